What follows belongs to an exercise in optimizing a design on an open flow for small area; a production flow would make more cautious choices. RTL that was checked went through simulation tests only; none was proved equivalent to the original. The runs stand in the order in which they began. Some may have run side by side, so a run need not build on the results above it, and the first need not be the original design. Not every run is shown, and edits may drop behaviour that the tests do not exercise. The RTL of runs 1 and 2 was laid out without a check of its function. No run shown here takes its clock network from TritonCTS; it comes from the design's own scripts or RTL. The clock input has no modelled driver; a real chip could not lean on it and would need a root buffer or a full tree. Power and IR drop assume default switching activity.

==> design.v <==
`timescale 1ns/1ps
module mtm_Alu (
    input  wire clk,    
    input  wire rst_n,  
    input  wire sin,    
    output wire sout    
);
localparam [1:0] RX = 2'd0, CP = 2'd1, TX = 2'd2, TE = 2'd3;
reg  [1:0]  ph;
reg  [3:0]  bc;
reg  [3:0]  fc;
reg  [64:0] q;       
reg         p;       
reg         ls, rs;  
reg         sd;      
reg         dly;     
reg         t;       
reg  [3:0]  crc;     
reg         op2, op0;
reg         cf;      
wire rx = (ph == RX);
wire cp = (ph == CP);
wire tx = (ph == TX);
wire te = (ph == TE);
wire pay   = !bc[3];                 
wire b7    = (bc == 4'd7);
wire b8    = (bc == 4'd8);
wire full  = !fc[3] && fc[2] && fc[1];  
wire tend  = tx && b8 && fc[2] && fc[0];
wire eend  = te && b7;
wire a   = q[0] ^ p;
wire b   = q[32] ^ p;
wire c   = op2 ? (a ^ b ^ cf) : (op0 ? (a | b) : (a & b));
wire cfn = op2 & (((a ^ op0) & b) | (((a ^ op0) | b) & cf));
wire step = cp && rs && !dly;    
reg  tbit;
always @* begin
    if (te)
        case ({t && full, dly})
            2'b11:   tbit = 8'b11001001 >> bc[2:0];    
            2'b10:   tbit = 8'b10100101 >> bc[2:0];    
            default: tbit = 8'b10010011 >> bc[2:0];    
        endcase
    else if (fc[2])
        tbit = (bc[2:0] == 3'd0) ? 1'b0 : (bc[2:0] == 3'd4) ? (q[63] ^ p) :
               bc[2] ? crc[2] : cf;    
    else
        tbit = q[31] ^ p;
end
wire cd  = tx ? tbit : (sin | (t && bc == 4'd0));
wire cfb = cd ^ (tx ? crc[2] : crc[3]);
wire crc_ok = (crc[2:0] == 3'd0) && !cfb;
wire push = rx && !t && (pay || (b8 && dly));
wire txsh = tx && pay && !fc[2];
wire up_n = ls && !push && !txsh;
reg  [1:0] ph_n;
reg  [3:0] bc_n, fc_n;
always @* begin
    ph_n = ph;
    fc_n = fc;
    if (rx && b8)
        bc_n = sin ? bc : 4'd15;
    else if (tend || (cp && !step))
        bc_n = bc;
    else
        bc_n = bc + 4'd1;
    if ((b7 && (tx || step || (rx && !t))) || tend)    
        fc_n = fc + 4'd1;
    if (rx && b7 && (t || full)) begin
        if (t && full && !dly && crc_ok) begin
            ph_n = CP;
        end else begin
            ph_n = TE;
        end
    end
    if (step && b7 && fc[0])
        ph_n = TX;
    if (tend)
        ph_n = RX;
    if (eend) begin
        ph_n = RX;
        fc_n = 4'd14;
    end
    if (!rst_n) begin
        ph_n = RX;
        bc_n = 4'd8;
        fc_n = 4'd14;
    end
end
wire cp_n   = cp && !(step && b7 && fc[0]);
wire push_n = rx && !t && ((!bc[3] && !b7) || (b7 && dly));
wire txsh_n = tx && !fc[2] && ((!bc[3] && !b7) || (bc == 4'd15));
wire ls_n   = push_n || txsh_n || (!cp_n && !up_n);
wire lo  = (dly ? sd : sin) ^ p;
wire hi  = 1'b0;
wire mid = step ? (c ^ p) : q[32];
integer i;
always @(posedge clk) begin
    p   <= !p;
    ls  <= ls_n;
    rs  <= !ls_n;
    ph  <= ph_n;
    bc  <= bc_n;
    fc  <= fc_n;
    q[0]  <= !((lo | rs) & (q[1] | ls));
    for (i = 1; i < 64; i = i + 1)
        if (i != 31) q[i] <= !((q[i-1] | rs) & (q[i+1] | ls));
    q[31] <= !((q[30] | rs) & (mid | ls));
    q[64] <= !((q[63] | rs) & (hi | ls));
    if (!cp && pay) crc <= {crc[2:0], 1'b0} ^ {2'b00, cfb, cfb};
    if (tend || eend) crc <= 4'd0;
    if (rx) sd <= sin;
    if (rx) begin
        if (bc == 4'd15) t <= sin;
        if (b8) dly <= 1'b0;
        if (!t && bc == 4'd0) dly <= rs;    
        if (t && bc == 4'd2) dly <= sin;
        if (t && bc == 4'd1) op2 <= sin;
        if (t && bc == 4'd3) op0 <= sin;
        cf <= 1'b0;
    end
    if (ph_n == CP) dly <= up_n;
    if (ph[1] && fc[2] && pay && bc[2:0] != 3'd0) begin    
        cf <= sd;
        sd <= t;
    end
    if (step) begin
        cf <= cfn;
        sd <= cf ^ cfn;
        t  <= t & !c;
    end
    if (!rst_n) begin
        p   <= 1'b0;
        ls  <= 1'b1;
        rs  <= 1'b0;
        crc <= 4'd0;
    end
end
assign sout = (rx || cp) || !((bc == 4'd14) || ((bc == 4'd15) && tx && !fc[2]) || (pay && !tbit));
endmodule
==> flow/run.sh <==
#!/bin/bash
# The standard layout (standard.sh, standard synthesis unchanged), with these changes:
#  - the port buffers are buf_1 cells;
#  - after clock tree synthesis, flow/clocktree.tcl replaces its tree by three clkbuf_16
#    buffers fed by the clock port, each driving the clock pins of a third of the
#    flip-flops (cut by position), and sets combinational gates to their smallest drive
#    (repair_design then fixes any slew or capacitance limit); the rest of the flow
#    (routing, finish) is standard.
# Logs: standard_cts.log and standard.log (make's output), clocktree.log (OpenROAD's),
# and each ORFS step's full log under orfs/logs.
set -euo pipefail
export CTS_ARGS="-sink_clustering_enable -repair_clock_nets -dont_use_dummy_load"
export BUFFER_PORTS_ARGS="-buffer_cell sky130_fd_sc_hd__buf_1"
bash standard.sh cts > standard_cts.log 2>&1
R=orfs/results/${FLOW_PLATFORM}/mtm_Alu/base
LIB=$(ls ${FLOW_HOME}/platforms/${FLOW_PLATFORM}/lib/sky130_fd_sc_hd__tt_025C_1v80.lib) \
PLATFORM_DIR=${FLOW_HOME}/platforms/${FLOW_PLATFORM} \
IN_ODB=$R/4_cts.odb IN_SDC=$R/4_cts.sdc OUT_ODB=$R/4_cts_new.odb \
NBUF=3 BUFCELL=sky130_fd_sc_hd__clkbuf_16 \
  openroad -no_init -exit flow/clocktree.tcl > clocktree.log 2>&1
cp $R/4_cts_new.odb $R/4_1_cts.odb
sleep 1
cp $R/4_cts_new.odb $R/4_cts.odb
rm -f $R/4_cts_new.odb
bash standard.sh > standard.log 2>&1
==> flow/clocktree.tcl <==
# Rebuild the clock tree that CTS made: drive the flip-flop clock pins from NBUF buffers of
# type BUFCELL, all fed by the clock port's net; then size gates down (below).
# Reads and writes the odb given in env vars.
set lib $::env(LIB)
read_db $::env(IN_ODB)
read_liberty $lib
read_sdc $::env(IN_SDC)
source $::env(PLATFORM_DIR)/setRC.tcl
set block [ord::get_db_block]
set nbuf $::env(NBUF)
set bufcell $::env(BUFCELL)
set db [ord::get_db]
set master [$db findMaster $bufcell]
# the clock port's net
set clkbterm [$block findBTerm clk]
set rootnet [$clkbterm getNet]
# collect sinks: flip-flop clock pins reached through the CTS buffers
set sinks {}
set todo [list $rootnet]
set cts_bufs {}
set cts_nets {}
while {[llength $todo] > 0} {
  set net [lindex $todo 0]
  set todo [lrange $todo 1 end]
  foreach it [$net getITerms] {
    if {[$it isOutputSignal]} { continue }
    set inst [$it getInst]
    set mname [[$inst getMaster] getName]
    if {[string match "*clkbuf*" $mname] || [string match "*clkinv*" $mname]} {
      lappend cts_bufs $inst
      foreach o [$inst getITerms] {
        if {[$o isOutputSignal] && [$o getNet] ne "NULL"} {
          lappend todo [$o getNet]
          lappend cts_nets [$o getNet]
        }
      }
    } else {
      lappend sinks $it
    }
  }
}
puts "sinks [llength $sinks], old clock buffers [llength $cts_bufs]"
foreach it $sinks { $it disconnect }
foreach inst $cts_bufs { odb::dbInst_destroy $inst }
foreach net $cts_nets { odb::dbNet_destroy $net }
# order the sinks by position and cut them into nbuf groups
set pts {}
foreach it $sinks {
  set inst [$it getInst]
  set loc [$inst getLocation]
  lappend pts [list [lindex $loc 0] [lindex $loc 1] $it]
}
set n [llength $pts]
if {$nbuf == 2} {
  set pts [lsort -integer -index 0 $pts]
  set groups [list [lrange $pts 0 [expr {$n/2-1}]] [lrange $pts [expr {$n/2}] end]]
} elseif {$nbuf == 4} {
  set pts [lsort -integer -index 0 $pts]
  set h [expr {$n/2}]
  set groups {}
  foreach half [list [lrange $pts 0 [expr {$h-1}]] [lrange $pts $h end]] {
    set half [lsort -integer -index 1 $half]
    set m [llength $half]
    lappend groups [lrange $half 0 [expr {$m/2-1}]] [lrange $half [expr {$m/2}] end]
  }
} else {
  set pts [lsort -integer -index 0 $pts]
  set groups {}
  for {set g 0} {$g < $nbuf} {incr g} {
    lappend groups [lrange $pts [expr {$g*$n/$nbuf}] [expr {($g+1)*$n/$nbuf-1}]]
  }
}
set g 0
foreach grp $groups {
  set sx 0; set sy 0
  foreach p $grp { incr sx [lindex $p 0]; incr sy [lindex $p 1] }
  set cx [expr {$sx / [llength $grp]}]
  set cy [expr {$sy / [llength $grp]}]
  set inst [odb::dbInst_create $block $master "clkbuf_leaf_$g"]
  $inst setLocation $cx $cy
  $inst setPlacementStatus PLACED
  set net [odb::dbNet_create $block "clknet_leaf_$g"]
  $net setSigType CLOCK
  foreach it [$inst getITerms] {
    set mt [[$it getMTerm] getName]
    if {$mt eq "A"} { $it connect $rootnet }
    if {$mt eq "X"} { $it connect $net }
  }
  foreach p $grp { [lindex $p 2] connect $net }
  puts "leaf $g: [llength $grp] sinks at $cx $cy"
  incr g
}
# Synthesis (ABC) leaves some gates of a low fanout at drive 2 or 4; put every
# combinational gate at its smallest drive, then let repair_design fix any slew or
# capacitance limit that this breaks. Flip-flops, buffers and clock cells stay as they are.
set ndown 0
foreach inst [$block getInsts] {
  set mname [[$inst getMaster] getName]
  if {![regexp {^(sky130_fd_sc_hd__[a-z0-9]+)_([0-9]+)$} $mname -> base drive]} { continue }
  if {$drive <= 1} { continue }
  if {[regexp {__(df|edf|sdf|clk|buf|tap|fill|decap|conb|dly)} $mname]} { continue }
  set small ""
  foreach d {0 1} {
    if {$small eq "" && [$db findMaster ${base}_$d] ne "NULL"} { set small ${base}_$d }
  }
  if {$small eq ""} { continue }
  puts "downsize [$inst getName] $mname -> $small"
  replace_cell [$inst getName] $small
  incr ndown
}
puts "downsized $ndown gates"
estimate_parasitics -placement
repair_design
detailed_placement
check_placement -verbose
estimate_parasitics -placement
report_clock_skew
set worst 0
foreach pin [all_registers -clock_pins -edge_triggered] {
  foreach edge {rise fall} {
    foreach a {min max} {
      set s [expr {[sta::time_ui_sta [get_property $pin slew_${a}_$edge]] * 1e12}]
      if {$s > $worst} { set worst $s }
    }
  }
}
puts "worst flip-flop clock pin slew (placement estimate): $worst ps"
report_check_types -max_slew -max_capacitance
write_db $::env(OUT_ODB)
==> standard.sh <==
#!/bin/bash
# synth_recipe.tcl (not shown) runs the flow's synth.tcl, then flattens the netlist and writes it again
# the make line also repeats each setting of config.mk as NAME=value (left out here)
make -C /OpenROAD-flow-scripts/flow DESIGN_CONFIG=/design/flow/config.mk WORK_HOME=/design/flow/orfs CLKGATE_MAP_FILE= SYNTH_SCRIPT=/design/flow/synth_recipe.tcl "${@:-finish}"
==> config.mk <==
export PLATFORM = sky130hd
export DESIGN_NAME = mtm_Alu
export DESIGN_NICKNAME = mtm_Alu
export VERILOG_FILES = /design/flow/design.v
export SDC_FILE = /design/flow/constraint.sdc
export NUM_CORES = 4
export LEC_CHECK = 0
export ABC_AREA = 1
export CAP_MARGIN = 20
export CORE_MARGIN = 2
export CORE_UTILIZATION = 40
export SLEW_MARGIN = 20
==> constraint.sdc <==
create_clock -name core_clock -period 8.0 [get_ports {clk}]
set_input_delay 1.6000 -clock core_clock [delete_from_list [all_inputs] [get_ports {clk}]]
set_output_delay 1.6000 -clock core_clock [all_outputs]
set_load 0.01 [all_outputs]
==> flow_summary.html, run 1 <==
<table>
<tr><th>Metric</th><th>Value</th></tr>
<tr><th colspan="2">STA</th></tr>
<tr><td>Post-Route Setup TNS</td><td>0 ns</td></tr>
<tr><td>Hold Slack</td><td>0.409 ns</td></tr>
<tr><td>Final hold viol count</td><td>0</td></tr>
<tr><td>Final Slew Violations</td><td>0</td></tr>
<tr><td>Clock tree skew after final layout</td><td>0.00615 ns</td></tr>
<tr><td>Share of the clock period used by the worst path after layout</td><td>45.1%</td></tr>
<tr><td>Final setup viols</td><td>0</td></tr>
<tr><td>Headroom to the max-slew limit</td><td>38.6%</td></tr>
<tr><td>Transition time at the pin with the least slew margin</td><td>0.915 ns</td></tr>
<tr><td>Post-layout min period</td><td>3.60 ns</td></tr>
<tr><td>Unrepaired setup endpoints after global routing</td><td>false</td></tr>
<tr><td>Max frequency</td><td>0.277 GHz</td></tr>
<tr><th colspan="2">Floorplanning</th></tr>
<tr><td>Vertical extent of the die</td><td>95.8 um</td></tr>
<tr><td>Full die area</td><td>0.00917 mm2</td></tr>
<tr><td>Starting Density</td><td>41.2%</td></tr>
<tr><td>Placeable core region</td><td>0.00818 mm2</td></tr>
<tr><td>Die width</td><td>95.8 um</td></tr>
<tr><td>Placement Rows</td><td>33</td></tr>
<tr><td># IOs</td><td>4</td></tr>
<tr><th colspan="2">Synthesis</th></tr>
<tr><td>Synth area leaders</td><td>sky130_fd_sc_hd__dfxtp_1, sky130_fd_sc_hd__o22ai_1, sky130_fd_sc_hd__edfxtp_1</td></tr>
<tr><td>Gate Count Post-Synth</td><td>373</td></tr>
<tr><td>Synth Area in XOR/XNOR</td><td>1.56%</td></tr>
<tr><td>Adder-cell share of the synthesized area</td><td>2.60%</td></tr>
<tr><td>Post-synthesis instance area</td><td>0.00337 mm2</td></tr>
<tr><td>Mean instance size in the synthesized netlist</td><td>9.03 um2</td></tr>
<tr><td>Number of warnings issued by yosys</td><td>1</td></tr>
<tr><td>Library cell with the largest summed area after synthesis</td><td>sky130_fd_sc_hd__dfxtp_1</td></tr>
<tr><td>Synth unique cells</td><td>36</td></tr>
<tr><td>Simple-gate share of the synthesized area</td><td>15.6%</td></tr>
<tr><td>Synthesized Nets</td><td>383</td></tr>
<tr><td>Synth Area in Compound Gates</td><td>20.5%</td></tr>
<tr><td>Post-synthesis register bit count</td><td>88</td></tr>
<tr><td>Sequential-to-total area share from yosys stat</td><td>54.1%</td></tr>
<tr><td>Proportion of synthesized area in mux cells</td><td>0%</td></tr>
<tr><td>Share of the synthesized area in the top cell type</td><td>48.7%</td></tr>
<tr><td>Combinational family with the most area after synthesis</td><td>compound AO/OA/AOI/OAI gates</td></tr>
<tr><th colspan="2">Setup path</th></tr>
<tr><td>Largest delay share family, worst path</td><td>simple AND/OR/NAND/NOR gates</td></tr>
<tr><td>Cell repeated most along the worst path</td><td>sky130_fd_sc_hd__nand2_1</td></tr>
<tr><td>Largest driver fanout on the critical path</td><td>7</td></tr>
<tr><td>Worst setup startpoint</td><td>fc[2]</td></tr>
<tr><td>Critical-path cell with the highest stage delay</td><td>sky130_fd_sc_hd__dfxtp_1</td></tr>
<tr><td>Setup slack of the worst register-to-register path</td><td>5.36 ns</td></tr>
<tr><td>Worst Path Buf+Inv</td><td>2</td></tr>
<tr><td>Startpoint-to-endpoint class of the critical path</td><td>reg2out</td></tr>
<tr><td>Reg2reg end</td><td>bc[2]</td></tr>
<tr><td>Required time at the worst-slack endpoint</td><td>6.40 ns</td></tr>
<tr><td>Cell Chain, Critical Path</td><td>nand2_1, nor2_1, nand2_1, nor2_1, nor2_1, inv_1, a21oi_1, o21ai_0, nand3_1, nand2_1, o21ai_1, nand2_1, buf_1</td></tr>
<tr><td>Data arrival, critical path</td><td>2.00 ns</td></tr>
<tr><td>Kind of start point of the critical path</td><td>flip-flop</td></tr>
<tr><td>Launch point of the worst reg-to-reg path</td><td>rs</td></tr>
<tr><td>Worst reg2reg path depth</td><td>7</td></tr>
<tr><td>Capturing element type of the critical path</td><td>output port</td></tr>
<tr><td>Critical path's largest stage delay</td><td>0.49 ns</td></tr>
<tr><th colspan="2">Layout</th></tr>
<tr><td>Share of cells above drive strength 1</td><td>1.38%</td></tr>
<tr><td>Antenna diode instance count</td><td>0</td></tr>
<tr><td>Post-layout util</td><td>42.1%</td></tr>
<tr><td>Final design area excluding fillers</td><td>0.00344 mm2</td></tr>
<tr><td>Number of inserted filler cells in the final layout</td><td>834</td></tr>
<tr><td>Relative area change from synthesis to final layout</td><td>2.19%</td></tr>
<tr><td>Count of nets after finishing</td><td>375</td></tr>
<tr><th colspan="2">Clock tree</th></tr>
<tr><td>Number of buffers inserted for hold repair after clock tree synthesis</td><td>0</td></tr>
<tr><td>Total setup buffers inserted after CTS</td><td>0</td></tr>
<tr><td>Total of cells resized after clock tree synthesis</td><td>0</td></tr>
<tr><td>Clock network latency to the later pin of the worst-skew pair</td><td>0.16 ns</td></tr>
<tr><td>Total number of clock tree sinks</td><td>88</td></tr>
<tr><td>Clk slew on worst S/H paths</td><td>0.10 ns</td></tr>
<tr><th colspan="2">Detailed routing</th></tr>
<tr><td>Vias after detailed routing</td><td>2497</td></tr>
<tr><td>DRC violation count after routing</td><td>0</td></tr>
<tr><td>Initial detailed-routing violation count</td><td>140</td></tr>
<tr><td>First-pass iteration count of the detailed router</td><td>4</td></tr>
<tr><td>Via density per instance</td><td>5.34</td></tr>
<tr><td>Residual antenna-violating net count after detailed routing</td><td>0</td></tr>
<tr><td>Wirelength, routed</td><td>6.38 mm</td></tr>
<tr><td>Routed length per placed instance</td><td>13.6 um</td></tr>
<tr><th colspan="2">Hold path</th></tr>
<tr><td>End point of the most critical hold path</td><td>q[63]</td></tr>
<tr><td>Min-Delay Path Depth</td><td>1</td></tr>
<tr><td>Type of the tightest min-delay check</td><td>reg2reg</td></tr>
<tr><td>HP Start</td><td>q[64]</td></tr>
<tr><th colspan="2">Global routing</th></tr>
<tr><td>Antenna violations before repair</td><td>0</td></tr>
<tr><td>Pin count of the biggest net entering global routing</td><td>67</td></tr>
<tr><td>Overall routing resource usage</td><td>14.7%</td></tr>
<tr><td>Number of global-route vias before repair</td><td>2309</td></tr>
<tr><td>Global-route wire length before repair</td><td>10.9 mm</td></tr>
<tr><td>Final global-route overflow total</td><td>0</td></tr>
<tr><th colspan="2">Power</th></tr>
<tr><td>Share of power burned in the clock network</td><td>13.8%</td></tr>
<tr><td>Combinational share of power</td><td>22.3%</td></tr>
<tr><td>Sw Share</td><td>31.8%</td></tr>
<tr><td>Fraction of power consumed by sequential logic</td><td>63.9%</td></tr>
<tr><td>PnR Total Power</td><td>1.24 mW</td></tr>
<tr><td>Leakage power</td><td>1.34 nW</td></tr>
<tr><td>Internal Pwr Total</td><td>847 uW</td></tr>
<tr><td>PwrDens</td><td>361 mW/mm2</td></tr>
<tr><td>Power dissipated by switching net loads</td><td>395 uW</td></tr>
<tr><td>Worst voltage drop across the vdd grid</td><td>0.203 mV</td></tr>
<tr><th colspan="2">Placement</th></tr>
<tr><td>Global placement routability congestion</td><td>0.895</td></tr>
<tr><td>Port buffer count</td><td>3</td></tr>
<tr><td>Post-DP HPWL</td><td>4.42 mm</td></tr>
<tr><td>Area after detailed placement</td><td>0.00345 mm2</td></tr>
<tr><th colspan="2">Job</th></tr>
<tr><td>Max-cap violations</td><td>0</td></tr>
<tr><th colspan="2">Status</th></tr>
<tr><td>Result of the run</td><td>complete, no violations</td></tr>
</table>
[worst register-to-register path, stage by stage, from the launching register on]
cell and delay, ns:
sky130_fd_sc_hd__dfxtp_4 0.79, sky130_fd_sc_hd__inv_1 0.14, sky130_fd_sc_hd__nor3_1 0.77, sky130_fd_sc_hd__o211ai_1 0.30, sky130_fd_sc_hd__nand2_1 0.21, sky130_fd_sc_hd__nand2_1 0.08, sky130_fd_sc_hd__xor2_1 0.16, sky130_fd_sc_hd__a21oi_1 0.08
[power groups by stage]
stage | combinational [mW] | clock, mW | sequential, mW
after global routing | 0.317 | 0.194 | 0.821
after CTS | 0.288 | 0.238 | 0.795
final | 0.277 | 0.171 | 0.793
after floorplan | 0.278 | 0 | 0.727
after global placement | 0.279 | 0 | 0.801
after detailed placement | 0.286 | 0 | 0.804
[final cells by class]
cell class	count	area (um2)	area share, %
Buffer	3	75.1	2.18
Tap cell	105	131	3.82
Timing Repair Buffer	3	11.3	0.327
Inverter	33	124	3.60
Multi-Input combinational cell	236	1270	37.0
Sequential cell	88	1830	53.1
[worst max path at each step]
stage,end,depth (start not counted)
floorplan,sout,11
CTS,sout,13
finish,sout,13
global placement,sout,13
detailed placement,sout,13
global route,sout,13
[flip-flops by register name, summed over array words and instances (netlist names)]
name / count
bc: 4
cf: 1
crc: 4
dly: 1
fc: 4
ls: 1
op0: 1
op2: 1
p: 1
ph: 2
q: 65
rs: 1
sd: 1
t: 1
[synth_stat cells, drive strengths merged]
master,number
a21oi,17
a21o,1
xor2,4
edfxtp,6
ha,7
clkbuf,8
buf,8
o22ai,66
nor4,1
nand4,3
a31oi,2
o21ai,21
nor3,5
xnor2,2
nand3,19
nand3b,2
a22oi,1
dfxtp,82
nor2,25
inv,33
nand2,54
o211ai,4
o31ai,2
[metrics by stage]
step                      instances  setup slack (ns)
after floorplan                 373              5.06
final                           468              4.40
after global placement          465              4.76
after CTS                       474              4.32
after global routing            468              4.16
after detailed placement        465              4.72
[cell families after synthesis]
family,count (synthesis)
compound gates,114
xor+xnor,6
fa+ha+maj,7
buf+inv,49
flops,88
simple gates,109
[layout by cell type, fill, tap and decap left out]
cell type / n
sky130_fd_sc_hd__buf_1: 3
sky130_fd_sc_hd__nand3b_1: 2
sky130_fd_sc_hd__o31ai_1: 2
sky130_fd_sc_hd__clkbuf_16: 3
sky130_fd_sc_hd__nor3_1: 5
sky130_fd_sc_hd__nor4_1: 1
sky130_fd_sc_hd__dfxtp_1: 80
sky130_fd_sc_hd__nand2_1: 54
sky130_fd_sc_hd__a21o_1: 1
sky130_fd_sc_hd__o22ai_1: 66
sky130_fd_sc_hd__nor2_1: 25
sky130_fd_sc_hd__dfxtp_4: 2
sky130_fd_sc_hd__xor2_1: 4
sky130_fd_sc_hd__a21oi_1: 17
sky130_fd_sc_hd__inv_1: 33
sky130_fd_sc_hd__o211ai_1: 4
sky130_fd_sc_hd__edfxtp_1: 6
sky130_fd_sc_hd__a31oi_1: 2
sky130_fd_sc_hd__nand3_1: 19
sky130_fd_sc_hd__o21ai_0: 19
sky130_fd_sc_hd__o21ai_1: 2
sky130_fd_sc_hd__ha_1: 7
sky130_fd_sc_hd__xnor2_1: 2
sky130_fd_sc_hd__nand4_1: 3
sky130_fd_sc_hd__a22oi_1: 1
[layer usage]
layer / routed length, um / global-route usage, % / share of wire (%) / vias to the layer above
met3: 118 / 2.35 / 1.8 / 9
met5: 0 / 0 / 0 / -
met4: 87 / 3.69 / 1.4 / 0
met2: 2930 / 23.8 / 46 / 24
li1: - / - / - / 1305
met1: 3250 / 20.5 / 51 / 1159
==> run 2, diff against run 1 <==
--- a/flow/run.sh
+++ b/flow/run.sh
@@ -1,4 +1,4 @@
 #!/bin/bash
-# The standard layout (standard.sh, standard synthesis unchanged), with these changes:
+# The standard layout (standard.sh), with these changes:
 #  - the port buffers are buf_1 cells;
 #  - after clock tree synthesis, flow/clocktree.tcl replaces its tree by three clkbuf_16
@@ -10,4 +10,11 @@
 # and each ORFS step's full log under orfs/logs.
 set -euo pipefail
+# Synthesis: ORFS's, unchanged but for the ABC script that maps the combinational logic
+# (flow/abc_area.script: area-oriented mapping, no up-sizing). Flip-flops are mapped before
+# ABC runs, so the registers, their names and their cell types are the standard synthesis's.
+rm -rf scripts_abc
+cp -r "${FLOW_HOME}/scripts" scripts_abc
+cp flow/abc_area.script scripts_abc/abc_area.script
+export SCRIPTS_DIR="$PWD/scripts_abc"
 export CTS_ARGS="-sink_clustering_enable -repair_clock_nets -dont_use_dummy_load"
 export BUFFER_PORTS_ARGS="-buffer_cell sky130_fd_sc_hd__buf_1"
==> flow/abc_area.script (new file) <==
strash
&get -n
&st
&synch2
&dch
&nf -R 1000 -p -F 8 -A 8 -C 32
&put
topo
==> run 2 against run 1 <==
  * Fmax increased by 1.7%
  * Still clean
  * Clock power about the same
  * Final cell count decreased by 9.6%
  * First-iteration DRC count increased by 14%
  * Global-route usage decreased by 1.1 points
  * Critical path depth decreased by 5
  * Flip-flop and latch count unchanged
==> flow_summary.html, run 2 <==
<table>
<tr><th>Metric</th><th>Value</th></tr>
<tr><th colspan="2">Status</th></tr>
<tr><td>Result of the run</td><td>complete, no violations</td></tr>
<tr><th colspan="2">Synthesis</th></tr>
<tr><td>Post-synthesis register bit count</td><td>88</td></tr>
<tr><td>Gate Count Post-Synth</td><td>315</td></tr>
<tr><td>Post-synthesis instance area</td><td>0.00314 mm2</td></tr>
<tr><td>Library cell with the largest summed area after synthesis</td><td>sky130_fd_sc_hd__dfxtp_1</td></tr>
<tr><td>Mean instance size in the synthesized netlist</td><td>9.96 um2</td></tr>
<tr><td>Number of warnings issued by yosys</td><td>1</td></tr>
<tr><td>EDFF count, synth</td><td>6</td></tr>
<tr><td>Share of the synthesized area in the top cell type</td><td>52.3%</td></tr>
<tr><td>Synth Area in Compound Gates</td><td>23.2%</td></tr>
<tr><td>Synth unique cells</td><td>27</td></tr>
<tr><td>Primary flip-flop cell chosen by synthesis mapping</td><td>sky130_fd_sc_hd__dfxtp_1</td></tr>
<tr><td>Proportion of synthesized area in mux cells</td><td>0.957%</td></tr>
<tr><td>Synth area leaders</td><td>sky130_fd_sc_hd__dfxtp_1, sky130_fd_sc_hd__o22ai_1, sky130_fd_sc_hd__edfxtp_1</td></tr>
<tr><td>Most instantiated library cell after synthesis</td><td>sky130_fd_sc_hd__dfxtp_1</td></tr>
<tr><td>Combinational family with the most area after synthesis</td><td>compound AO/OA/AOI/OAI gates</td></tr>
<tr><td>Adder-cell share of the synthesized area</td><td>2.79%</td></tr>
<tr><td>Async set-reset flop share out of synthesis</td><td>0%</td></tr>
<tr><td>Synth Area in XOR/XNOR</td><td>3.63%</td></tr>
<tr><td>Simple-gate share of the synthesized area</td><td>10.2%</td></tr>
<tr><td>Sequential-to-total area share from yosys stat</td><td>58.1%</td></tr>
<tr><td>Post-synth top cells</td><td>sky130_fd_sc_hd__dfxtp_1, sky130_fd_sc_hd__o22ai_1, sky130_fd_sc_hd__nand2_1</td></tr>
<tr><td>Synthesized Nets</td><td>325</td></tr>
<tr><th colspan="2">Setup path</th></tr>
<tr><td>Required time at the worst-slack endpoint</td><td>6.40 ns</td></tr>
<tr><td>Critical-path cell with the highest stage delay</td><td>sky130_fd_sc_hd__dfxtp_1</td></tr>
<tr><td>Reg2reg end</td><td>bc[3]</td></tr>
<tr><td>Cell Chain, Critical Path</td><td>clkinv_1, ha_1, o21ai_0, a21oi_1, o22a_1, o22ai_1, o211ai_1, buf_1</td></tr>
<tr><td>Worst setup startpoint</td><td>bc[1]</td></tr>
<tr><td>WP depth</td><td>8</td></tr>
<tr><td>Largest delay share family, worst path</td><td>compound AO/OA/AOI/OAI gates</td></tr>
<tr><td>Setup slack of the worst register-to-register path</td><td>5.59 ns</td></tr>
<tr><td>Data arrival, critical path</td><td>1.94 ns</td></tr>
<tr><td>Worst Path Buf+Inv</td><td>2</td></tr>
<tr><td>Capturing element type of the critical path</td><td>output port</td></tr>
<tr><td>Largest driver fanout on the critical path</td><td>8</td></tr>
<tr><td>Startpoint-to-endpoint class of the critical path</td><td>reg2out</td></tr>
<tr><td>CP endpoint</td><td>sout</td></tr>
<tr><td>Worst reg2reg path depth</td><td>10</td></tr>
<tr><td>Kind of start point of the critical path</td><td>flip-flop</td></tr>
<tr><td>Critical path's largest stage delay</td><td>0.49 ns</td></tr>
<tr><td>Launch point of the worst reg-to-reg path</td><td>bc[1]</td></tr>
<tr><th colspan="2">STA</th></tr>
<tr><td>Unrepaired setup endpoints after global routing</td><td>false</td></tr>
<tr><td>Share of the clock period used by the worst path after layout</td><td>44.3%</td></tr>
<tr><td>Post-Route Setup TNS</td><td>0 ns</td></tr>
<tr><td>Final Slew Violations</td><td>0</td></tr>
<tr><td>Transition time at the pin with the least slew margin</td><td>0.637 ns</td></tr>
<tr><td>Headroom to the max-slew limit</td><td>57.5%</td></tr>
<tr><td>Final hold viol count</td><td>0</td></tr>
<tr><td>Final setup viols</td><td>0</td></tr>
<tr><td>Post-layout min period</td><td>3.54 ns</td></tr>
<tr><td>Clock tree skew after final layout</td><td>0.00600 ns</td></tr>
<tr><td>Max frequency</td><td>0.282 GHz</td></tr>
<tr><th colspan="2">Global routing</th></tr>
<tr><td>Number of global-route vias before repair</td><td>2103</td></tr>
<tr><td>Overall routing resource usage</td><td>13.6%</td></tr>
<tr><td>Global-route wire length before repair</td><td>9.74 mm</td></tr>
<tr><td>Pin count of the biggest net entering global routing</td><td>68</td></tr>
<tr><td>Antenna violations before repair</td><td>0</td></tr>
<tr><td>Final global-route overflow total</td><td>0</td></tr>
<tr><th colspan="2">Layout</th></tr>
<tr><td>Number of inserted filler cells in the final layout</td><td>751</td></tr>
<tr><td>Largest register by flop count</td><td>q</td></tr>
<tr><td>Count of nets after finishing</td><td>333</td></tr>
<tr><td>Most frequent standard cell in the layout excluding fill and tap cells</td><td>sky130_fd_sc_hd__dfxtp_1</td></tr>
<tr><td>Share of cells above drive strength 1</td><td>1.56%</td></tr>
<tr><td>Antenna diode instance count</td><td>0</td></tr>
<tr><td>Relative area change from synthesis to final layout</td><td>7.06%</td></tr>
<tr><td>Top library cells by usage in the layout, fill and taps aside</td><td>sky130_fd_sc_hd__dfxtp_1, sky130_fd_sc_hd__o22ai_1, sky130_fd_sc_hd__nand2_1, sky130_fd_sc_hd__o21ai_0, sky130_fd_sc_hd__nor2_1</td></tr>
<tr><td>Flip-flop count of the largest register, all copies and words added</td><td>65</td></tr>
<tr><td>Post-layout util</td><td>43.9%</td></tr>
<tr><th colspan="2">Power</th></tr>
<tr><td>Worst voltage drop across the vdd grid</td><td>0.135 mV</td></tr>
<tr><td>Leakage power</td><td>1.20 nW</td></tr>
<tr><td>PwrDens</td><td>364 mW/mm2</td></tr>
<tr><th colspan="2">Hold path</th></tr>
<tr><td>Type of the tightest min-delay check</td><td>reg2reg</td></tr>
<tr><td>HP Start</td><td>q[64]</td></tr>
<tr><th colspan="2">Floorplanning</th></tr>
<tr><td>Full die area</td><td>0.00857 mm2</td></tr>
<tr><td>Placeable core region</td><td>0.00765 mm2</td></tr>
<tr><td>Vertical extent of the die</td><td>92.6 um</td></tr>
<tr><td>Placement Rows</td><td>32</td></tr>
<tr><td>Starting Density</td><td>41.0%</td></tr>
<tr><td>Die width</td><td>92.6 um</td></tr>
<tr><td># IOs</td><td>4</td></tr>
<tr><th colspan="2">Detailed routing</th></tr>
<tr><td>Via density per instance</td><td>5.52</td></tr>
<tr><td>Routed length per placed instance</td><td>13.5 um</td></tr>
<tr><td>Residual antenna-violating net count after detailed routing</td><td>0</td></tr>
<tr><td>Vias after detailed routing</td><td>2334</td></tr>
<tr><td>Wirelength, routed</td><td>5.71 mm</td></tr>
<tr><td>First-pass iteration count of the detailed router</td><td>4</td></tr>
<tr><td>Initial detailed-routing violation count</td><td>160</td></tr>
<tr><td>DRC violation count after routing</td><td>0</td></tr>
<tr><th colspan="2">Placement</th></tr>
<tr><td>Port buffer count</td><td>3</td></tr>
<tr><td>Global placement routability congestion</td><td>0.820</td></tr>
<tr><td>Post-DP HPWL</td><td>3.76 mm</td></tr>
<tr><th colspan="2">Clock tree</th></tr>
<tr><td>Total of cells resized after clock tree synthesis</td><td>0</td></tr>
<tr><td>Clk slew on worst S/H paths</td><td>0.10 ns</td></tr>
<tr><td>Clock network latency to the later pin of the worst-skew pair</td><td>0.16 ns</td></tr>
<tr><td>Number of buffers inserted for hold repair after clock tree synthesis</td><td>0</td></tr>
<tr><td>Total setup buffers inserted after CTS</td><td>0</td></tr>
<tr><td>Total number of clock tree sinks</td><td>88</td></tr>
<tr><th colspan="2">Job</th></tr>
<tr><td>Max-cap violations</td><td>0</td></tr>
</table>
==> run 2: cell types whose count changed after synthesis, moves of 4 or more <==
cell,change
sky130_fd_sc_hd__inv_1,-31
sky130_fd_sc_hd__nand2_1,-15
sky130_fd_sc_hd__nand3_1,-15
sky130_fd_sc_hd__o21ai_0,+11
sky130_fd_sc_hd__clkinv_1,+10
sky130_fd_sc_hd__clkbuf_1,-8
sky130_fd_sc_hd__nand2_2,-8
sky130_fd_sc_hd__buf_1,-6
sky130_fd_sc_hd__and3_1,+5
sky130_fd_sc_hd__xnor2_1,+5
sky130_fd_sc_hd__nor2_2,-4
sky130_fd_sc_hd__nor3_1,+4
==> run 2: area by class of cell <==
class,count,area (um2),area share [%]
Inverter,10,37.5,1.12
Buffer,3,75.1,2.24
Multi-Input combinational cell,217,1280,38.0
Timing Repair Buffer,3,11.3,0.335
Sequential cell,88,1830,54.5
Tap cell,102,128,3.80
==> run 2: per-stage QoR <==
step / power (mW) / instances / instance area, um2 / setup WS (ns) / hold slack (ns)
floorplan: 0.975 / 315 / 3140 / 4.94 / 0.399
global placement: 1.05 / 420 / 3280 / 4.75 / 0.405
detailed placement: 1.06 / 420 / 3280 / 4.64 / 0.410
CTS: 1.29 / 429 / 3400 / 4.28 / 0.424
global route: 1.31 / 423 / 3360 / 4.28 / 0.456
finish: 1.22 / 423 / 3360 / 4.46 / 0.424
==> run 2: kinds of logic (layout without fill, tap and decap cells) <==
kind of cell,Yosys count,after routing
AO/OA/AOI/OAI,122,122
XOR/XNOR,13,13
adder cells (fa/ha/maj),7,7
buffers and inverters,10,16
flip-flops,88,88
multiplexers,3,3
AND/OR/NAND/NOR,72,72
==> run 2: worst min path at each step <==
stage | to | slack [ns] | cells after the start
finish | q[63] | 0.42 | 1
global route | q[63] | 0.46 | 1
CTS | q[63] | 0.42 | 1
detailed placement | q[63] | 0.41 | 1
global placement | q[63] | 0.41 | 1
floorplan | q[63] | 0.40 | 1
==> run 2: power breakdown <==
group	switching, mW	internal (mW)
combinational	0.113	0.139
clock	0.102	0.0694
sequential	0.162	0.637
==> run 2: routing by layer <==
| metal | vias to the layer above | wire length, um | track usage (%) | part of all wire, % |
|---|---|---|---|---|
| li1 | 1194 | - | - | - |
| met1 | 1104 | 2940 | 18.7 | 51 |
| met5 | - | 0 | 0 | 0 |
| met2 | 31 | 2560 | 21.9 | 45 |
| met3 | 5 | 152 | 2.85 | 2.7 |
| met4 | 0 | 59 | 3.11 | 1.0 |
==> run 2: worst reg2reg max path: cells and delay by family (launching register included) <==
kind,cells,cell delay [ns]
AO/OA/AOI/OAI,2,0.52
flip-flops,1,0.49
buffers and inverters,1,0.15
AND/OR/NAND/NOR,5,0.72
XOR/XNOR,1,0.15
adder cells (fa/ha/maj),1,0.28
==> run 3, diff against run 2 <==
--- a/design.v
+++ b/design.v
@@ -27,6 +27,5 @@
 wire b8    = (bc == 4'd8);
 wire full  = !fc[3] && fc[2] && fc[1];  
-wire tend  = tx && b8 && fc[2] && fc[0];
-wire eend  = te && b7;
+wire rend  = ph[1] && b7 && (ph[0] || fc[2]);    
 wire a   = q[0] ^ p;
 wire b   = q[32] ^ p;
@@ -48,6 +47,6 @@
         tbit = q[31] ^ p;
 end
-wire cd  = tx ? tbit : (sin | (t && bc == 4'd0));
-wire cfb = cd ^ (tx ? crc[2] : crc[3]);
+wire cd  = ph[1] ? tbit : (sin | (t && bc == 4'd0));    
+wire cfb = cd ^ (ph[1] ? crc[2] : crc[3]);
 wire crc_ok = (crc[2:0] == 3'd0) && !cfb;
 wire push = rx && !t && (pay || (b8 && dly));
@@ -61,9 +60,9 @@
     if (rx && b8)
         bc_n = sin ? bc : 4'd15;
-    else if (tend || (cp && !step))
+    else if (cp && !step)
         bc_n = bc;
     else
         bc_n = bc + 4'd1;
-    if ((b7 && (tx || step || (rx && !t))) || tend)    
+    if (b7 && (tx || step || (rx && !t)))    
         fc_n = fc + 4'd1;
     if (rx && b7 && (t || full)) begin
@@ -76,7 +75,5 @@
     if (step && b7 && fc[0])
         ph_n = TX;
-    if (tend)
-        ph_n = RX;
-    if (eend) begin
+    if (rend) begin
         ph_n = RX;
         fc_n = 4'd14;
@@ -109,5 +106,5 @@
     q[64] <= !((q[63] | rs) & (hi | ls));
     if (!cp && pay) crc <= {crc[2:0], 1'b0} ^ {2'b00, cfb, cfb};
-    if (tend || eend) crc <= 4'd0;
+    if (rend) crc <= 4'd0;
     if (rx) sd <= sin;
     if (rx) begin
@@ -116,6 +113,6 @@
         if (!t && bc == 4'd0) dly <= rs;    
         if (t && bc == 4'd2) dly <= sin;
-        if (t && bc == 4'd1) op2 <= sin;
-        if (t && bc == 4'd3) op0 <= sin;
+        if (bc == 4'd1) op2 <= sin;    
+        if (bc == 4'd3) op0 <= sin;
         cf <= 1'b0;
     end
--- a/flow/run.sh
+++ b/flow/run.sh
@@ -10,6 +10,6 @@
 # and each ORFS step's full log under orfs/logs.
 set -euo pipefail
-# Synthesis: ORFS's, unchanged but for the ABC script that maps the combinational logic
-# (flow/abc_area.script: area-oriented mapping, no up-sizing). Flip-flops are mapped before
+# Synthesis: ORFS's, unchanged but for the mapping of the combinational logic: the ABC
+# script (flow/abc_area.script: area-oriented mapping, no up-sizing), and no adder cells. Flip-flops are mapped before
 # ABC runs, so the registers, their names and their cell types are the standard synthesis's.
 rm -rf scripts_abc
@@ -17,4 +17,6 @@
 cp flow/abc_area.script scripts_abc/abc_area.script
 export SCRIPTS_DIR="$PWD/scripts_abc"
+# No adder extraction either: ABC maps the counters' increments with the rest.
+export ADDER_MAP_FILE=
 export CTS_ARGS="-sink_clustering_enable -repair_clock_nets -dont_use_dummy_load"
 export BUFFER_PORTS_ARGS="-buffer_cell sky130_fd_sc_hd__buf_1"
==> run 3 against run 2 <==
  * Setup slack better by 0.067 ns
  * First-iteration DRC count is 0.63% lower
  * Via count is 0.56% lower
  * Flip-flop and latch count stayed put
  * Sequential share of layout area is 0.95 points higher
  * Total power is 3.6% lower
  * Wire length is 0.49% lower
  * Critical endpoint unchanged
  * Worst hold slack worse by 0.00098 ns
  * Core utilization is 1.1 points higher
  * Largest cell class unchanged
==> flow_summary.html, run 3 <==
<table>
<tr><th>Metric</th><th>Value</th></tr>
<tr><th colspan="2">Synthesis</th></tr>
<tr><td>Synth unique cells</td><td>34</td></tr>
<tr><td>Library cell with the largest summed area after synthesis</td><td>sky130_fd_sc_hd__dfxtp_1</td></tr>
<tr><td>Synth area leaders</td><td>sky130_fd_sc_hd__dfxtp_1, sky130_fd_sc_hd__o22ai_1, sky130_fd_sc_hd__edfxtp_1</td></tr>
<tr><td>Mean instance size in the synthesized netlist</td><td>10.1 um2</td></tr>
<tr><td>Most instantiated library cell after synthesis</td><td>sky130_fd_sc_hd__dfxtp_1</td></tr>
<tr><td>EDFF count, synth</td><td>6</td></tr>
<tr><td>Sequential-to-total area share from yosys stat</td><td>59.2%</td></tr>
<tr><td>Number of warnings issued by yosys</td><td>1</td></tr>
<tr><td>Share of the synthesized area in the top cell type</td><td>53.4%</td></tr>
<tr><td>Post-synthesis register bit count</td><td>88</td></tr>
<tr><td>Async set-reset flop share out of synthesis</td><td>0%</td></tr>
<tr><td>Synthesized Nets</td><td>306</td></tr>
<tr><td>Primary flip-flop cell chosen by synthesis mapping</td><td>sky130_fd_sc_hd__dfxtp_1</td></tr>
<tr><td>Gate Count Post-Synth</td><td>303</td></tr>
<tr><td>Post-synth top cells</td><td>sky130_fd_sc_hd__dfxtp_1, sky130_fd_sc_hd__o22ai_1, sky130_fd_sc_hd__nand2_1</td></tr>
<tr><td>Post-synthesis instance area</td><td>0.00308 mm2</td></tr>
<tr><th colspan="2">Layout</th></tr>
<tr><td>Antenna diode instance count</td><td>0</td></tr>
<tr><td>Final design area excluding fillers</td><td>0.00330 mm2</td></tr>
<tr><td>Count of nets after finishing</td><td>315</td></tr>
<tr><td>Largest register by flop count</td><td>q</td></tr>
<tr><td>Flip-flop count of the largest register, all copies and words added</td><td>65</td></tr>
<tr><td>Area of the multi-input gates</td><td>0.00124 mm2</td></tr>
<tr><td>Relative area change from synthesis to final layout</td><td>7.32%</td></tr>
<tr><td>Post-layout util</td><td>45.0%</td></tr>
<tr><td>Top library cells by usage in the layout, fill and taps aside</td><td>sky130_fd_sc_hd__dfxtp_1, sky130_fd_sc_hd__o22ai_1, sky130_fd_sc_hd__nand2_1, sky130_fd_sc_hd__a21oi_1, sky130_fd_sc_hd__o21ai_0</td></tr>
<tr><td>Number of inserted filler cells in the final layout</td><td>700</td></tr>
<tr><td>Number of non-filler instances in the completed layout</td><td>409</td></tr>
<tr><td>Most frequent standard cell in the layout excluding fill and tap cells</td><td>sky130_fd_sc_hd__dfxtp_1</td></tr>
<tr><td>Share of cells above drive strength 1</td><td>1.94%</td></tr>
<tr><td>Sequential cell area</td><td>0.00183 mm2</td></tr>
<tr><th colspan="2">Setup path</th></tr>
<tr><td>Startpoint-to-endpoint class of the critical path</td><td>reg2out</td></tr>
<tr><td>Cell repeated most along the worst path</td><td>sky130_fd_sc_hd__a21oi_1</td></tr>
<tr><td>Data arrival, critical path</td><td>1.88 ns</td></tr>
<tr><td>Required time at the worst-slack endpoint</td><td>6.40 ns</td></tr>
<tr><td>Reg2reg end</td><td>dly</td></tr>
<tr><td>Cell Chain, Critical Path</td><td>o22ai_1, a21oi_1, a31oi_1, a21oi_1, o21ai_0, o211ai_1, buf_1</td></tr>
<tr><td>Capturing element type of the critical path</td><td>output port</td></tr>
<tr><td>Critical path's largest stage delay</td><td>0.63 ns</td></tr>
<tr><td>Critical-path cell with the highest stage delay</td><td>sky130_fd_sc_hd__dfxtp_1</td></tr>
<tr><td>Largest driver fanout on the critical path</td><td>15</td></tr>
<tr><td>Worst reg2reg path depth</td><td>7</td></tr>
<tr><td>Kind of start point of the critical path</td><td>flip-flop</td></tr>
<tr><td>Launch point of the worst reg-to-reg path</td><td>ph[0]</td></tr>
<tr><td>Setup slack of the worst register-to-register path</td><td>5.24 ns</td></tr>
<tr><th colspan="2">Placement</th></tr>
<tr><td>Cell count after placement</td><td>406</td></tr>
<tr><td>Post-DP HPWL</td><td>3.76 mm</td></tr>
<tr><td>Area after detailed placement</td><td>0.00322 mm2</td></tr>
<tr><td>Worst slack at placement</td><td>4.75 ns</td></tr>
<tr><td>Global placement routability congestion</td><td>0.806</td></tr>
<tr><td>Port buffer count</td><td>3</td></tr>
<tr><th colspan="2">Floorplanning</th></tr>
<tr><td>Full die area</td><td>0.00841 mm2</td></tr>
<tr><td>Vertical extent of the die</td><td>91.7 um</td></tr>
<tr><td># IOs</td><td>4</td></tr>
<tr><td>Placeable core region</td><td>0.00733 mm2</td></tr>
<tr><td>Placement Rows</td><td>31</td></tr>
<tr><td>Die width</td><td>91.7 um</td></tr>
<tr><td>Starting Density</td><td>42.0%</td></tr>
<tr><th colspan="2">Clock tree</th></tr>
<tr><td>Total setup buffers inserted after CTS</td><td>0</td></tr>
<tr><td>Number of buffers inserted for hold repair after clock tree synthesis</td><td>0</td></tr>
<tr><td>Total of cells resized after clock tree synthesis</td><td>0</td></tr>
<tr><td>Clk slew on worst S/H paths</td><td>0.10 ns</td></tr>
<tr><td>Clock network latency to the later pin of the worst-skew pair</td><td>0.17 ns</td></tr>
<tr><td>Total number of clock tree sinks</td><td>88</td></tr>
<tr><th colspan="2">STA</th></tr>
<tr><td>Final Slew Violations</td><td>0</td></tr>
<tr><td>Clock tree skew after final layout</td><td>0.00576 ns</td></tr>
<tr><td>Post-Route Setup TNS</td><td>0 ns</td></tr>
<tr><td>Hold Slack</td><td>0.423 ns</td></tr>
<tr><td>Headroom to the max-slew limit</td><td>51.6%</td></tr>
<tr><td>Post-layout min period</td><td>3.48 ns</td></tr>
<tr><td>Final setup viols</td><td>0</td></tr>
<tr><td>Final hold viol count</td><td>0</td></tr>
<tr><td>Transition time at the pin with the least slew margin</td><td>0.723 ns</td></tr>
<tr><td>Minimum setup slack in the final design</td><td>4.52 ns</td></tr>
<tr><td>Unrepaired setup endpoints after global routing</td><td>false</td></tr>
<tr><td>Share of the clock period used by the worst path after layout</td><td>43.4%</td></tr>
<tr><td>Max frequency</td><td>0.288 GHz</td></tr>
<tr><th colspan="2">Global routing</th></tr>
<tr><td>Number of global-route vias before repair</td><td>2133</td></tr>
<tr><td>Pin count of the biggest net entering global routing</td><td>68</td></tr>
<tr><td>Final global-route overflow total</td><td>0</td></tr>
<tr><td>Global-route wire length before repair</td><td>9.92 mm</td></tr>
<tr><td>Overall routing resource usage</td><td>14.0%</td></tr>
<tr><td>Antenna violations before repair</td><td>0</td></tr>
<tr><th colspan="2">Hold path</th></tr>
<tr><td>HP Start</td><td>q[64]</td></tr>
<tr><td>Min-Delay Path Depth</td><td>1</td></tr>
<tr><td>Type of the tightest min-delay check</td><td>reg2reg</td></tr>
<tr><td>End point of the most critical hold path</td><td>q[63]</td></tr>
<tr><th colspan="2">Detailed routing</th></tr>
<tr><td>Residual antenna-violating net count after detailed routing</td><td>0</td></tr>
<tr><td>First-pass iteration count of the detailed router</td><td>4</td></tr>
<tr><td>Routed length per placed instance</td><td>13.9 um</td></tr>
<tr><td>Met2 routed wirelength</td><td>2.61 mm</td></tr>
<tr><td>Top Metal Used</td><td>met4</td></tr>
<tr><td>Initial detailed-routing violation count</td><td>159</td></tr>
<tr><td>Wirelength, routed</td><td>5.69 mm</td></tr>
<tr><td>Routed length on met3</td><td>156 um</td></tr>
<tr><td>Via density per instance</td><td>5.67</td></tr>
<tr><td>DRC violation count after routing</td><td>0</td></tr>
<tr><td>Routed metal-1 wire length</td><td>2.88 mm</td></tr>
<tr><td>Vias after detailed routing</td><td>2321</td></tr>
<tr><th colspan="2">Power</th></tr>
<tr><td>PwrDens</td><td>357 mW/mm2</td></tr>
<tr><td>Worst voltage drop across the vdd grid</td><td>0.146 mV</td></tr>
<tr><td>PnR Total Power</td><td>1.18 mW</td></tr>
<tr><td>Leakage power</td><td>1.19 nW</td></tr>
<tr><th colspan="2">Job</th></tr>
<tr><td>Max-cap violations</td><td>0</td></tr>
<tr><th colspan="2">Status</th></tr>
<tr><td>Result of the run</td><td>complete, no violations</td></tr>
</table>
run 3: cell count changes in the layout (fill, tap and decap cells not counted), moves of 3 or more:
cell | before | now
sky130_fd_sc_hd__a21oi_1 | 14 | 19
sky130_fd_sc_hd__ha_1 | 7 | 0
sky130_fd_sc_hd__and3_1 | 5 | 2
sky130_fd_sc_hd__nor3_1 | 7 | 4
sky130_fd_sc_hd__o22ai_1 | 64 | 68
sky130_fd_sc_hd__nor4_1 | 0 | 3
sky130_fd_sc_hd__nand2_1 | 30 | 26
sky130_fd_sc_hd__clkinv_1 | 10 | 4
sky130_fd_sc_hd__o21ai_0 | 29 | 18
run 3: logic make-up (layout without fill, tap and decap cells):
group | Yosys count | in the layout | synth area share, %
AO/OA/AOI/OAI | 121 | 121 | 24.1
flip-flops | 88 | 88 | 59.2
AND/OR/NAND/NOR | 73 | 73 | 11.2
XOR/XNOR | 15 | 15 | 4.27
buffers and inverters | 4 | 11 | 0.488
multiplexers | 2 | 2 | 0.651
run 3: how the worst max path moves through the flow:
| stage | from | depth (start not counted) | slack, ns | to |
|---|---|---|---|---|
| floorplan | fc[2] | 8 | 5.06 | sout |
| global placement | sin | 8 | 4.78 | dly |
| detailed placement | bc[2] | 5 | 4.75 | sout |
| CTS | bc[0] | 5 | 4.39 | sout |
| global route | bc[0] | 5 | 4.32 | sout |
| finish | bc[2] | 7 | 4.52 | sout |
run 3: per-layer routing:
layer,track usage [%],up-vias
li1,-,1176
met1,19.5,1108
met2,23.2,34
met3,1.97,3
met4,2.78,0
met5,0,-
run 3: cell type report:
class	count	area share [%]
buffer	3	2.27
inverter	4	0.455
multi-input combinational	211	37.5
sequential	88	55.4
tap	99	3.75
timing repair buffer	4	0.569
run 3: power by group:
group	internal (mW)	switching, mW
clock network	0.0694	0.103
registers	0.631	0.160
logic	0.128	0.0875
run 3: critical path: cells and delay by family (launching register included):
family	cells	cell delay (ns)
AOI/OAI and AO/OA	6	0.90
buffers and inverters	1	0.17
DFF	1	0.63
==> run 4, diff against run 3 <==
--- a/design.v
+++ b/design.v
@@ -41,9 +41,8 @@
             default: tbit = 8'b10010011 >> bc[2:0];    
         endcase
-    else if (fc[2])
-        tbit = (bc[2:0] == 3'd0) ? 1'b0 : (bc[2:0] == 3'd4) ? (q[63] ^ p) :
-               bc[2] ? crc[2] : cf;    
+    else if (fc[2] && bc[2] && bc[1:0] != 2'd0)
+        tbit = crc[2];
     else
-        tbit = q[31] ^ p;
+        tbit = q[31] ^ p;    
 end
 wire cd  = ph[1] ? tbit : (sin | (t && bc == 4'd0));    
@@ -51,5 +50,5 @@
 wire crc_ok = (crc[2:0] == 3'd0) && !cfb;
 wire push = rx && !t && (pay || (b8 && dly));
-wire txsh = tx && pay && !fc[2];
+wire txsh = tx && pay;
 wire up_n = ls && !push && !txsh;
 reg  [1:0] ph_n;
@@ -87,7 +86,16 @@
 wire cp_n   = cp && !(step && b7 && fc[0]);
 wire push_n = rx && !t && ((!bc[3] && !b7) || (b7 && dly));
-wire txsh_n = tx && !fc[2] && ((!bc[3] && !b7) || (bc == 4'd15));
+wire txsh_n = tx && ((!bc[3] && !b7) || (bc == 4'd15));
 wire ls_n   = push_n || txsh_n || (!cp_n && !up_n);
-wire lo  = (dly ? sd : sin) ^ p;
+reg  flagv;
+always @*
+    case (bc[2:0])
+        3'd1:    flagv = cf;
+        3'd2:    flagv = sd;
+        3'd3:    flagv = t;
+        3'd4:    flagv = q[35] ^ p;
+        default: flagv = 1'b0;
+    endcase
+wire lo  = (tx ? flagv : dly ? sd : sin) ^ p;
 wire hi  = 1'b0;
 wire mid = step ? (c ^ p) : q[32];
@@ -118,8 +126,4 @@
     end
     if (ph_n == CP) dly <= up_n;
-    if (ph[1] && fc[2] && pay && bc[2:0] != 3'd0) begin    
-        cf <= sd;
-        sd <= t;
-    end
     if (step) begin
         cf <= cfn;
==> run 4 against run 3 <==
  * Clock skew increased by 0.0050 ns
  * Core utilization decreased by 0.32 points
  * Largest cell class unchanged
  * Highest routed layer unchanged
  * Clock power barely moved
  * Still clean on timing, DRC and antenna
  * Sequential share of layout area rose by 0.40 points
  * Combinational power is 6% higher
  * Wire length shrank 0.60%
  * Register-to-register slack lost 0.05 ns
  * Global-route usage about the same
  * Synthesized cell count shrank 1.3%
  * First-iteration DRC count fell by 14%
  * Die area decreased by 0.51%
==> flow_summary.html, run 4 <==
<table>
<tr><th>Metric</th><th>Value</th></tr>
<tr><th colspan="2">Status</th></tr>
<tr><td>Result of the run</td><td>complete, no violations</td></tr>
<tr><th colspan="2">Detailed routing</th></tr>
<tr><td>Via density per instance</td><td>5.57</td></tr>
<tr><td>Initial detailed-routing violation count</td><td>136</td></tr>
<tr><td>Wirelength, routed</td><td>5.65 mm</td></tr>
<tr><td>Routed length per placed instance</td><td>14.0 um</td></tr>
<tr><td>Residual antenna-violating net count after detailed routing</td><td>0</td></tr>
<tr><td>Vias after detailed routing</td><td>2249</td></tr>
<tr><td>First-pass iteration count of the detailed router</td><td>5</td></tr>
<tr><td>DRC violation count after routing</td><td>0</td></tr>
<tr><th colspan="2">STA</th></tr>
<tr><td>Final Slew Violations</td><td>0</td></tr>
<tr><td>Hold Slack</td><td>0.428 ns</td></tr>
<tr><td>Post-Route Setup TNS</td><td>0 ns</td></tr>
<tr><td>Minimum setup slack in the final design</td><td>4.46 ns</td></tr>
<tr><td>Share of the clock period used by the worst path after layout</td><td>44.2%</td></tr>
<tr><td>Headroom to the max-slew limit</td><td>56.6%</td></tr>
<tr><td>Final hold viol count</td><td>0</td></tr>
<tr><td>Post-layout min period</td><td>3.54 ns</td></tr>
<tr><td>Final setup viols</td><td>0</td></tr>
<tr><td>Unrepaired setup endpoints after global routing</td><td>false</td></tr>
<tr><td>Clock tree skew after final layout</td><td>0.0107 ns</td></tr>
<tr><td>Transition time at the pin with the least slew margin</td><td>0.651 ns</td></tr>
<tr><td>Max frequency</td><td>0.283 GHz</td></tr>
<tr><th colspan="2">Floorplanning</th></tr>
<tr><td>Vertical extent of the die</td><td>91.5 um</td></tr>
<tr><td>Placeable core region</td><td>0.00733 mm2</td></tr>
<tr><td>Placement Rows</td><td>31</td></tr>
<tr><td>Starting Density</td><td>41.7%</td></tr>
<tr><td># IOs</td><td>4</td></tr>
<tr><td>Full die area</td><td>0.00836 mm2</td></tr>
<tr><td>Die width</td><td>91.5 um</td></tr>
<tr><th colspan="2">Job</th></tr>
<tr><td>Max-cap violations</td><td>0</td></tr>
<tr><th colspan="2">Synthesis</th></tr>
<tr><td>Share of the synthesized area in the top cell type</td><td>53.7%</td></tr>
<tr><td>Gate Count Post-Synth</td><td>299</td></tr>
<tr><td>Async set-reset flop share out of synthesis</td><td>0%</td></tr>
<tr><td>Synth unique cells</td><td>35</td></tr>
<tr><td>Synth area leaders</td><td>sky130_fd_sc_hd__dfxtp_1, sky130_fd_sc_hd__o22ai_1, sky130_fd_sc_hd__edfxtp_1</td></tr>
<tr><td>Most instantiated library cell after synthesis</td><td>sky130_fd_sc_hd__dfxtp_1</td></tr>
<tr><td>Synthesized Nets</td><td>302</td></tr>
<tr><td>Mean instance size in the synthesized netlist</td><td>10.2 um2</td></tr>
<tr><td>Primary flip-flop cell chosen by synthesis mapping</td><td>sky130_fd_sc_hd__dfxtp_1</td></tr>
<tr><td>Post-synthesis register bit count</td><td>88</td></tr>
<tr><td>Sequential-to-total area share from yosys stat</td><td>59.6%</td></tr>
<tr><td>Library cell with the largest summed area after synthesis</td><td>sky130_fd_sc_hd__dfxtp_1</td></tr>
<tr><td>Number of warnings issued by yosys</td><td>1</td></tr>
<tr><td>EDFF count, synth</td><td>6</td></tr>
<tr><td>Post-synthesis instance area</td><td>0.00306 mm2</td></tr>
<tr><td>Post-synth top cells</td><td>sky130_fd_sc_hd__dfxtp_1, sky130_fd_sc_hd__o22ai_1, sky130_fd_sc_hd__o21ai_0</td></tr>
<tr><th colspan="2">Clock tree</th></tr>
<tr><td>Clock network latency to the later pin of the worst-skew pair</td><td>0.17 ns</td></tr>
<tr><td>Clk slew on worst S/H paths</td><td>0.11 ns</td></tr>
<tr><td>Total number of clock tree sinks</td><td>88</td></tr>
<tr><td>Number of buffers inserted for hold repair after clock tree synthesis</td><td>0</td></tr>
<tr><td>Total setup buffers inserted after CTS</td><td>0</td></tr>
<tr><td>Total of cells resized after clock tree synthesis</td><td>0</td></tr>
<tr><th colspan="2">Power</th></tr>
<tr><td>Fraction of power consumed by sequential logic</td><td>67.0%</td></tr>
<tr><td>PwrDens</td><td>372 mW/mm2</td></tr>
<tr><td>Leakage power</td><td>1.15 nW</td></tr>
<tr><td>Share of power burned in the clock network</td><td>14.2%</td></tr>
<tr><td>Combinational share of power</td><td>18.7%</td></tr>
<tr><td>Worst voltage drop across the vdd grid</td><td>0.236 mV</td></tr>
<tr><td>Power dissipated by switching net loads</td><td>377 uW</td></tr>
<tr><td>PnR Total Power</td><td>1.22 mW</td></tr>
<tr><td>Internal Pwr Total</td><td>842 uW</td></tr>
<tr><td>Sw Share</td><td>30.9%</td></tr>
<tr><th colspan="2">Global routing</th></tr>
<tr><td>Global-route wire length before repair</td><td>9.79 mm</td></tr>
<tr><td>Met1 Use GR</td><td>19.6%</td></tr>
<tr><td>Most used routing layer</td><td>met2</td></tr>
<tr><td>Number of global-route vias before repair</td><td>2122</td></tr>
<tr><td>Pin count of the biggest net entering global routing</td><td>68</td></tr>
<tr><td>Met3 track demand over resource</td><td>2.57%</td></tr>
<tr><td>Overall routing resource usage</td><td>14.0%</td></tr>
<tr><td>Antenna violations before repair</td><td>0</td></tr>
<tr><td>Met2 track utilization from global routing</td><td>21.8%</td></tr>
<tr><td>Final global-route overflow total</td><td>0</td></tr>
<tr><th colspan="2">Placement</th></tr>
<tr><td>Port buffer count</td><td>3</td></tr>
<tr><td>Post-DP HPWL</td><td>3.59 mm</td></tr>
<tr><td>Global placement routability congestion</td><td>0.800</td></tr>
<tr><td>Worst slack at placement</td><td>4.70 ns</td></tr>
<tr><th colspan="2">Layout</th></tr>
<tr><td>Number of inserted filler cells in the final layout</td><td>693</td></tr>
<tr><td>Flip-flop count of the largest register, all copies and words added</td><td>65</td></tr>
<tr><td>Largest register by flop count</td><td>q</td></tr>
<tr><td>Relative area change from synthesis to final layout</td><td>7.12%</td></tr>
<tr><td>Top library cells by usage in the layout, fill and taps aside</td><td>sky130_fd_sc_hd__dfxtp_1, sky130_fd_sc_hd__o22ai_1, sky130_fd_sc_hd__o21ai_0, sky130_fd_sc_hd__a21oi_1, sky130_fd_sc_hd__nand2_1</td></tr>
<tr><td>Antenna diode instance count</td><td>0</td></tr>
<tr><td>Count of nets after finishing</td><td>310</td></tr>
<tr><td>Share of cells above drive strength 1</td><td>1.64%</td></tr>
<tr><td>Post-layout util</td><td>44.7%</td></tr>
<tr><td>Most frequent standard cell in the layout excluding fill and tap cells</td><td>sky130_fd_sc_hd__dfxtp_1</td></tr>
<tr><th colspan="2">Setup path</th></tr>
<tr><td>Capturing element type of the critical path</td><td>output port</td></tr>
<tr><td>Required time at the worst-slack endpoint</td><td>6.40 ns</td></tr>
<tr><td>Kind of start point of the critical path</td><td>flip-flop</td></tr>
<tr><td>Startpoint-to-endpoint class of the critical path</td><td>reg2out</td></tr>
<tr><td>Largest driver fanout on the critical path</td><td>19</td></tr>
<tr><td>Data arrival, critical path</td><td>1.94 ns</td></tr>
<tr><th colspan="2">Hold path</th></tr>
<tr><td>Type of the tightest min-delay check</td><td>reg2reg</td></tr>
</table>
==> run 4: per-stage QoR <==
stage | area [um2] | instances
after floorplan | 3060 | 299
after global placement | 3200 | 401
after detailed placement | 3200 | 401
after CTS | 3320 | 410
after global routing | 3280 | 404
final | 3280 | 404
==> run 4: critical path, stage by stage, from the launching register on <==
cell,delay [ns]
sky130_fd_sc_hd__dfxtp_1,0.70
sky130_fd_sc_hd__nor3_1,0.21
sky130_fd_sc_hd__or3_1,0.40
sky130_fd_sc_hd__o22ai_1,0.20
sky130_fd_sc_hd__o211ai_1,0.10
sky130_fd_sc_hd__buf_1,0.16
==> run 4: cells by family (layout without fill, tap and decap cells) <==
group	count (synthesis)	after routing	share of synthesized area [%]
buf+inv	6	12	0.736
simple gates	60	60	9.28
flops	88	88	59.5
compound gates	127	127	25.1
xor+xnor	14	14	4.01
mux	4	4	1.31
==> run 4: power groups by stage <==
stage	Clock (mW)	Sequential, mW	Combinational [mW]
after floorplan	0	0.771	0.199
after global placement	0	0.819	0.221
after detailed placement	0	0.821	0.230
after CTS	0.241	0.815	0.231
after global routing	0.194	0.846	0.260
final	0.173	0.817	0.229
==> run 4: final timing paths <==
kind                            startpoint  endpoint  slack [ns]  cells after the start
worst min-delay path                 q[64]     q[63]        0.43                      1
worst max-delay path                 bc[0]      sout        4.46                      5
worst max register to register       bc[0]       dly        5.19                      9
worst min register to register       q[64]     q[63]        0.43                      1
==> run 4: final cells by class <==
| class | count | area (um2) | share of cell area (%) |
|---|---|---|---|
| plain buffers | 3 | 75.1 | 2.29 |
| inverters | 6 | 22.5 | 0.687 |
| multi-input cells | 205 | 1210 | 37.1 |
| flip-flops and latches | 88 | 1830 | 55.8 |
| well taps | 99 | 124 | 3.78 |
| repair buffers | 3 | 11.3 | 0.344 |
==> run 4: per-layer routing <==
layer,wire [um],vias to the layer above
met5,0,-
met4,89,0
met3,204,6
met2,2420,41
met1,2940,1041
li1,-,1161
==> run 5, diff against run 4 <==
--- a/flow/run.sh
+++ b/flow/run.sh
@@ -11,5 +11,5 @@
 set -euo pipefail
 # Synthesis: ORFS's, unchanged but for the mapping of the combinational logic: the ABC
-# script (flow/abc_area.script: area-oriented mapping, no up-sizing), and no adder cells. Flip-flops are mapped before
+# script (flow/abc_area.script: AIG optimisation by &deepsyn, then area-oriented mapping, no up-sizing), and no adder cells. Flip-flops are mapped before
 # ABC runs, so the registers, their names and their cell types are the standard synthesis's.
 rm -rf scripts_abc
==> flow/abc_area.script (replaced) <==
strash
&get -n
&st
&deepsyn -I 5 -J 50
&put
dch
amap -F 4 -A 8
topo
==> run 5 against run 4 <==
  * Wire length increased by 0.37%
  * Register-to-register slack got worse by 0.45 ns
  * Area after synthesis decreased by 2.1%
  * Design area decreased by 1.9%
  * Setup slack got worse by 0.39 ns
==> flow_summary.html, run 5 <==
<table>
<tr><th>Metric</th><th>Value</th></tr>
<tr><th colspan="2">Power</th></tr>
<tr><td>Combinational share of power</td><td>20.3%</td></tr>
<tr><td>Leakage power</td><td>1.11 nW</td></tr>
<tr><td>Internal Pwr Total</td><td>825 uW</td></tr>
<tr><td>PwrDens</td><td>375 mW/mm2</td></tr>
<tr><td>Power dissipated by switching net loads</td><td>380 uW</td></tr>
<tr><td>Share of power burned in the clock network</td><td>14.4%</td></tr>
<tr><td>Sw Share</td><td>31.5%</td></tr>
<tr><td>Fraction of power consumed by sequential logic</td><td>65.3%</td></tr>
<tr><td>Worst voltage drop across the vdd grid</td><td>0.284 mV</td></tr>
<tr><th colspan="2">STA</th></tr>
<tr><td>Transition time at the pin with the least slew margin</td><td>0.648 ns</td></tr>
<tr><td>Post-layout min period</td><td>3.93 ns</td></tr>
<tr><td>Final hold viol count</td><td>0</td></tr>
<tr><td>Share of the clock period used by the worst path after layout</td><td>49.2%</td></tr>
<tr><td>Headroom to the max-slew limit</td><td>56.8%</td></tr>
<tr><td>Max frequency</td><td>0.254 GHz</td></tr>
<tr><td>Post-Route Setup TNS</td><td>0 ns</td></tr>
<tr><td>Hold Slack</td><td>0.427 ns</td></tr>
<tr><td>Unrepaired setup endpoints after global routing</td><td>false</td></tr>
<tr><td>Final Slew Violations</td><td>0</td></tr>
<tr><td>Final setup viols</td><td>0</td></tr>
<tr><td>Clock tree skew after final layout</td><td>0.0115 ns</td></tr>
<tr><th colspan="2">Detailed routing</th></tr>
<tr><td>Via density per instance</td><td>5.60</td></tr>
<tr><td>DRC violation count after routing</td><td>0</td></tr>
<tr><td>Vias after detailed routing</td><td>2326</td></tr>
<tr><td>First-pass iteration count of the detailed router</td><td>4</td></tr>
<tr><td>Residual antenna-violating net count after detailed routing</td><td>0</td></tr>
<tr><td>Routed length per placed instance</td><td>13.7 um</td></tr>
<tr><td>Initial detailed-routing violation count</td><td>93</td></tr>
<tr><td>Wirelength, routed</td><td>5.67 mm</td></tr>
<tr><th colspan="2">Synthesis</th></tr>
<tr><td>Share of the synthesized area in the top cell type</td><td>54.8%</td></tr>
<tr><td>Gate Count Post-Synth</td><td>310</td></tr>
<tr><td>Mean instance size in the synthesized netlist</td><td>9.66 um2</td></tr>
<tr><td>Synth area leaders</td><td>sky130_fd_sc_hd__dfxtp_1, sky130_fd_sc_hd__o22ai_1, sky130_fd_sc_hd__edfxtp_1</td></tr>
<tr><td>Synth unique cells</td><td>24</td></tr>
<tr><td>Async set-reset flop share out of synthesis</td><td>0%</td></tr>
<tr><td>Library cell with the largest summed area after synthesis</td><td>sky130_fd_sc_hd__dfxtp_1</td></tr>
<tr><td>Post-synth top cells</td><td>sky130_fd_sc_hd__dfxtp_1, sky130_fd_sc_hd__o22ai_1, sky130_fd_sc_hd__clkinv_1</td></tr>
<tr><td>Number of warnings issued by yosys</td><td>1</td></tr>
<tr><td>EDFF count, synth</td><td>6</td></tr>
<tr><td>Post-synthesis instance area</td><td>0.00300 mm2</td></tr>
<tr><td>Primary flip-flop cell chosen by synthesis mapping</td><td>sky130_fd_sc_hd__dfxtp_1</td></tr>
<tr><td>Sequential-to-total area share from yosys stat</td><td>60.8%</td></tr>
<tr><td>Most instantiated library cell after synthesis</td><td>sky130_fd_sc_hd__dfxtp_1</td></tr>
<tr><td>Synthesized Nets</td><td>313</td></tr>
<tr><td>Post-synthesis register bit count</td><td>88</td></tr>
<tr><th colspan="2">Floorplanning</th></tr>
<tr><td>Full die area</td><td>0.00820 mm2</td></tr>
<tr><td>Placeable core region</td><td>0.00725 mm2</td></tr>
<tr><td>Die width</td><td>90.5 um</td></tr>
<tr><td>Starting Density</td><td>41.3%</td></tr>
<tr><td>Vertical extent of the die</td><td>90.5 um</td></tr>
<tr><td># IOs</td><td>4</td></tr>
<tr><td>Placement Rows</td><td>31</td></tr>
<tr><th colspan="2">Placement</th></tr>
<tr><td>Port buffer count</td><td>3</td></tr>
<tr><td>Post-DP HPWL</td><td>3.93 mm</td></tr>
<tr><td>Global placement routability congestion</td><td>0.913</td></tr>
<tr><th colspan="2">Layout</th></tr>
<tr><td>Most frequent standard cell in the layout excluding fill and tap cells</td><td>sky130_fd_sc_hd__dfxtp_1</td></tr>
<tr><td>Share of cells above drive strength 1</td><td>1.58%</td></tr>
<tr><td>Relative area change from synthesis to final layout</td><td>7.27%</td></tr>
<tr><td>Top library cells by usage in the layout, fill and taps aside</td><td>sky130_fd_sc_hd__dfxtp_1, sky130_fd_sc_hd__o22ai_1, sky130_fd_sc_hd__clkinv_1, sky130_fd_sc_hd__o21ai_0, sky130_fd_sc_hd__nor2_1</td></tr>
<tr><td>Largest register by flop count</td><td>q</td></tr>
<tr><td>Antenna diode instance count</td><td>0</td></tr>
<tr><td>Count of nets after finishing</td><td>321</td></tr>
<tr><td>Post-layout util</td><td>44.3%</td></tr>
<tr><td>Flip-flop count of the largest register, all copies and words added</td><td>65</td></tr>
<tr><th colspan="2">Setup path</th></tr>
<tr><td>Required time at the worst-slack endpoint</td><td>6.40 ns</td></tr>
<tr><td>Largest delay share family, worst path</td><td>compound AO/OA/AOI/OAI gates</td></tr>
<tr><td>Critical-path cell with the highest stage delay</td><td>sky130_fd_sc_hd__nor4_1</td></tr>
<tr><td>Kind of start point of the critical path</td><td>flip-flop</td></tr>
<tr><td>Cell Chain, Critical Path</td><td>clkinv_1, nor4_1, o21ai_0, nand2_1, o211ai_1, o311ai_0, o21ai_0, a221o_1, buf_1</td></tr>
<tr><td>Startpoint-to-endpoint class of the critical path</td><td>reg2out</td></tr>
<tr><td>Worst Path Buf+Inv</td><td>2</td></tr>
<tr><td>Critical path's largest stage delay</td><td>0.44 ns</td></tr>
<tr><td>Largest driver fanout on the critical path</td><td>8</td></tr>
<tr><td>Capturing element type of the critical path</td><td>output port</td></tr>
<tr><td>Cell repeated most along the worst path</td><td>sky130_fd_sc_hd__o21ai_0</td></tr>
<tr><td>Data arrival, critical path</td><td>2.33 ns</td></tr>
<tr><th colspan="2">Status</th></tr>
<tr><td>Result of the run</td><td>complete, no violations</td></tr>
<tr><th colspan="2">Clock tree</th></tr>
<tr><td>Total setup buffers inserted after CTS</td><td>0</td></tr>
<tr><td>Number of buffers inserted for hold repair after clock tree synthesis</td><td>0</td></tr>
<tr><td>Clk slew on worst S/H paths</td><td>0.11 ns</td></tr>
<tr><td>Clock network latency to the later pin of the worst-skew pair</td><td>0.17 ns</td></tr>
<tr><td>Total of cells resized after clock tree synthesis</td><td>0</td></tr>
<tr><td>Total number of clock tree sinks</td><td>88</td></tr>
<tr><th colspan="2">Global routing</th></tr>
<tr><td>Global-route wire length before repair</td><td>9.80 mm</td></tr>
<tr><td>Antenna violations before repair</td><td>0</td></tr>
<tr><td>Pin count of the biggest net entering global routing</td><td>67</td></tr>
<tr><td>Number of global-route vias before repair</td><td>2117</td></tr>
<tr><td>Final global-route overflow total</td><td>0</td></tr>
<tr><td>Overall routing resource usage</td><td>13.9%</td></tr>
<tr><th colspan="2">Hold path</th></tr>
<tr><td>Type of the tightest min-delay check</td><td>reg2reg</td></tr>
<tr><th colspan="2">Job</th></tr>
<tr><td>Max-cap violations</td><td>0</td></tr>
</table>
-- run 5: changes by cell type after synthesis, sizes merged, moves of 3 or more --
cell    before  now
a211oi       3    0
a21oi       20   14
clkinv       6   37
mux2i        4    0
o22ai       66   74
nor2        16   22
xor2         8    0
xnor2        6    0
nor3         2   11
o221ai       0    3
nand2       19   11
nor2b        5    2
-- run 5: final timing paths --
check	start	to	slack (ns)	depth (start not counted)
setup / recovery	t	sout	4.07	9
hold / removal	q[64]	q[63]	0.43	1
setup reg to reg	t	dly	4.74	16
hold reg to reg	q[64]	q[63]	0.43	1
-- run 5: layer usage --
| layer | GRT usage [%] | share of wire, % | routed length [um] |
|---|---|---|---|
| met5 | 0 | 0 | 0 |
| met4 | 3.08 | 1.0 | 58 |
| met3 | 2.75 | 4.2 | 238 |
| met1 | 20.7 | 51 | 2910 |
| met2 | 20.9 | 43 | 2460 |
-- run 5: power by group through the flow --
| stage | sequential [mW] | combinational (mW) | clock [mW] |
|---|---|---|---|
| 5_1_grt | 0.813 | 0.281 | 0.195 |
| 3_3_place_gp | 0.795 | 0.234 | 0 |
| 2_1_floorplan | 0.752 | 0.204 | 0 |
| 4_1_cts | 0.787 | 0.245 | 0.242 |
| 6_report | 0.787 | 0.244 | 0.174 |
| 3_5_place_dp | 0.797 | 0.244 | 0 |
-- run 5: area by class of cell --
cell class,instances,area [um2]
tap,99,124
inverter,37,139
buffer,3,75.1
sequential,88,1830
timing repair buffer,3,11.3
multi-input combinational,185,1030
fill,711,4040
-- run 5: kinds of logic (layout without fill, tap and decap cells) --
family,count (synthesis),in the layout,share of synthesized area (%)
AO/OA/AOI/OAI,128,128,26.1
flip-flops,88,88,60.8
AND/OR/NAND/NOR,57,57,8.44
buffers and inverters,37,43,4.64
-- run 5: metrics by stage --
stage	setup slack (ns)	power [mW]	std cells	instance area, um2
global route	3.83	1.29	415	3210
finish	4.07	1.20	415	3210
CTS	3.94	1.27	421	3260
floorplan	4.71	0.956	310	3000
detailed placement	4.29	1.04	412	3130
global placement	4.40	1.03	412	3130

[separate check: timing with driven ports]
The results above use ideal ports. As a check the final layouts listed here were re-extracted and re-timed, cells and wires unchanged. Step 1: set_driving_cell puts a clkbuf_16 on clk and a buf_2 on each other input, an assumption about the parent block. Step 2 moves the port delays by t, midway between the first and last clock arrival at a register: inputs arrive t later, outputs are due t later. That takes back most of the time a late clock gives input paths. a / b / c = ideal ports / drivers / drivers and shift; a / b = the first two.
run | shift t [ns] | setup WS [ns] | worst setup path after step 2
run 1 | 0.223 | 4.396 / 4.333 / 4.556 | register to output
run 2 | 0.220 | 4.457 / 4.398 / 4.617 | register to output
run 3 | 0.222 | 4.525 / 4.466 / 4.687 | register to output
run 4 | 0.218 | 4.461 / 4.405 / 4.623 | register to output
run 5 | 0.220 | 4.067 / 4.010 / 4.230 | register to output
After both steps setup and hold are still met in every run listed.
